Context: an optimization exercise on an open-source flow, tuned for small area. The choices shown serve that exercise and are no tape-out recipe.
Only simulation tests tie the RTL to the original design; equivalence was not proved.
Runs are listed by start time; runs that overlapped did not see each other's results, and the first one shown may already differ from the original design.
Not every run is shown, and edits may drop behaviour that the tests do not exercise.
The clock cells of runs 5 to 10 come from the design's own scripts or RTL, not from TritonCTS.
The clock input has no modelled driver; a real chip could not lean on it and would need a root buffer or a full tree.
Power figures rest on the tool's default switching activity, not on a simulated workload.

==> flow/design.v <==
module PWM_play #(parameter LOD = 4095) (
        input pwm_clk,
        input rst,               
        input [15:0] pwm_data,
        output reg audio_out
);
    reg  [11:0] r;
    wire [10:0] q  = pwm_data[14:4];
    wire [3:0]  f  = pwm_data[3:0];
    wire [2:0]  h  = pwm_data[14:12];
    wire        d15 = pwm_data[15];
    wire g = (f[2] & ~h[2]) |
             (~(f[2] ^ h[2]) & ((f[1] & ~h[1]) | (~(f[1] ^ h[1]) & f[0] & ~h[0])));
    wire cin = d15 ? (f[3] | g) : (f[3] & g);
    wire [11:0] k;
    assign k[0] = cin;
    genvar i;
    generate for (i = 0; i < 11; i = i + 1) begin : cc
        assign k[i+1] = (r[i] & q[i]) | (k[i] & (r[i] | q[i]));
    end endgenerate
    wire [12:0] a;
    assign a[0] = 1'b1;
    generate for (i = 0; i < 12; i = i + 1) begin : ic
        assign a[i+1] = a[i] & r[i];
    end endgenerate
    wire r_zero = ~|r;
    wire hit = d15 ? (r[11] | a[11] | k[11]) : (r[11] & k[11]);
    wire [11:0] r_inc = r ^ a[11:0];
    wire [11:0] r_next = {r_inc[11:1], r_inc[0] | (a[11] & ~r[11])};
    always @(posedge pwm_clk) begin
        if (rst) begin
            r         <= 12'd1;
            audio_out <= 1'b0;
        end else begin
            r         <= r_next;
            audio_out <= hit & ~r_zero;
        end
    end
endmodule
==> flow/flow/run.sh <==
#!/bin/bash
# Standard layout; logs kept in the work folder.
bash standard.sh > standard.log 2>&1
==> flow/standard.sh <==
#!/bin/bash
# synth_recipe.tcl (not shown) runs the flow's synth.tcl, then flattens the netlist and writes it again
# the make line also repeats each setting of config.mk as NAME=value (left out here)
make -C /OpenROAD-flow-scripts/flow DESIGN_CONFIG=/design/flow/config.mk WORK_HOME=/design/flow/orfs CLKGATE_MAP_FILE= SYNTH_SCRIPT=/design/flow/synth_recipe.tcl "${@:-finish}"
==> flow/config.mk <==
export PLATFORM = sky130hd
export DESIGN_NAME = PWM_play
export DESIGN_NICKNAME = PWM_play
export VERILOG_FILES = /design/flow/design.v
export SDC_FILE = /design/flow/constraint.sdc
export NUM_CORES = 4
export LEC_CHECK = 0
export CAP_MARGIN = 20
export CORE_AREA = 5 5 95 95
export DIE_AREA = 0 0 100 100
export SLEW_MARGIN = 20
==> flow/constraint.sdc <==
create_clock -name core_clock -period 10.0 [get_ports {pwm_clk}]
set_input_delay 2.0000 -clock core_clock [delete_from_list [all_inputs] [get_ports {pwm_clk}]]
set_output_delay 2.0000 -clock core_clock [all_outputs]
set_load 0.01 [all_outputs]
==> results by group, run 1 <==
Hold path
  • Type of the worst min-delay path: register to register
  • Worst min-delay path startpoint: r[0]

GRT
  • Number of global-route vias before repair: 711
  • Initial antenna violation count: 0
  • Largest net degree at the start of global routing: 14
  • Total gr overflow: 0
  • First-pass GRT wire length: 3260 um
  • Total Routing Usage GR: 0.0430

Synthesis
  • Asr flop ratio synth: 0
  • Most common cell in the netlist: ha_1
  • Synth top cells by count: ha_1 (15), dfxtp_1 (13), nor2b_1 (12)
  • Post-synth EDFFs: 0
  • Yosys top cell by area: dfxtp_1
  • Seq/Total Area, Yosys: 0.333
  • Yosys Warn Count: 1
  • Synth Instances: 83
  • Syn avg cell area: 9.41 um^2
  • Synth area leaders: dfxtp_1 (33%), ha_1 (24%), nor2b_1 (9.6%)
  • Synthesis-stage register bit count: 13
  • Synth top area share: 0.333
  • Distinct cells, synth: 26
  • Mapped Area: 781 um^2
  • Post-synth top flop: dfxtp_1
  • Net count after synthesis: 116

Timing
  • Final worst setup slack: 6.37 ns
  • Max_slew headroom: 0.688
  • Final min period: 3.63 ns
  • Setup violations, final: 0
  • Hold WS: 0.560 ns
  • Clk_skew: 0.00708 ns
  • RSZ-0062 raised after global routing: no
  • Pins Over Slew Limit: 0
  • Max Freq: 275 MHz
  • Share of the clock period used by the worst path: 0.363
  • Fin. Hold Viols: 0
  • Setup TNS: 0 ns
  • Slew @ Worst Pin: 0.466 ns

Setup path
  • WP data arrival: around 3.8 ns
  • R2r startpoint: r[1]
  • Endpoint class of the critical path: register
  • Slowest CP cell: clkdlybuf4s50_1
  • CP Data Required Time: slightly above 10 ns
  • CP Class: input pin to register
  • Worst setup startpoint: pwm_data[14]
  • Max FO, Critical Path: 3
  • Startpoint Class: input pin
  • Max incr delay on CP: 0.50 ns
  • Crit-path cells: clkdlybuf4s50_1, inv_1, ha_1, nand4b_1, and3_1, a2111oi_2, o22ai_1, a211oi_1

CTS
  • Cts repair resizes: 0
  • CTS sink count: 13
  • Setup Fix Bufs, Post-CTS: 0
  • Inserted Clock Buffers: 3
  • H-tree Lvls: 1
  • Clock buffer depth: 2
  • Root buffer cell: clkbuf_8
  • Worst-Skew Late Latency: around 0.24 ns
  • CTS tree: done
  • Hold_buf cts: 0
  • Worst-path clk slew: 0.06 ns

Placement
  • Hpwl dp: roughly 1700 um
  • Dpl cells: 202
  • Placer congestion estimate: 0.738
  • Pre-CTS setup slack: about 6 ns
  • Port bufs: 18

Die
  • DIE HEIGHT: 100 um
  • Ports: 19
  • Row cnt: 32
  • Die width: 100 um
  • Die ar.: roughly 10000 um^2
  • Initial core utilization: 0.100
  • Core Area: 7810 um^2

Drt
  • DR iter-0 viols: 23
  • Drt first pass iters: 4
  • Via density per instance: 3.38
  • Vias: 697
  • DR WL/cell: 9.79 um
  • Antenna viol nets, final: 0
  • Final WL: 2020 um
  • # DRC: 0

Layout
  • Diode count: 0
  • Nets: 138
  • Syn-to-layout area delta: 44.7%
  • Share of cells above drive strength 1: 0.0481
  • Fill cells: 889
  • Non-filler cells in the finished layout: 206

Power
  • Pleak: 0.000454 uW
  • Power after layout: 120 uW
  • Peak VDD IR: 23.3 uV
  • Power per standard cell area: 106 nW/um^2

Status
  • Outcome: timing/DRC/antenna clean

Run
  • Max Cap Viol: 0
[kinds of logic (layout without fill, tap and decap cells)]
logic type / count (synthesis) / in the layout / synth area share
simple gates: 25 / 25 / 0.184
compound gates: 20 / 20 / 0.184
fa+ha+maj: 16 / 16 / 0.255
flops: 13 / 13 / 0.333
buf+inv: 9 / 30 / 0.0433
[metrics by stage]
stage	instance area [um^2]	util
3_5_place_dp	1080	0.139
5_1_grt	1130	0.145
3_3_place_gp	1080	0.139
6_report	1130	0.145
2_1_floorplan	781	-
4_1_cts	1130	0.145
[routing by layer]
| layer | track usage | vias to the layer above | part of all wire |
|---|---|---|---|
| li1 | - | 348 | - |
| met1 | 0.0473 | 331 | 0.43 |
| met2 | 0.0605 | 16 | 0.43 |
| met3 | 0.0320 | 2 | 0.13 |
| met4 | 0.0218 | 0 | 0.0064 |
| met5 | 0 | - | 0 |
[registers in the layout (all words and copies together), names as in the netlist]
register,cells
r,12
audio_out,1
[cell type report]
class                           instances  area (um^2)  share of cell area
Clock buffer                            4         45.0              0.0399
Inverter                                8         30.0              0.0266
Multi-Input combinational cell         61          487               0.431
Sequential cell                        13          260               0.230
Tap cell                              102          128               0.113
Timing Repair Buffer                   18          180               0.159
[power by group]
| group | internal (uW) | switching [uW] | total, uW |
|---|---|---|---|
| combinational | 10.9 | 7.57 | 18.5 |
| clock | 28.1 | 18.5 | 46.5 |
| sequential | 53.4 | 1.82 | 55.2 |
| total | 92.4 | 27.8 | 120 |
[worst paths after layout]
kind	end	slack (ns)	cells after the start
setup / recovery	audio_out	6.37	8
hold / removal	r[0]	0.56	2
setup reg to reg	audio_out	6.95	16
hold reg to reg	r[0]	0.56	2
[placed cells by master, fill, tap and decap left out, types with 2 or more instances in the layout]
master and n:
clkdlybuf4s50_1 18, ha_1 15, dfxtp_1 13, nor2b_1 12
inv_1 8, nor2_1 4, a21oi_1 4, o22ai_1 4
clkbuf_8 3, nand2_1 2, o21ai_0 2, a222oi_1 2
o211ai_1 2
[critical path: cells and delay by family]
kind	cells	cell delay (ns)
AOI/OAI and AO/OA	3	0.69
adders and majority gates	1	0.29
buffers and inverters	2	0.55
and+or+nand+nor	2	0.26
==> inputs of run 2 (changes only) <==
==> flow/flow/run.sh (replaced) <==
#!/bin/bash
# Standard ORFS layout with three changes: synthesis leaves adders to abc (no half/full
# adder cells) with abc's area script, ports are buffered with buf_1, and the clock tree
# is built from small clock buffers. Each step's full output is kept in standard.log and
# ORFS's own logs under orfs/logs.
bash standard.sh ADDER_MAP_FILE= ABC_AREA=1 \
  'BUFFER_PORTS_ARGS=-buffer_cell sky130_fd_sc_hd__buf_1' \
  finish > standard.log 2>&1
--- a/flow/config.mk
+++ b/flow/config.mk
@@ -5,7 +5,9 @@
 export SDC_FILE = /design/flow/constraint.sdc
 export NUM_CORES = 4
 export LEC_CHECK = 0
+export ABC_AREA = 1
 export CAP_MARGIN = 20
 export CORE_AREA = 5 5 95 95
+export CTS_BUF_LIST = sky130_fd_sc_hd__clkbuf_1 sky130_fd_sc_hd__clkbuf_2
 export DIE_AREA = 0 0 100 100
 export SLEW_MARGIN = 20
==> results by group, run 2 <==
Drt
  • DR iter-0 viols: 28
  • Vias: 815
  • # DRC: 0
  • DR WL/cell: roughly 8 um
  • Antenna viol nets, final: 0
  • Final WL: 2010 um
  • Via density per instance: 3.16
  • Drt first pass iters: 4

CTS
  • Hold_buf cts: 0
  • Root buffer cell: clkbuf_2
  • Cts repair resizes: 0
  • Inserted Clock Buffers: 3
  • H-tree Lvls: 1
  • Clock buffer depth: 2
  • Worst-Skew Late Latency: 0.26 ns
  • Worst-path clk slew: between 0.1 and 0.15 ns
  • CTS sink count: 13
  • Setup Fix Bufs, Post-CTS: 0
  • CTS tree: done

Synthesis
  • Synthesis-stage register bit count: 13
  • Most common cell in the netlist: nand2_1
  • Synth area leaders: dfxtp_1 (32%), nand2_1 (14%), inv_1 (12%)
  • Yosys top cell by area: dfxtp_1
  • Asr flop ratio synth: 0
  • Synth top cells by count: nand2_1 (31), inv_1 (27), nor2_1 (14)
  • Post-synth top flop: dfxtp_1
  • Synth Instances: 135
  • Net count after synthesis: roughly 150
  • Syn avg cell area: slightly above 6 um^2
  • Yosys Warn Count: 1
  • Mapped Area: 825 um^2
  • Seq/Total Area, Yosys: 0.316
  • Distinct cells, synth: 18
  • Synth top area share: 0.316
  • Post-synth EDFFs: 0

Timing
  • Pins Over Slew Limit: 0
  • Slew @ Worst Pin: around 0.34 ns
  • Share of the clock period used by the worst path: 0.310
  • Final min period: 3.10 ns
  • Hold WS: approximately 0.51 ns
  • Setup violations, final: 0
  • Setup TNS: 0 ns
  • RSZ-0062 raised after global routing: no
  • Max_slew headroom: 0.770
  • Clk_skew: 0.00679 ns
  • Max Freq: between 300 and 400 MHz
  • Fin. Hold Viols: 0

Layout
  • Fill cells: 923
  • Reg with most FFs: r
  • Most common cell after layout, fill and taps aside: nand2_1
  • Syn-to-layout area delta: 25.5%
  • Util after Layout: 0.133
  • Diode count: 0
  • Nets: 175
  • Top Registers: r (12), audio_out (1)
  • Share of cells above drive strength 1: 0.154
  • Max reg flops: 12
  • Most frequent cells in the layout: nand2_1 (31), inv_1 (27), buf_1 (18)
  • Fin area: 1030 um^2

Setup path
  • Crit-path cells: buf_1, inv_1, nand2_1, nand2_1, inv_1, nand2_1, nand2_1, nand2_1, nand2_1, nand2_1, nand2_1, nand2_1, nand2_1, nand2_1, nand2_1, nand2_1, nand2_1, nand2_1, nand2_1, nand2_1, nand2_1, a21oi_2
  • Endpoint class of the critical path: register
  • Reg2reg end: audio_out
  • Worst path most repeated cell: nand2_1
  • Worst reg-to-reg path cell count: 18
  • R2r startpoint: r[0]
  • Max FO, Critical Path: 3
  • WP data arrival: 3.31 ns
  • CP Class: input pin to register
  • Slowest CP cell: a21oi_2
  • Startpoint Class: input pin
  • Worst setup startpoint: pwm_data[13]
  • CP Data Required Time: 10.21 ns
  • Max incr delay on CP: 0.11 ns
  • R2R Setup Slk: approximately 8 ns

Power
  • Power per standard cell area: between 90 and 100 nW/um^2
  • Peak VDD IR: around 21 uV
  • Pleak: 0.000444 uW

Placement
  • Hpwl dp: between 1500 and 2000 um
  • Area after DPL: around 1000 um^2
  • Placer congestion estimate: 0.751
  • Port bufs: 18

Hold path
  • Worst min-delay path startpoint: r[11]
  • Hold path depth: 1
  • Type of the worst min-delay path: register to register
  • Worst Hold End: r[11]

Die
  • Row cnt: 32
  • Core Area: around 7800 um^2
  • Initial core utilization: 0.106
  • DIE HEIGHT: 100 um
  • Die width: 100 um
  • Ports: 19
  • Die ar.: approximately 10000 um^2

GRT
  • Total gr overflow: 0
  • Initial antenna violation count: 0
  • Number of global-route vias before repair: 821
  • Total Routing Usage GR: 0.0451
  • Largest net degree at the start of global routing: 14
  • First-pass GRT wire length: roughly 3600 um

Run
  • Max Cap Viol: 0

Status
  • Outcome: timing/DRC/antenna clean
[run 2: cell types whose count changed after synthesis, moves of 8 or more]
cell,previous run,this run
nand2_1,2,31
o21ai_0,2,11
ha_1,15,0
nor2b_1,12,0
nor2_1,4,14
inv_2,0,8
inv_1,8,27
[run 2: area by class of cell]
type / instances / area [um^2] / area share
Multi-Input combinational cell: 86 / 429 / 0.415
Sequential cell: 13 / 260 / 0.252
Inverter: 35 / 131 / 0.127
Tap cell: 102 / 128 / 0.123
Timing Repair Buffer: 18 / 67.6 / 0.0653
Clock buffer: 4 / 18.8 / 0.0181
[run 2: layer usage]
layer	vias up	part of all wire	global-route usage
met5	-	0	0
met4	0	0.023	0.0311
met3	2	0.026	0.00486
met2	17	0.38	0.0631
met1	346	0.57	0.0640
li1	450	-	-
[run 2: where the power goes]
group	switching (uW)	internal (uW)	total, uW
Clock	15.8	9.69	25.5
Sequential	1.63	53.0	54.6
Combinational	8.64	5.51	14.1
[run 2: worst max-delay path, delay by kind of cell]
family	cells	cell delay, ns
AND/OR/NAND/NOR	18	0.97
AO/OA/AOI/OAI	1	0.11
buffers and inverters	3	0.20
[run 2: worst max-delay path by stage]
| stage | endpoint | slack [ns] |
|---|---|---|
| after floorplan | audio_out | 6.96 |
| after global placement | audio_out | 6.66 |
| after detailed placement | audio_out | 6.59 |
| after CTS | audio_out | 6.88 |
| after global routing | audio_out | 6.60 |
| final | audio_out | 6.90 |
[run 2: per-stage QoR]
stage	total power, uW	std cells	setup slack, ns
floorplan	64.8	135	6.96
global placement	69.6	254	6.66
detailed placement	70.1	254	6.59
CTS	96.2	258	6.88
global route	102	258	6.60
finish	94.3	258	6.90
[run 2: cell families (layout without fill, tap and decap cells)]
group | Yosys count | in the layout | synth area share
and+or+nand+nor | 61 | 61 | 0.355
AOI/OAI and AO/OA | 25 | 25 | 0.165
DFF | 13 | 13 | 0.316
buffers and inverters | 36 | 57 | 0.164
==> inputs of run 3 (changes only) <==
==> flow/flow/run.sh (replaced) <==
#!/bin/bash
# Standard ORFS layout (standard.sh) with these changes:
#  - synthesis is synth_recipe.tcl's, except that adders are left to abc (no half/full adder
#    cells) and abc maps with the area-oriented script flow/area.abc;
#  - ports are buffered with buf_1;
#  - the clock tree uses small clock buffers (CTS_BUF_LIST in config.mk).
# Full tool output goes to standard.log; ORFS's per-step logs stay under orfs/logs.
set -uo pipefail
here=$(pwd)
# synth_recipe.tcl's first line (synth without fsm and share passes) is kept in our copy.
head -1 synth_recipe.tcl > synth_check.log
export ABC_SCRIPT_FILE=$here/flow/area.abc
bash standard.sh ADDER_MAP_FILE= \
  SYNTH_SCRIPT=$here/flow/synth_recipe_abc.tcl \
  'BUFFER_PORTS_ARGS=-buffer_cell sky130_fd_sc_hd__buf_1' \
  finish > standard.log 2>&1
==> flow/flow/area.abc (new file) <==
strash
&get -n
&st
&synch2
&nf -R 1000
&st
&dch
&nf -R 1000
&st
&dch
&nf -R 1000
&put
topo
==> flow/flow/synth_recipe_abc.tcl (new file) <==
proc synth {args} { yosys synth -nofsm -noshare {*}$args }
# Run the final technology mapping with the ABC script named in ABC_SCRIPT_FILE.
proc abc {args} {
  set i [lsearch -exact $args -script]
  if { $i >= 0 && [info exists ::env(ABC_SCRIPT_FILE)] } {
    set args [lreplace $args [expr {$i+1}] [expr {$i+1}] $::env(ABC_SCRIPT_FILE)]
  }
  yosys abc {*}$args
}
source $::env(SCRIPTS_DIR)/synth.tcl
# left out here: clear keep_hierarchy, flatten, clean up, hide names made inside functions, write 1_2_yosys.v
--- a/flow/config.mk
+++ b/flow/config.mk
@@ -5,7 +5,6 @@
 export SDC_FILE = /design/flow/constraint.sdc
 export NUM_CORES = 4
 export LEC_CHECK = 0
-export ABC_AREA = 1
 export CAP_MARGIN = 20
 export CORE_AREA = 5 5 95 95
 export CTS_BUF_LIST = sky130_fd_sc_hd__clkbuf_1 sky130_fd_sc_hd__clkbuf_2
==> results by group, run 3 <==
Synthesis
  • Post-synth top flop: dfxtp_1
  • Post-Synth XOR/XNOR Area: 0
  • Post-synthesis compound-gate area fraction: 0.362
  • Yosys Warn Count: 1
  • Syn avg cell area: 8.35 um^2
  • Main combinational cell family by area after synthesis: compound AO/OA/AOI/OAI gates
  • Seq/Total Area, Yosys: 0.421
  • Synthesis-stage register bit count: 13
  • Synth top cells by count: a21oi_1 (13), dfxtp_1 (13), nor3_1 (7)
  • Asr flop ratio synth: 0
  • Mapped Area: 618 um^2
  • Yosys top cell by area: dfxtp_1
  • Simple-gate share of the synthesized area: 0.198
  • Distinct cells, synth: 21
  • Synth top area share: 0.421
  • Net count after synthesis: 92
  • Adder-cell area share of the yosys netlist: 0
  • Post-synth EDFFs: 0
  • Synth area leaders: dfxtp_1 (42%), a21oi_1 (11%), nor3_1 (5.7%)
  • Synth Instances: 74
  • Mux cell area share after synthesis: 0

Run
  • Max Cap Viol: 0

Layout
  • Reg with most FFs: r
  • Diode count: 0
  • Fin area: 832 um^2
  • Max reg flops: 12
  • Most common cell after layout, fill and taps aside: buf_1
  • Syn-to-layout area delta: 34.6%
  • Non-filler cells in the finished layout: 198
  • Share of cells above drive strength 1: 0.0313
  • Util after Layout: 0.107
  • Top Registers: r (12), audio_out (1)
  • Nets: 115
  • Most frequent cells in the layout: buf_1 (18), a21oi_1 (13), dfxtp_1 (13)

CTS
  • H-tree Lvls: 1
  • Worst-Skew Late Latency: 0.26 ns
  • CTS sink count: 13
  • Hold_buf cts: 0
  • Clock buffer depth: 2
  • Inserted Clock Buffers: 3
  • Setup Fix Bufs, Post-CTS: 0
  • CTS tree: done
  • Root buffer cell: clkbuf_2
  • Worst-path clk slew: 0.12 ns
  • Cts repair resizes: 0

Timing
  • Max Freq: 276 MHz
  • RSZ-0062 raised after global routing: no
  • Setup TNS: 0 ns
  • Fin. Hold Viols: 0
  • Clk_skew: between 0.005 and 0.006 ns
  • Share of the clock period used by the worst path: 0.362
  • Setup violations, final: 0
  • Pins Over Slew Limit: 0
  • Slew @ Worst Pin: 0.578 ns
  • Final min period: between 3 and 4 ns
  • Max_slew headroom: 0.615

Setup path
  • CP Data Required Time: 10.17 ns
  • Worst setup startpoint: pwm_data[1]
  • Endpoint class of the critical path: register
  • Max FO, Critical Path: 2
  • Max incr delay on CP: ~0.25 ns
  • R2r startpoint: r[0]
  • R2R Setup Slk: 7.52 ns
  • Crit path max-delay family: compound AO/OA/AOI/OAI gates
  • Slowest CP cell: a311oi_1
  • CP Class: input pin to register
  • CP Buf/Inv Count: 2
  • Crit-path cells: buf_1, clkinv_1, a211oi_1, o221ai_1, a21oi_1, a221oi_1, o21ai_0, o221ai_1, a21oi_1, a21oi_1, o21ai_0, o221ai_1, a311oi_1
  • Startpoint Class: input pin
  • WP data arrival: 3.80 ns

Drt
  • Final WL: 1700 um
  • # DRC: 0
  • Vias: approximately 650
  • Drt first pass iters: 4
  • DR WL/cell: 8.58 um
  • Antenna viol nets, final: 0
  • DR iter-0 viols: 16
  • Via density per instance: 3.26

Placement
  • Placer congestion estimate: 0.813
  • Area after DPL: between 800 and 900 um^2
  • Port bufs: 18
  • Dpl cells: 194
  • Hpwl dp: 1370 um

Status
  • Outcome: timing/DRC/antenna clean

Die
  • Initial core utilization: 0.0792
  • Die ar.: ~10000 um^2
  • Row cnt: 32
  • DIE HEIGHT: 100 um
  • Ports: 19
  • Core Area: just under 8000 um^2
  • Die width: 100 um

GRT
  • Largest net degree at the start of global routing: 14
  • Initial antenna violation count: 0
  • Total Routing Usage GR: 0.0330
  • Total gr overflow: 0
  • First-pass GRT wire length: 2620 um
  • Number of global-route vias before repair: 571

Power
  • Power per standard cell area: 109 nW/um^2
  • Pleak: 0.000246 uW
  • Peak VDD IR: 61.3 uV

Hold path
  • Worst min-delay path startpoint: r[11]
  • Type of the worst min-delay path: register to register
## run 3: area by class of cell
cell class,count,area [um^2]
fill,923,6980
multi-input combinational,58,347
sequential,13,260
tap,102,128
timing repair buffer,18,67.6
clock buffer,4,18.8
inverter,3,11.3
## run 3: power breakdown
part           internal [uW]  total, uW  switching, uW
Combinational           4.81       10.2           5.35
Clock                   9.68       26.1           16.4
Sequential              53.0       54.9           1.87
Total                   67.5       91.1           23.6
## run 3: final timing paths
path                            cells after the start         to
worst min register to register                      1      r[11]
worst max register to register                      8  audio_out
worst min-delay path                                1      r[11]
worst max-delay path                               13  audio_out
## run 3: stage by stage
step | total power [uW] | setup slack [ns] | hold WS (ns)
2_1_floorplan | 60.8 | 6.45 | 0.450
3_3_place_gp | 66.1 | 6.04 | 0.473
3_5_place_dp | 66.1 | 6.06 | 0.488
4_1_cts | 93.2 | 6.35 | 0.511
5_1_grt | 97.5 | 6.11 | 0.544
6_report | 91.1 | 6.38 | 0.506
## run 3: cells by family after synthesis
| group | Yosys count |
|---|---|
| AO/OA/AOI/OAI | 35 |
| flip-flops | 13 |
| AND/OR/NAND/NOR | 23 |
| buffers and inverters | 3 |
## run 3: worst reg2reg max path, stage by stage, from the launching register on
cell and delay [ns]:
dfxtp_1 0.48, and3_1 0.28, and3_1 0.21, and2_0 0.26, and3_1 0.23, and2_0 0.24, and3_1 0.28, o21ai_0 0.11
a311oi_1 0.29
## run 3: layer usage
layer / track usage / vias up / wire length, um
li1: - / 339 / -
met4: 0.0187 / 0 / 27
met3: 0.00834 / 4 / 94
met5: 0 / - / 0
met1: 0.0410 / 281 / 800
met2: 0.0518 / 22 / 776
==> inputs of run 4 (changes only) <==
==> flow/flow/run.sh (replaced) <==
#!/bin/bash
# Standard ORFS layout (standard.sh) with these changes:
#  - synthesis is synth_recipe.tcl's, except that adders are left to abc (no half/full adder
#    cells) and abc maps with the area-oriented script flow/area.abc;
#  - ports are buffered with buf_1;
#  - the clock tree is one level of clkbuf_4 buffers, without dummy loads.
# Full tool output goes to standard.log; ORFS's per-step logs stay under orfs/logs.
set -uo pipefail
here=$(pwd)
export ABC_SCRIPT_FILE=$here/flow/area.abc
bash standard.sh ADDER_MAP_FILE= \
  SYNTH_SCRIPT=$here/flow/synth_recipe_abc.tcl \
  'BUFFER_PORTS_ARGS=-buffer_cell sky130_fd_sc_hd__buf_1' \
  'CTS_ARGS=-buf_list sky130_fd_sc_hd__clkbuf_4 -root_buf sky130_fd_sc_hd__clkbuf_4 -sink_clustering_enable -sink_clustering_size 30 -sink_clustering_max_diameter 200 -dont_use_dummy_load -repair_clock_nets' \
  finish > standard.log 2>&1
--- a/flow/config.mk
+++ b/flow/config.mk
@@ -7,6 +7,5 @@
 export LEC_CHECK = 0
 export CAP_MARGIN = 20
 export CORE_AREA = 5 5 95 95
-export CTS_BUF_LIST = sky130_fd_sc_hd__clkbuf_1 sky130_fd_sc_hd__clkbuf_2
 export DIE_AREA = 0 0 100 100
 export SLEW_MARGIN = 20
==> results by group, run 4 <==
Status
  • Outcome: timing/DRC/antenna clean

Setup path
  • Crit-path cells: buf_1, clkinv_1, a211oi_1, o221ai_1, a21oi_1, a221oi_1, o21ai_0, o221ai_1, a21oi_1, a21oi_1, o21ai_0, o221ai_1, a311oi_1
  • Max incr delay on CP: 0.25 ns
  • CP Class: input pin to register
  • Endpoint class of the critical path: register
  • Max FO, Critical Path: 2
  • CP Data Required Time: slightly above 10 ns
  • Startpoint Class: input pin
  • Slowest CP cell: a311oi_1
  • WP data arrival: 3.79 ns

Layout
  • Share of cells above drive strength 1: 0.0316
  • Syn-to-layout area delta: 35.2%
  • Diode count: 0
  • Reg with most FFs: r
  • Most common cell after layout, fill and taps aside: buf_1
  • Most frequent cells in the layout: buf_1 (18), a21oi_1 (13), dfxtp_1 (13)
  • Nets: about 120
  • Max reg flops: 12
  • Fin area: 836 um^2
  • Fill cells: 922
  • Top Registers: r (12), audio_out (1)

Timing
  • Final min period: 3.63 ns
  • Max_slew headroom: 0.615
  • Setup TNS: 0 ns
  • Share of the clock period used by the worst path: 0.363
  • Max Freq: 276 MHz
  • Fin. Hold Viols: 0
  • RSZ-0062 raised after global routing: no
  • Setup violations, final: 0
  • Pins Over Slew Limit: 0
  • Slew @ Worst Pin: approximately 0.58 ns
  • Clk_skew: between 0.009 and 0.01 ns

Synthesis
  • Synth top cells by count: a21oi_1 (13), dfxtp_1 (13), nor3_1 (7)
  • Yosys top cell by area: dfxtp_1
  • Yosys Warn Count: 1
  • Seq/Total Area, Yosys: 0.421
  • Syn avg cell area: 8.35 um^2
  • Distinct cells, synth: 21
  • Synthesis-stage register bit count: 13
  • Net count after synthesis: approximately 90
  • Synth area leaders: dfxtp_1 (42%), a21oi_1 (11%), nor3_1 (5.7%)
  • Synth Instances: 74
  • Asr flop ratio synth: 0
  • Mapped Area: roughly 620 um^2
  • Post-synth top flop: dfxtp_1
  • Synth top area share: 0.421
  • Post-synth EDFFs: 0

GRT
  • Largest net degree at the start of global routing: 14
  • First-pass GRT wire length: around 2600 um
  • Number of global-route vias before repair: 564
  • Total gr overflow: 0
  • Initial antenna violation count: 0
  • Total Routing Usage GR: 0.0330

Power
  • Sw Share: 0.238
  • Switching Power: roughly 22 uW
  • Comb pwr share: 0.108
  • Peak VDD IR: 62.0 uV
  • Pleak: about 0.00025 uW
  • Sequential group share of total power: 0.582
  • Power per standard cell area: 113 nW/um^2
  • Internal power: roughly 72 uW
  • Clock power frac: 0.310

CTS
  • CTS tree: done
  • Clock buffer depth: 2
  • H-tree Lvls: 1
  • Setup Fix Bufs, Post-CTS: 0
  • Hold_buf cts: 0
  • Worst-path clk slew: about 0.070 ns
  • Root buffer cell: clkbuf_4
  • Inserted Clock Buffers: 3
  • Worst-Skew Late Latency: 0.27 ns
  • Cts repair resizes: 0
  • CTS sink count: 13

Die
  • Initial core utilization: 0.0792
  • Die width: 100 um
  • DIE HEIGHT: 100 um
  • Ports: 19
  • Row cnt: 32
  • Die ar.: 10000 um^2
  • Core Area: about 7800 um^2

Drt
  • Antenna viol nets, final: 0
  • Drt first pass iters: 4
  • DR iter-0 viols: 17
  • Via density per instance: 3.26
  • DR top layer: met4
  • # DRC: 0
  • DR WL/cell: ~8.5 um
  • Final WL: 1670 um
  • Metal-1 WL: between 700 and 800 um
  • Met2 WL: ~770 um
  • Vias: 642
  • Met3 wire len: 89 um

Placement
  • Port bufs: 18
  • Area after DPL: 813 um^2
  • Hpwl dp: 1370 um
  • Placer congestion estimate: a little over 0.8

Hold path
  • Type of the worst min-delay path: register to register

Run
  • Max Cap Viol: 0
==> run 4: cell counts after synthesis <==
Identical to the previous run, type by type.
==> run 4: worst paths after layout <==
check / from / to / slack (ns) / cells past startpoint
max: pwm_data[1] / audio_out / 6.37 / 13
min: r[11] / r[11] / 0.50 / 1
max reg2reg: r[0] / audio_out / 7.54 / 8
min reg2reg: r[11] / r[11] / 0.50 / 1
==> run 4: layout make-up <==
| type | instances | area (um^2) | area share |
|---|---|---|---|
| Inverter | 3 | 11.3 | 0.0135 |
| Clock buffer | 3 | 22.5 | 0.0269 |
| Multi-Input combinational cell | 58 | 347 | 0.415 |
| Tap cell | 102 | 128 | 0.153 |
| Timing Repair Buffer | 18 | 67.6 | 0.0808 |
| Sequential cell | 13 | 260 | 0.311 |
==> run 4: cells by family (layout without fill, tap and decap cells) <==
kind of cell | Yosys count | after routing | share of synthesized area
AOI/OAI and AO/OA | 35 | 35 | 0.362
buffers and inverters | 3 | 24 | 0.0182
DFF | 13 | 13 | 0.421
and+or+nand+nor | 23 | 23 | 0.198
==> run 4: per-stage QoR <==
step                      cells  power (uW)  setup WS, ns  hold WS [ns]   util
after floorplan              74        60.8          6.45         0.450      -
after global placement      194        66.1          6.04         0.473  0.104
after detailed placement    194        66.1          6.06         0.488  0.104
after CTS                   197        96.4          6.34         0.503  0.107
after global routing        197         101          6.09         0.534  0.107
final                       197        94.1          6.37         0.497  0.107
==> run 4: layer usage <==
metal  track usage  vias to the layer above
met5             0                        -
met4        0.0187                        0
met3       0.00834                        4
met2        0.0508                       20
met1        0.0418                      279
li1              -                      339
==> run 4: critical path: cells and delay by family <==
kind	cells	cell delay, ns
AO/OA/AOI/OAI	11	1.66
buffers and inverters	2	0.14
==> run 4: power by group through the flow <==
stage          clock network, uW  logic (uW)  registers, uW
2_1_floorplan                  0        5.23           55.6
3_3_place_gp                   0        10.1           56.0
3_5_place_dp                   0        10.1           56.0
4_1_cts                     31.5        10.2           54.7
5_1_grt                     34.2        11.6           55.0
6_report                    29.2        10.1           54.8
==> inputs of run 5 (changes only) <==
==> flow/flow/run.sh (replaced) <==
#!/bin/bash
# Standard ORFS layout (standard.sh) with these changes:
#  - synthesis is synth_recipe.tcl's, except that adders are left to abc (no half/full adder
#    cells) and abc maps with the area-oriented script flow/area.abc;
#  - ports are buffered with buf_1;
#  - the clock reaches all flip-flops through one clkbuf_4 (flow/one_clkbuf.tcl, run before
#    the CTS step in place of clock_tree_synthesis).
# Full tool output goes to standard.log; ORFS's per-step logs stay under orfs/logs.
set -uo pipefail
here=$(pwd)
export ABC_SCRIPT_FILE=$here/flow/area.abc
export ONE_CLKBUF_CELL=sky130_fd_sc_hd__clkbuf_4
bash standard.sh ADDER_MAP_FILE= \
  SYNTH_SCRIPT=$here/flow/synth_recipe_abc.tcl \
  'BUFFER_PORTS_ARGS=-buffer_cell sky130_fd_sc_hd__buf_1' \
  PRE_CTS_TCL=$here/flow/one_clkbuf.tcl \
  finish > standard.log 2>&1
==> flow/flow/one_clkbuf.tcl (new file) <==
# Clock distribution for a small design: one clock buffer, placed at the centre of the
# flip-flops it drives, takes the clock from the port to every flip-flop, so every register's
# clock arrives through the same single buffer. The standard CTS call is then skipped.
set block [ord::get_db_block]
set master [[ord::get_db] findMaster $::env(ONE_CLKBUF_CELL)]
set clk_net [$block findNet pwm_clk]
set inst [odb::dbInst_create $block $master clkbuf_0_pwm_clk]
set new_net [odb::dbNet_create $block clknet_0_pwm_clk]
$new_net setSigType CLOCK
set sx 0; set sy 0; set n 0
foreach iterm [$clk_net getITerms] {
  set i [$iterm getInst]
  if { [$i getName] eq "clkbuf_0_pwm_clk" } { continue }
  lassign [$i getLocation] x y
  set sx [expr {$sx + $x}]; set sy [expr {$sy + $y}]; incr n
  $iterm disconnect
  $iterm connect $new_net
}
[$inst findITerm A] connect $clk_net
[$inst findITerm X] connect $new_net
$inst setLocation [expr {int($sx / $n)}] [expr {int($sy / $n)}]
$inst setPlacementStatus PLACED
puts "one_clkbuf: $n clock sinks moved to [$new_net getName], driven by [$master getName]"
rename clock_tree_synthesis orig_clock_tree_synthesis
proc clock_tree_synthesis { args } { puts "one_clkbuf: clock_tree_synthesis skipped" }
--- a/flow/config.mk
+++ b/flow/config.mk
@@ -8,4 +8,5 @@
 export CAP_MARGIN = 20
 export CORE_AREA = 5 5 95 95
 export DIE_AREA = 0 0 100 100
+export PLACE_DENSITY = 0.9
 export SLEW_MARGIN = 20
==> results by group, run 5 <==
Status
  • Outcome: timing/DRC/antenna clean

Layout
  • Max reg flops: 12
  • Share of cells above drive strength 1: 0.0108
  • Fin area: between 800 and 900 um^2
  • Util after Layout: 0.105
  • Most common cell after layout, fill and taps aside: buf_1
  • Diode count: 0
  • Top Registers: r (12), audio_out (1)
  • Reg with most FFs: r
  • Most frequent cells in the layout: buf_1 (18), a21oi_1 (13), dfxtp_1 (13)
  • Nets: 113
  • Syn-to-layout area delta: 32.8%

Setup path
  • Max incr delay on CP: ~0.26 ns
  • Endpoint class of the critical path: register
  • CP Class: input pin to register
  • Crit path max-delay family: compound AO/OA/AOI/OAI gates
  • Max FO, Critical Path: 2
  • Crit-path cells: buf_1, clkinv_1, a211oi_1, o221ai_1, a21oi_1, a221oi_1, o21ai_0, o221ai_1, a21oi_1, a21oi_1, o21ai_0, o221ai_1, a311oi_1
  • Slowest CP cell: a311oi_1
  • CP Data Required Time: 10.09 ns
  • CP Buf/Inv Count: 2
  • WP data arrival: 3.90 ns
  • Startpoint Class: input pin

Die
  • Core Area: 7810 um^2
  • Initial core utilization: 0.0792
  • Die ar.: 10000 um^2
  • DIE HEIGHT: 100 um
  • Die width: 100 um
  • Row cnt: 32
  • Ports: 19

CTS
  • Worst-path clk slew: 0.12 ns
  • Hold_buf cts: 0
  • Setup Fix Bufs, Post-CTS: 0
  • Worst-Skew Late Latency: approximately 0.18 ns
  • Cts repair resizes: 0

GRT
  • Total gr overflow: 0
  • First-pass GRT wire length: 2760 um
  • Total Routing Usage GR: 0.0311
  • Initial antenna violation count: 0
  • Largest net degree at the start of global routing: 14
  • Number of global-route vias before repair: 671

Drt
  • DR iter-0 viols: 23
  • Via density per instance: about 3.3
  • Vias: 637
  • Final WL: 1580 um
  • # DRC: 0
  • Metal-1 WL: 706 um
  • Met2 WL: 778 um
  • Antenna viol nets, final: 0
  • DR top layer: met4
  • Drt first pass iters: 4
  • Met3 wire len: roughly 84 um
  • DR WL/cell: 8.11 um

Synthesis
  • Post-synth EDFFs: 0
  • Yosys top cell by area: dfxtp_1
  • Asr flop ratio synth: 0
  • Synth top area share: 0.421
  • Yosys Warn Count: 1
  • Synth top cells by count: a21oi_1 (13), dfxtp_1 (13), nor3_1 (7)
  • Syn avg cell area: ~8.4 um^2
  • Distinct cells, synth: 21
  • Seq/Total Area, Yosys: 0.421
  • Net count after synthesis: 92
  • Post-synth top flop: dfxtp_1
  • Synth Instances: 74
  • Mapped Area: around 620 um^2
  • Synthesis-stage register bit count: 13
  • Synth area leaders: dfxtp_1 (42%), a21oi_1 (11%), nor3_1 (5.7%)

Timing
  • RSZ-0062 raised after global routing: no
  • Max Freq: 262 MHz
  • Setup TNS: 0 ns
  • Fin. Hold Viols: 0
  • Setup violations, final: 0
  • Max_slew headroom: 0.644
  • Hold WS: 0.519 ns
  • Pins Over Slew Limit: 0
  • Clk_skew: ~0.00048 ns
  • Share of the clock period used by the worst path: 0.382
  • Slew @ Worst Pin: roughly 0.53 ns
  • Final min period: between 3 and 4 ns

Hold path
  • Type of the worst min-delay path: register to register

Placement
  • Placer congestion estimate: 0.805
  • Area after DPL: 813 um^2
  • Port bufs: 18
  • Hpwl dp: 1300 um

Run
  • Max Cap Viol: 0

Power
  • Power per standard cell area: 100 nW/um^2
  • Pleak: 0.000237 uW
  • Peak VDD IR: 56.4 uV
==> run 5: cells by family after synthesis <==
| kind of cell | synth area share |
|---|---|
| compound gates | 0.362 |
| simple gates | 0.198 |
| flops | 0.421 |
| buf+inv | 0.0182 |
==> run 5: layout make-up <==
class,instances,area [um^2]
buffer,1,7.51
fill,916,6990
inverter,3,11.3
multi-input combinational,58,347
sequential,13,260
tap,102,128
timing repair buffer,18,67.6
==> run 5: power breakdown <==
part | internal [uW] | leakage, uW | switching [uW] | total, uW
registers | 53.0 | 0.000106 | 1.84 | 54.8
clock network | 4.83 | 0.00000460 | 12.4 | 17.2
logic | 4.81 | 0.000127 | 5.42 | 10.2
total | 62.6 | 0.000237 | 19.7 | 82.3
==> run 5: routing by layer <==
metal | vias to the layer above | global-route usage
li1 | 331 | -
met1 | 290 | 0.0377
met2 | 14 | 0.0590
met3 | 2 | 0.00486
met4 | 0 | 0.00415
met5 | - | 0
==> run 5: path summary, 6_finish.rpt <==
path               startpoint  slack (ns)  cells after the start        end
setup / recovery  pwm_data[1]        6.18                     13  audio_out
hold reg to reg         r[11]        0.52                      1      r[11]
hold / removal          r[11]        0.52                      1      r[11]
setup reg to reg         r[0]        7.53                      8  audio_out
==> run 5: worst reg2reg max path: stages, from the launching register on <==
cell and delay (ns):
dfxtp_1 0.47, and3_1 0.29, and3_1 0.22, and2_0 0.24, and3_1 0.23, and2_0 0.25
and3_1 0.27, o21ai_0 0.09, a311oi_1 0.31
==> run 5: per-stage QoR <==
step                      total power [uW]  worst slack [ns]  std cells
after floorplan                       60.8              6.45         74
after global placement                65.8              6.08        194
after detailed placement              66.2              6.01        194
after CTS                             78.9              5.98        195
after global routing                  86.5              5.94        195
final                                 82.3              6.18        195
==> inputs of run 6 (changes only) <==
==> flow/flow/run.sh (replaced) <==
#!/bin/bash
# Standard ORFS layout (standard.sh) with these changes:
#  - synthesis is synth_recipe.tcl's, except that adders are left to abc (no half/full adder
#    cells) and abc maps with the area-oriented script flow/area.abc;
#  - ports are buffered with buf_1;
#  - the clock reaches all flip-flops through one clkbuf_8 (flow/one_clkbuf.tcl, run before
#    the CTS step in place of clock_tree_synthesis).
# Full tool output goes to standard.log; ORFS's per-step logs stay under orfs/logs.
set -uo pipefail
here=$(pwd)
export ABC_SCRIPT_FILE=$here/flow/area.abc
export ONE_CLKBUF_CELL=sky130_fd_sc_hd__clkbuf_8
bash standard.sh ADDER_MAP_FILE= \
  SYNTH_SCRIPT=$here/flow/synth_recipe_abc.tcl \
  'BUFFER_PORTS_ARGS=-buffer_cell sky130_fd_sc_hd__buf_1' \
  PRE_CTS_TCL=$here/flow/one_clkbuf.tcl \
  finish > standard.log 2>&1
--- a/flow/config.mk
+++ b/flow/config.mk
@@ -8,5 +8,4 @@
 export CAP_MARGIN = 20
 export CORE_AREA = 5 5 95 95
 export DIE_AREA = 0 0 100 100
-export PLACE_DENSITY = 0.9
 export SLEW_MARGIN = 20
==> results by group, run 6 <==
Status
  • Outcome: timing/DRC/antenna clean

Layout
  • Most frequent cells in the layout: buf_1 (18), a21oi_1 (13), dfxtp_1 (13)
  • Max reg flops: 12
  • Diode count: 0
  • Syn-to-layout area delta: 33.8%
  • Top Registers: r (12), audio_out (1)
  • Share of cells above drive strength 1: 0.0108
  • Reg with most FFs: r
  • Nets: 113
  • Most common cell after layout, fill and taps aside: buf_1

Setup path
  • WP data arrival: 3.80 ns
  • Crit-path cells: buf_1, clkinv_1, a211oi_1, o221ai_1, a21oi_1, a221oi_1, o21ai_0, o221ai_1, a21oi_1, a21oi_1, o21ai_0, o221ai_1, a311oi_1
  • Slowest CP cell: a311oi_1
  • Max FO, Critical Path: 2
  • CP Buf/Inv Count: 2
  • Startpoint Class: input pin
  • R2R Setup Slk: approximately 7.5 ns
  • Crit path max-delay family: compound AO/OA/AOI/OAI gates
  • Endpoint class of the critical path: register
  • CP Data Required Time: 10.05 ns
  • Max incr delay on CP: 0.25 ns
  • CP Class: input pin to register

GRT
  • Initial antenna violation count: 0
  • Largest net degree at the start of global routing: 14
  • Total gr overflow: 0
  • Number of global-route vias before repair: 550
  • Total Routing Usage GR: 0.0304
  • First-pass GRT wire length: 2610 um

Timing
  • Slew @ Worst Pin: a little under 0.6 ns
  • Setup TNS: 0 ns
  • Max Freq: ~270 MHz
  • Final min period: around 3.7 ns
  • Pins Over Slew Limit: 0
  • Share of the clock period used by the worst path: 0.374
  • Max_slew headroom: 0.614
  • Hold WS: slightly above 0.5 ns
  • Setup violations, final: 0
  • Fin. Hold Viols: 0
  • RSZ-0062 raised after global routing: no
  • Clk_skew: 0.000571 ns

Synthesis
  • Mapped Area: 618 um^2
  • Synth top area share: 0.421
  • Asr flop ratio synth: 0
  • Yosys Warn Count: 1
  • Synth top cells by count: a21oi_1 (13), dfxtp_1 (13), nor3_1 (7)
  • Distinct cells, synth: 21
  • Synth Instances: 74
  • Post-synth EDFFs: 0
  • Syn avg cell area: 8.35 um^2
  • Post-synth top flop: dfxtp_1
  • Synth area leaders: dfxtp_1 (42%), a21oi_1 (11%), nor3_1 (5.7%)
  • Net count after synthesis: 92
  • Synthesis-stage register bit count: 13
  • Yosys top cell by area: dfxtp_1
  • Seq/Total Area, Yosys: 0.421

CTS
  • Worst-Skew Late Latency: 0.15 ns
  • Setup Fix Bufs, Post-CTS: 0
  • Worst-path clk slew: 0.09 ns
  • Hold_buf cts: 0
  • Cts repair resizes: 0

Placement
  • Hpwl dp: between 1000 and 1500 um
  • Placer congestion estimate: 0.813
  • Port bufs: 18

Power
  • Sw Share: 0.239
  • Clock power frac: 0.262
  • Comb pwr share: 0.115
  • Peak VDD IR: ~57 uV
  • Power per standard cell area: 106 nW/um^2
  • Internal power: approximately 67 uW
  • Switching Power: 21.0 uW
  • Pleak: 0.000240 uW
  • Sequential group share of total power: 0.623

Die
  • Die width: 100 um
  • Ports: 19
  • Core Area: 7810 um^2
  • Initial core utilization: 0.0792
  • Row cnt: 32
  • Die ar.: around 10000 um^2
  • DIE HEIGHT: 100 um

Drt
  • Final WL: 1660 um
  • DR iter-0 viols: 24
  • Drt first pass iters: 4
  • Met2 WL: 758 um
  • DR WL/cell: 8.49 um
  • Vias: 629
  • Metal-1 WL: ~790 um
  • DR top layer: met4
  • Via density per instance: roughly 3.2
  • Antenna viol nets, final: 0
  • Met3 wire len: 98 um
  • # DRC: 0

Hold path
  • Type of the worst min-delay path: register to register

Run
  • Max Cap Viol: 0
## run 6: cell count changes in the layout (fill, tap and decap cells not counted)
cell / before / now
clkbuf_4: 1 / 0
clkbuf_8: 0 / 1
## run 6: final timing paths
check | startpoint | to | cells after the start
worst min-delay path | r[11] | r[11] | 1
worst max register to register | r[0] | audio_out | 8
worst max-delay path | pwm_data[1] | audio_out | 13
worst min register to register | r[11] | r[11] | 1
## run 6: final cells by class
cell class                      instances  area, um^2
Multi-Input combinational cell         58         347
Fill cell                             920        6980
Inverter                                3        11.3
Sequential cell                        13         260
Timing Repair Buffer                   18        67.6
Buffer                                  1        13.8
Tap cell                              102         128
## run 6: cells by family (layout without fill, tap and decap cells)
family / count (synthesis) / in the layout / synth area share
buf+inv: 3 / 22 / 0.0182
compound gates: 35 / 35 / 0.362
flops: 13 / 13 / 0.421
simple gates: 23 / 23 / 0.198
## run 6: per-layer routing
layer / vias up / track usage
met4: 0 / 0.00207
met3: 2 / 0.00417
met5: - / 0
li1: 332 / -
met1: 271 / 0.0422
met2: 24 / 0.0523
## run 6: stage by stage
stage	util	cell area, um^2	total power (uW)	instances	worst slack [ns]
3_3_place_gp	0.104	813	66.1	194	6.04
2_1_floorplan	-	618	60.8	74	6.45
6_report	0.106	827	88.0	195	6.26
5_1_grt	0.106	827	93.9	195	5.97
4_1_cts	0.106	827	83.1	195	6.06
3_5_place_dp	0.104	813	66.1	194	6.06
## run 6: worst register-to-register path, delay by kind of cell (launching register included)
family             cells  cell delay (ns)
AOI/OAI and AO/OA      2             0.40
DFF                    1             0.46
and+or+nand+nor        6             1.52
## run 6: power groups by stage
stage	registers, uW	logic (uW)	clock network [uW]
3_5_place_dp	56.0	10.1	0
3_3_place_gp	56.0	10.1	0
6_report	54.8	10.2	23.0
4_1_cts	56.0	10.2	16.9
2_1_floorplan	55.6	5.23	0
5_1_grt	55.0	11.6	27.3
==> inputs of run 7 (changes only) <==
==> flow/flow/run.sh (replaced) <==
#!/bin/bash
# Standard ORFS layout (standard.sh) with these changes:
#  - synthesis is synth_recipe.tcl's, except that adders are left to abc (no half/full adder
#    cells) and abc maps with the area-oriented script flow/area.abc;
#  - ports are buffered with buf_1;
#  - the clock reaches all flip-flops through one clkbuf_4 (flow/one_clkbuf.tcl, run before
#    the CTS step in place of clock_tree_synthesis).
# Full tool output goes to standard.log; ORFS's per-step logs stay under orfs/logs.
set -uo pipefail
here=$(pwd)
export ABC_SCRIPT_FILE=$here/flow/area.abc
export ONE_CLKBUF_CELL=sky130_fd_sc_hd__clkbuf_4
bash standard.sh ADDER_MAP_FILE= \
  SYNTH_SCRIPT=$here/flow/synth_recipe_abc.tcl \
  'BUFFER_PORTS_ARGS=-buffer_cell sky130_fd_sc_hd__buf_1' \
  PRE_CTS_TCL=$here/flow/one_clkbuf.tcl \
  finish > standard.log 2>&1
--- a/flow/config.mk
+++ b/flow/config.mk
@@ -6,6 +6,9 @@
 export NUM_CORES = 4
 export LEC_CHECK = 0
 export CAP_MARGIN = 20
+export CELL_PAD_IN_SITES_DETAIL_PLACEMENT = 0
+export CELL_PAD_IN_SITES_GLOBAL_PLACEMENT = 0
 export CORE_AREA = 5 5 95 95
 export DIE_AREA = 0 0 100 100
+export PLACE_DENSITY = 0.95
 export SLEW_MARGIN = 20
==> results by group, run 7 <==
Placement
  • Port bufs: 18
  • Pre-CTS setup slack: roughly 6.0 ns
  • Placer congestion estimate: 0.805
  • Dpl cells: around 190

Timing
  • Slew @ Worst Pin: 0.509 ns
  • Fin. Hold Viols: 0
  • RSZ-0062 raised after global routing: no
  • Share of the clock period used by the worst path: 0.375
  • Pins Over Slew Limit: 0
  • Clk_skew: 0.000793 ns
  • Max Freq: 267 MHz
  • Final min period: 3.75 ns
  • Final worst setup slack: 6.25 ns
  • Setup TNS: 0 ns
  • Setup violations, final: 0
  • Max_slew headroom: 0.661

Status
  • Outcome: timing/DRC/antenna clean

Synthesis
  • Mapped Area: roughly 620 um^2
  • Synth area leaders: dfxtp_1 (42%), a21oi_1 (11%), nor3_1 (5.7%)
  • Yosys Warn Count: 1
  • Post-synth top flop: dfxtp_1
  • Synth Instances: between 70 and 80
  • Net count after synthesis: 92
  • Syn avg cell area: 8.35 um^2
  • Post-synth EDFFs: 0
  • Distinct cells, synth: 21
  • Synth top area share: 0.421
  • Synth top cells by count: a21oi_1 (13), dfxtp_1 (13), nor3_1 (7)
  • Asr flop ratio synth: 0
  • Seq/Total Area, Yosys: 0.421
  • Synthesis-stage register bit count: 13
  • Yosys top cell by area: dfxtp_1

CTS
  • Worst-Skew Late Latency: between 0.15 and 0.2 ns
  • Worst-path clk slew: between 0.1 and 0.15 ns
  • Cts repair resizes: 0
  • Hold_buf cts: 0
  • Setup Fix Bufs, Post-CTS: 0

Drt
  • Antenna viol nets, final: 0
  • Final WL: 1720 um
  • DR iter-0 viols: 15
  • Via density per instance: about 3.4
  • Vias: 662
  • Drt first pass iters: 4
  • DR WL/cell: 8.81 um
  • # DRC: 0

Layout
  • Nets: 113
  • Most frequent cells in the layout: buf_1 (18), a21oi_1 (13), dfxtp_1 (13)
  • Diode count: 0
  • Top Registers: r (12), audio_out (1)
  • Syn-to-layout area delta: 32.8%
  • Non-filler cells in the finished layout: 195
  • Share of cells above drive strength 1: 0.0108
  • Reg with most FFs: r
  • Most common cell after layout, fill and taps aside: buf_1
  • Max reg flops: 12

Setup path
  • R2R Setup Slk: 7.59 ns
  • Critical Path End: audio_out
  • Crit-path cells: buf_1, clkinv_1, a211oi_1, o221ai_1, a21oi_1, a221oi_1, o21ai_0, o221ai_1, a21oi_1, a21oi_1, o21ai_0, o221ai_1, a311oi_1
  • Worst setup startpoint: pwm_data[1]
  • Max incr delay on CP: 0.27 ns
  • CP Class: input pin to register
  • Slowest CP cell: a211oi_1
  • R2r startpoint: r[0]
  • Startpoint Class: input pin
  • Endpoint class of the critical path: register
  • WP data arrival: 3.85 ns
  • CP Data Required Time: 10.10 ns
  • Worst reg-to-reg path cell count: 8
  • Max FO, Critical Path: 2
  • Reg2reg end: audio_out

Power
  • Peak VDD IR: between 60 and 70 uV
  • Pleak: 0.000237 uW
  • Power per standard cell area: 100 nW/um^2

GRT
  • Total gr overflow: 0
  • Number of global-route vias before repair: 594
  • Total Routing Usage GR: 0.0327
  • First-pass GRT wire length: around 2800 um
  • Initial antenna violation count: 0
  • Largest net degree at the start of global routing: 14

Die
  • Initial core utilization: 0.0792
  • Core Area: 7810 um^2
  • DIE HEIGHT: 100 um
  • Die width: 100 um
  • Ports: 19
  • Row cnt: 32
  • Die ar.: around 10000 um^2

Hold path
  • Type of the worst min-delay path: register to register

Run
  • Max Cap Viol: 0
## run 7: cell counts after synthesis
Identical to the previous run, type by type.
## run 7: where the power goes
part | leakage, uW | switching (uW) | internal, uW
sequential | 0.000106 | 1.95 | 53.0
clock | 0.00000460 | 12.5 | 4.83
combinational | 0.000127 | 5.37 | 4.81
total | 0.000237 | 19.8 | 62.6
## run 7: cells by family after synthesis
group | count (synthesis) | synth area share
AO/OA/AOI/OAI | 35 | 0.362
flip-flops | 13 | 0.421
AND/OR/NAND/NOR | 23 | 0.198
buffers and inverters | 3 | 0.0182
## run 7: cell type report
class	instances	area, um^2
multi-input cells	58	347
flip-flops and latches	13	260
fillers	909	6990
plain buffers	1	7.51
repair buffers	18	67.6
well taps	102	128
inverters	3	11.3
## run 7: worst min path at each step
stage	startpoint	end	slack (ns)	depth (start not counted)
finish	r[11]	r[11]	0.51	1
global route	r[0]	r[0]	0.56	1
CTS	r[11]	r[11]	0.47	1
detailed placement	r[11]	r[11]	0.47	1
global placement	r[11]	r[11]	0.47	1
floorplan	r[11]	r[11]	0.45	1
## run 7: worst max-delay path, delay by kind of cell
family                 cells  cell delay [ns]
AOI/OAI and AO/OA         11             1.71
buffers and inverters      2             0.14
## run 7: routing by layer
layer	vias up	part of all wire	global-route usage
met2	24	0.50	0.0616
met1	307	0.44	0.0427
met3	0	0.056	0.00278
met5	-	0	0
li1	331	-	-
met4	0	0	0.00104
## run 7: stage by stage
step | util | area [um^2] | total power [uW] | hold WS (ns)
2_1_floorplan | - | 618 | 60.8 | 0.450
3_3_place_gp | 0.104 | 813 | 65.6 | 0.467
3_5_place_dp | 0.104 | 813 | 66.2 | 0.472
4_1_cts | 0.105 | 821 | 79.0 | 0.472
5_1_grt | 0.105 | 821 | 86.5 | 0.558
6_report | 0.105 | 821 | 82.4 | 0.508
==> inputs of run 8 (changes only) <==
==> flow/flow/run.sh (replaced) <==
#!/bin/bash
# Standard ORFS layout (standard.sh) with these changes:
#  - synthesis is synth_recipe.tcl's, except that adders are left to abc (no half/full adder
#    cells) and abc maps with the area-oriented script flow/area.abc;
#  - ports are buffered with buf_1;
#  - the clock reaches all flip-flops through one buf_6 (flow/one_clkbuf.tcl, run before
#    the CTS step in place of clock_tree_synthesis).
# Full tool output goes to standard.log; ORFS's per-step logs stay under orfs/logs.
set -uo pipefail
here=$(pwd)
export ABC_SCRIPT_FILE=$here/flow/area.abc
export ONE_CLKBUF_CELL=sky130_fd_sc_hd__buf_6
bash standard.sh ADDER_MAP_FILE= \
  SYNTH_SCRIPT=$here/flow/synth_recipe_abc.tcl \
  'BUFFER_PORTS_ARGS=-buffer_cell sky130_fd_sc_hd__buf_1' \
  PRE_CTS_TCL=$here/flow/one_clkbuf.tcl \
  finish > standard.log 2>&1
==> flow/config.mk (replaced) <==
export PLATFORM = sky130hd
export DESIGN_NAME = PWM_play
export DESIGN_NICKNAME = PWM_play
export VERILOG_FILES = /design/flow/design.v
export SDC_FILE = /design/flow/constraint.sdc
export NUM_CORES = 4
export LEC_CHECK = 0
export CAP_MARGIN = 20
export CORE_AREA = 5 5 95 95
export DIE_AREA = 0 0 100 100
export SLEW_MARGIN = 20
==> results by group, run 8 <==
Status
  • Outcome: timing/DRC/antenna clean

Die
  • Row cnt: 32
  • DIE HEIGHT: approximately 100 um
  • Initial core utilization: 0.0792
  • Ports: 19
  • Die width: 100 um
  • Die ar.: 10000 um^2
  • Core Area: just under 8000 um^2

Synthesis
  • Synthesis-stage register bit count: 13
  • Net count after synthesis: 92
  • Yosys Warn Count: 1
  • Syn avg cell area: 8.35 um^2
  • Yosys top cell by area: dfxtp_1
  • Post-synth EDFFs: 0
  • Synth top area share: 0.421
  • Synth Instances: between 70 and 80
  • Seq/Total Area, Yosys: 0.421
  • Post-synth top flop: dfxtp_1
  • Mapped Area: 618 um^2
  • Asr flop ratio synth: 0
  • Synth area leaders: dfxtp_1 (42%), a21oi_1 (11%), nor3_1 (5.7%)
  • Synth top cells by count: a21oi_1 (13), dfxtp_1 (13), nor3_1 (7)
  • Distinct cells, synth: 21

CTS
  • Worst-path clk slew: 0.09 ns
  • Worst-Skew Late Latency: 0.12 ns
  • Hold_buf cts: 0
  • Setup Fix Bufs, Post-CTS: 0
  • Cts repair resizes: 0

Power
  • Clock power frac: 0.249
  • Sw Share: 0.239
  • Internal power: 65.8 uW
  • Pleak: between 0.0002 and 0.00025 uW
  • Switching Power: between 20 and 25 uW
  • Power per standard cell area: 105 nW/um^2
  • Comb pwr share: 0.117
  • Peak VDD IR: between 50 and 60 uV
  • Power after layout: 86.5 uW
  • Sequential group share of total power: 0.634

GRT
  • GR peak layer: met2
  • Total gr overflow: 0
  • Number of global-route vias before repair: 550
  • Largest net degree at the start of global routing: 14
  • Met3 GRT Util: 0.00417
  • Initial antenna violation count: 0
  • GR Layer Usage met1: 0.0422
  • Total Routing Usage GR: 0.0304
  • Met2 GRT Util: 0.0523
  • First-pass GRT wire length: between 2000 and 3000 um

Placement
  • Placer congestion estimate: 0.813
  • Hpwl dp: between 1000 and 1500 um
  • Pre-CTS setup slack: 6.06 ns
  • Area after DPL: 813 um^2
  • Port bufs: 18

Layout
  • Reg with most FFs: r
  • Most common cell after layout, fill and taps aside: buf_1
  • Share of cells above drive strength 1: 0.0108
  • Max reg flops: 12
  • Syn-to-layout area delta: 33.4%
  • Fin area: approximately 800 um^2
  • Nets: 113
  • Diode count: 0
  • Most frequent cells in the layout: buf_1 (18), a21oi_1 (13), dfxtp_1 (13)
  • Top Registers: r (12), audio_out (1)

Timing
  • Setup violations, final: 0
  • Share of the clock period used by the worst path: 0.377
  • Fin. Hold Viols: 0
  • RSZ-0062 raised after global routing: no
  • Clk_skew: 0.000571 ns
  • Final worst setup slack: 6.23 ns
  • Max Freq: 265 MHz
  • Final min period: 3.77 ns
  • Setup TNS: 0 ns
  • Max_slew headroom: 0.617
  • Slew @ Worst Pin: 0.574 ns
  • Pins Over Slew Limit: 0

Run
  • Max Cap Viol: 0

Drt
  • # DRC: 0
  • Via density per instance: 3.24
  • Antenna viol nets, final: 0
  • Final WL: 1650 um
  • Drt first pass iters: 4
  • DR WL/cell: 8.48 um
  • DR iter-0 viols: 24
  • Vias: 631

Setup path
  • Startpoint Class: input pin
  • Endpoint class of the critical path: register
  • CP Class: input pin to register
  • Max FO, Critical Path: 2
  • CP Data Required Time: about 10 ns
  • R2R Setup Slk: 7.52 ns
  • WP data arrival: 3.80 ns

Hold path
  • Type of the worst min-delay path: register to register
[run 8: cell counts after synthesis]
No cell type changed its count.
[run 8: cell families after synthesis]
group	Yosys count	share of synthesized area
compound gates	35	0.362
simple gates	23	0.198
flops	13	0.421
buf+inv	3	0.0182
[run 8: cell type report]
type | count | area [um^2]
fillers | 921 | 6980
multi-input cells | 58 | 347
flip-flops and latches | 13 | 260
well taps | 102 | 128
repair buffers | 18 | 67.6
plain buffers | 1 | 11.3
inverters | 3 | 11.3
[run 8: power by group through the flow]
stage	Clock (uW)	Combinational, uW	Sequential, uW
after floorplan	0	5.23	55.6
after global placement	0	10.1	56.0
after detailed placement	0	10.1	56.0
after CTS	15.8	10.2	56.0
after global routing	26.1	11.6	55.0
final	21.5	10.1	54.8
[run 8: per-layer routing]
| metal | up-vias | part of all wire |
|---|---|---|
| li1 | 334 | - |
| met1 | 277 | 0.47 |
| met2 | 18 | 0.47 |
| met3 | 2 | 0.057 |
| met4 | 0 | 0.0048 |
| met5 | - | 0 |
[run 8: worst max-delay path: stages]
cell and delay [ns]:
buf_1 0.07, clkinv_1 0.07, a211oi_1 0.23, o221ai_1 0.15
a21oi_1 0.15, a221oi_1 0.06, o21ai_0 0.17, o221ai_1 0.14
a21oi_1 0.14, a21oi_1 0.06, o21ai_0 0.17, o221ai_1 0.14
a311oi_1 0.25
[run 8: path summary, 6_finish.rpt]
check / startpoint / to / depth (start not counted)
hold / removal: r[11] / r[11] / 1
setup / recovery: pwm_data[1] / audio_out / 13
hold reg to reg: r[11] / r[11] / 1
setup reg to reg: r[0] / audio_out / 8
[run 8: metrics by stage]
stage	hold slack, ns	std cells	util
final	0.505	195	0.106
after global routing	0.542	195	0.106
after CTS	0.488	195	0.106
after detailed placement	0.488	194	0.104
after global placement	0.473	194	0.104
after floorplan	0.450	74	-
==> inputs of run 9 (changes only) <==
==> flow/flow/run.sh (replaced) <==
#!/bin/bash
# Standard ORFS layout (standard.sh) with these changes:
#  - synthesis is synth_recipe.tcl's, except that adders are left to abc (no half/full adder
#    cells) and abc maps with the area-oriented script flow/area.abc;
#  - ports are buffered with buf_1;
#  - the clock reaches all flip-flops through one buf_4 (flow/one_clkbuf.tcl, run before
#    the CTS step in place of clock_tree_synthesis).
# Full tool output goes to standard.log; ORFS's per-step logs stay under orfs/logs.
set -uo pipefail
here=$(pwd)
export ABC_SCRIPT_FILE=$here/flow/area.abc
export ONE_CLKBUF_CELL=sky130_fd_sc_hd__buf_4
bash standard.sh ADDER_MAP_FILE= \
  SYNTH_SCRIPT=$here/flow/synth_recipe_abc.tcl \
  'BUFFER_PORTS_ARGS=-buffer_cell sky130_fd_sc_hd__buf_1' \
  PRE_CTS_TCL=$here/flow/one_clkbuf.tcl \
  finish > standard.log 2>&1
==> results by group, run 9 <==
Drt
  • Drt first pass iters: 4
  • Final WL: ~1600 um
  • DR WL/cell: around 8.4 um
  • Antenna viol nets, final: 0
  • DR iter-0 viols: 24
  • # DRC: 0
  • Via density per instance: ~3.2
  • Vias: 629

Timing
  • RSZ-0062 raised after global routing: no
  • Max Freq: about 270 MHz
  • Setup violations, final: 0
  • Clk_skew: 0.000570 ns
  • Fin. Hold Viols: 0
  • Pins Over Slew Limit: 0
  • Final worst setup slack: 6.27 ns
  • Share of the clock period used by the worst path: 0.373
  • Max_slew headroom: 0.614
  • Setup TNS: 0 ns
  • Slew @ Worst Pin: roughly 0.58 ns
  • Final min period: 3.73 ns

Hold path
  • Type of the worst min-delay path: register to register

Power
  • Comb pwr share: 0.121
  • Power per standard cell area: 102 nW/um^2
  • Sequential group share of total power: 0.654
  • Internal power: 63.1 uW
  • Pleak: 0.000238 uW
  • Peak VDD IR: roughly 50 uV
  • Sw Share: 0.247
  • Switching Power: 20.7 uW
  • Clock power frac: 0.226

Placement
  • Port bufs: 18
  • Placer congestion estimate: 0.813
  • Pre-CTS setup slack: 6.06 ns
  • Hpwl dp: 1370 um
  • Area after DPL: 813 um^2

Layout
  • Most common cell after layout, fill and taps aside: buf_1
  • Diode count: 0
  • Syn-to-layout area delta: 32.8%
  • Fill cells: 921
  • Max reg flops: 12
  • Share of cells above drive strength 1: 0.0108
  • Most frequent cells in the layout: buf_1 (18), a21oi_1 (13), dfxtp_1 (13)
  • Nets: 113
  • Fin area: 821 um^2
  • Top Registers: r (12), audio_out (1)
  • Reg with most FFs: r

Setup path
  • Crit path max-delay family: compound AO/OA/AOI/OAI gates
  • Slowest CP cell: a311oi_1
  • Worst setup startpoint: pwm_data[1]
  • Reg2reg end: audio_out
  • Worst reg-to-reg path cell count: 8
  • R2r startpoint: r[0]
  • Endpoint class of the critical path: register
  • CP Data Required Time: between 10 and 15 ns
  • Cell depth of the worst setup path: 13
  • Critical Path End: audio_out
  • Startpoint Class: input pin
  • Max FO, Critical Path: 2
  • CP Class: input pin to register
  • WP data arrival: 3.79 ns
  • R2R Setup Slk: 7.52 ns
  • Crit-path cells: buf_1, clkinv_1, a211oi_1, o221ai_1, a21oi_1, a221oi_1, o21ai_0, o221ai_1, a21oi_1, a21oi_1, o21ai_0, o221ai_1, a311oi_1
  • CP Buf/Inv Count: 2
  • Max incr delay on CP: 0.25 ns

Die
  • DIE HEIGHT: 100 um
  • Core Area: 7810 um^2
  • Initial core utilization: 0.0792
  • Die width: 100 um
  • Ports: 19
  • Row cnt: 32
  • Die ar.: 10000 um^2

Run
  • Max Cap Viol: 0

Synthesis
  • Yosys top cell by area: dfxtp_1
  • Asr flop ratio synth: 0
  • Net count after synthesis: 92
  • Synth area leaders: dfxtp_1 (42%), a21oi_1 (11%), nor3_1 (5.7%)
  • Syn avg cell area: 8.35 um^2
  • Synth Instances: 74
  • Synth top cells by count: a21oi_1 (13), dfxtp_1 (13), nor3_1 (7)
  • Synth top area share: 0.421
  • Mapped Area: between 600 and 700 um^2
  • Post-synth top flop: dfxtp_1
  • Yosys Warn Count: 1
  • Synthesis-stage register bit count: 13
  • Post-synth EDFFs: 0
  • Seq/Total Area, Yosys: 0.421
  • Distinct cells, synth: 21

CTS
  • Hold_buf cts: 0
  • Cts repair resizes: 0
  • Worst-path clk slew: approximately 0.12 ns
  • Worst-Skew Late Latency: 0.16 ns
  • Setup Fix Bufs, Post-CTS: 0

GRT
  • Total gr overflow: 0
  • Largest net degree at the start of global routing: 14
  • Initial antenna violation count: 0
  • Total Routing Usage GR: 0.0304
  • First-pass GRT wire length: 2610 um
  • Number of global-route vias before repair: 550

Status
  • Outcome: timing/DRC/antenna clean
run 9: layout make-up:
| class | instances | area [um^2] | area share |
|---|---|---|---|
| tap | 102 | 128 | 0.155 |
| buffer | 1 | 7.51 | 0.00915 |
| inverter | 3 | 11.3 | 0.0137 |
| multi-input combinational | 58 | 347 | 0.422 |
| sequential | 13 | 260 | 0.317 |
| timing repair buffer | 18 | 67.6 | 0.0823 |
run 9: cells by family (layout without fill, tap and decap cells):
logic type / count (synthesis) / count (layout) / share of synthesized area
AO/OA/AOI/OAI: 35 / 35 / 0.362
AND/OR/NAND/NOR: 23 / 23 / 0.198
flip-flops: 13 / 13 / 0.421
buffers and inverters: 3 / 22 / 0.0182
run 9: routing by layer:
| metal | vias up | global-route usage | part of all wire |
|---|---|---|---|
| li1 | 332 | - | - |
| met1 | 273 | 0.0422 | 0.47 |
| met2 | 22 | 0.0523 | 0.47 |
| met3 | 2 | 0.00417 | 0.062 |
| met4 | 0 | 0.00207 | 0.0049 |
| met5 | - | 0 | 0 |
run 9: worst min-delay path by stage:
stage               startpoint  slack [ns]  cells past startpoint  endpoint
detailed placement       r[11]        0.49                      1     r[11]
finish                   r[11]        0.51                      1     r[11]
global placement         r[11]        0.47                      1     r[11]
floorplan                r[11]        0.45                      1     r[11]
CTS                      r[11]        0.49                      1     r[11]
global route             r[11]        0.55                      1     r[11]
run 9: power by group through the flow:
stage               clock network [uW]  registers [uW]  logic, uW
floorplan                            0            55.6       5.23
global placement                     0            56.0       10.1
detailed placement                   0            56.0       10.1
CTS                               13.1            56.0       10.2
global route                      23.4            55.1       11.6
finish                            18.9            54.8       10.1
run 9: worst reg2reg max path, delay by kind of cell (launching register included):
family / cells / cell delay [ns]
simple gates: 6 / 1.52
flops: 1 / 0.47
compound gates: 2 / 0.40
run 9: through the flow:
step | util | std cells | hold slack, ns | total power (uW)
after floorplan | - | 74 | 0.450 | 60.8
after global placement | 0.104 | 194 | 0.473 | 66.1
after detailed placement | 0.104 | 194 | 0.488 | 66.1
after CTS | 0.105 | 195 | 0.488 | 79.3
after global routing | 0.105 | 195 | 0.545 | 90.0
final | 0.105 | 195 | 0.511 | 83.8
==> inputs of run 10 (changes only) <==
--- a/flow/config.mk
+++ b/flow/config.mk
@@ -8,4 +8,5 @@
 export CAP_MARGIN = 20
 export CORE_AREA = 5 5 95 95
 export DIE_AREA = 0 0 100 100
+export PLACE_DENSITY = 0.95
 export SLEW_MARGIN = 20
==> results by group, run 10 <==
GRT
  • Met3 GRT Util: 0.00278
  • Largest net degree at the start of global routing: 14
  • GR Layer Usage met1: 0.0427
  • Total Routing Usage GR: 0.0327
  • Initial antenna violation count: 0
  • First-pass GRT wire length: 2790 um
  • GR peak layer: met2
  • Number of global-route vias before repair: between 500 and 600
  • Met2 GRT Util: 0.0616
  • Total gr overflow: 0

Timing
  • Clk_skew: 0.000572 ns
  • Final min period: ~3.8 ns
  • Fin. Hold Viols: 0
  • Max_slew headroom: 0.656
  • Max Freq: 264 MHz
  • Setup TNS: 0 ns
  • Pins Over Slew Limit: 0
  • RSZ-0062 raised after global routing: no
  • Final worst setup slack: 6.21 ns
  • Setup violations, final: 0
  • Share of the clock period used by the worst path: 0.379
  • Slew @ Worst Pin: 0.516 ns

Die
  • Core Area: 7810 um^2
  • Row cnt: 32
  • Ports: 19
  • DIE HEIGHT: 100 um
  • Initial core utilization: 0.0792
  • Die ar.: around 10000 um^2
  • Die width: 100 um

Power
  • Power after layout: 83.2 uW
  • Pleak: ~0.00024 uW
  • Clock power frac: 0.217
  • Internal power: 63.1 uW
  • Switching Power: 20.1 uW
  • Sw Share: 0.242
  • Sequential group share of total power: 0.661
  • Power per standard cell area: 101 nW/um^2
  • Comb pwr share: 0.123
  • Peak VDD IR: 67.4 uV

Synthesis
  • Synth top area share: 0.421
  • Distinct cells, synth: 21
  • Net count after synthesis: 92
  • Post-synth top flop: dfxtp_1
  • Synth Instances: 74
  • Post-synth EDFFs: 0
  • Mapped Area: 618 um^2
  • Synthesis-stage register bit count: 13
  • Seq/Total Area, Yosys: 0.421
  • Synth top cells by count: a21oi_1 (13), dfxtp_1 (13), nor3_1 (7)
  • Synth area leaders: dfxtp_1 (42%), a21oi_1 (11%), nor3_1 (5.7%)
  • Syn avg cell area: 8.35 um^2
  • Asr flop ratio synth: 0
  • Yosys top cell by area: dfxtp_1
  • Yosys Warn Count: 1

Layout
  • Syn-to-layout area delta: 32.8%
  • Non-filler cells in the finished layout: slightly below 200
  • Nets: around 110
  • Max reg flops: 12
  • Most frequent cells in the layout: buf_1 (18), a21oi_1 (13), dfxtp_1 (13)
  • Fill cells: slightly above 900
  • Reg with most FFs: r
  • Share of cells above drive strength 1: 0.0108
  • Diode count: 0
  • Fin area: 821 um^2
  • Most common cell after layout, fill and taps aside: buf_1
  • Top Registers: r (12), audio_out (1)

Drt
  • Antenna viol nets, final: 0
  • Via density per instance: 3.37
  • Final WL: 1730 um
  • DR WL/cell: 8.85 um
  • # DRC: 0
  • Drt first pass iters: 4
  • Vias: 658
  • DR iter-0 viols: 20

Status
  • Outcome: timing/DRC/antenna clean

CTS
  • Setup Fix Bufs, Post-CTS: 0
  • Hold_buf cts: 0
  • Worst-Skew Late Latency: approximately 0.15 ns
  • Worst-path clk slew: 0.12 ns
  • Cts repair resizes: 0

Placement
  • Placer congestion estimate: just over 0.8
  • Port bufs: 18
  • Dpl cells: 194
  • Pre-CTS setup slack: 5.99 ns
  • Area after DPL: ~810 um^2

Setup path
  • WP data arrival: 3.86 ns
  • Endpoint class of the critical path: register
  • Startpoint Class: input pin
  • CP Class: input pin to register
  • R2R Setup Slk: between 7 and 8 ns
  • CP Data Required Time: 10.07 ns
  • Max FO, Critical Path: 2

Run
  • Max Cap Viol: 0

Hold path
  • Type of the worst min-delay path: register to register
[run 10: cell counts after synthesis]
Identical to the previous run, type by type.
[run 10: path summary, 6_finish.rpt]
| kind | startpoint | endpoint | cells after the start |
|---|---|---|---|
| hold / removal | r[11] | r[11] | 1 |
| setup reg to reg | r[0] | audio_out | 8 |
| setup / recovery | pwm_data[1] | audio_out | 13 |
| hold reg to reg | r[11] | r[11] | 1 |
[run 10: final cells by class]
type | count | area, um^2 | area share
multi-input combinational | 58 | 347 | 0.422
sequential | 13 | 260 | 0.317
tap | 102 | 128 | 0.155
timing repair buffer | 18 | 67.6 | 0.0823
inverter | 3 | 11.3 | 0.0137
buffer | 1 | 7.51 | 0.00915
[run 10: power by group through the flow]
stage,sequential (uW),combinational [uW],clock (uW)
finish,54.9,10.2,18.0
global route,55.3,11.6,20.1
CTS,56.1,10.2,13.1
detailed placement,56.0,10.2,0
global placement,55.9,9.77,0
floorplan,55.6,5.23,0
[run 10: logic make-up (layout without fill, tap and decap cells)]
group	count (synthesis)	count (layout)	synth area share
AOI/OAI and AO/OA	35	35	0.362
buffers and inverters	3	22	0.0182
DFF	13	13	0.421
and+or+nand+nor	23	23	0.198
[run 10: layer usage]
layer	vias to the layer above	routed length, um
met2	22	860
met4	0	0
met1	306	775
li1	330	-
met3	0	90
met5	-	0
[run 10: critical path: stages]
cell	delay, ns
buf_1	0.07
clkinv_1	0.07
a211oi_1	0.27
o221ai_1	0.16
a21oi_1	0.19
a221oi_1	0.07
o21ai_0	0.17
o221ai_1	0.13
a21oi_1	0.16
a21oi_1	0.07
o21ai_0	0.16
o221ai_1	0.13
a311oi_1	0.21
[run 10: through the flow]
step	hold WS, ns	utilization
after floorplan	0.450	-
after global placement	0.467	0.104
after detailed placement	0.472	0.104
after CTS	0.472	0.105
after global routing	0.556	0.105
final	0.504	0.105

==> separate check: timing with driven ports <==
No port has a modelled driver above. Below, the same layouts with a new extraction and two added sets of constraints.
Step 1 (the two cells are an assumption about what drives the block):
set clk [get_ports {pwm_clk}]
set_driving_cell -lib_cell sky130_fd_sc_hd__clkbuf_16 $clk
set_driving_cell -lib_cell sky130_fd_sc_hd__buf_2 [delete_from_list [all_inputs] $clk]
Step 2, shift: input delay + t, output delay - t, t = (earliest + latest rising clock arrival at the registers) / 2. This alone moves slack from input paths to output paths.
Slacks: no drivers / after step 1 / after step 2; pairs: no drivers / after step 1.
run | t (ns) | setup slack, ns | worst setup path after step 2 | slew at the worst register clock pin (ns)
run 1 | 0.267 | 6.367 / 6.362 / 6.096 | input to register | 0.06 / 0.06
run 2 | 0.277 | 6.896 / 6.896 / 6.620 | input to register | 0.12 / 0.12
run 3 | 0.279 | 6.376 / 6.372 / 6.093 | input to register | 0.12 / 0.12
run 4 | 0.284 | 6.371 / 6.368 / 6.084 | input to register | 0.08 / 0.08
run 5 | 0.197 | 6.183 / 6.180 / 5.983 | input to register | 0.12 / 0.12
run 6 | 0.167 | 6.258 / 6.256 / 6.089 | input to register | 0.09 / 0.09
run 7 | 0.196 | 6.250 / 6.243 / 6.047 | input to register | 0.12 / 0.12
run 8 | 0.143 | 6.230 / 6.230 / 6.087 | input to register | 0.09 / 0.09
run 9 | 0.175 | 6.275 / 6.272 / 6.096 | input to register | 0.12 / 0.12
run 10 | 0.168 | 6.213 / 6.206 / 6.038 | input to register | 0.12 / 0.12
After both steps setup and hold are still met in every run listed. For run 4, which loses most, drivers alone change the setup slack by -0.003 ns; drivers and shift together by -0.287 ns.
